This design comes from an exercise in tuning for small area and a short achievable clock period on the open sky130 flow, not from production work. Where RTL was checked, it was by simulation tests only, not by an equivalence proof against the original. The runs stand in the order in which they began. Some may have run side by side, so a run need not build on the results above it, and the first need not be the original design. The series may have gaps, and a smaller design here may also do less where the tests do not look. The RTL of run 1 was laid out without a check of its function. Power and IR drop assume default switching activity.

[flow/config.mk]
export PLATFORM = sky130hd
export DESIGN_NAME = cpu5
export DESIGN_NICKNAME = cpu5
export VERILOG_FILES = /design/flow/design.v
export SDC_FILE = /design/flow/constraint.sdc
export NUM_CORES = 4
export LEC_CHECK = 0
export CAP_MARGIN = 20
export CORE_MARGIN = 2
export CORE_UTILIZATION = 40
export SLEW_MARGIN = 20
[flow/constraint.sdc]
create_clock -name core_clock -period 6.0 [get_ports {clk}]
set_input_delay 1.2000 -clock core_clock [delete_from_list [all_inputs] [get_ports {clk}]]
set_output_delay 1.2000 -clock core_clock [all_outputs]
set_load 0.01 [all_outputs]
[flow/design.v]
`timescale 1ns / 1ps
module DFF1(DFFIN1, DFFOUT1, clk);
    input DFFIN1, clk;
    output reg DFFOUT1;
    always @(posedge clk) begin
        DFFOUT1 <= DFFIN1;
    end
endmodule
`timescale 1ns / 1ps
module DFF2(
    input [1:0] DFFIN2,
    input clk,
    output reg [1:0] DFFOUT2
    );
    always @(posedge clk) begin
        DFFOUT2 <= DFFIN2;
    end
endmodule
`timescale 1ns / 1ps
module DFF3(DFFIN3, DFFOUT3, clk);
    input [2:0] DFFIN3; 
    input clk;
    output reg [2:0] DFFOUT3;
    always @(posedge clk) begin
        DFFOUT3 <= DFFIN3;
    end
endmodule
`timescale 1ns / 1ps
module DFF32(DFFIN32, DFFOUT32, clk);
    input [31:0] DFFIN32;
    input clk;
    output reg [31:0] DFFOUT32;
    always @(posedge clk) begin
        DFFOUT32 <= DFFIN32;
    end
endmodule
`timescale 1ns / 1ps
module PC_pipe(
    input [31:0] branchIn,
    output reg [31:0] val,
    input clk, rst
    );
    always@(posedge clk) begin
        if(rst)
            val <= 32'b0;
        else
            val <= branchIn;
    end
endmodule
`timescale 1ns / 1ps
module IF_ID(
    input [31:0] ibus, pcPlus4ValIn,
    input clk,
    output [31:0] instruction, pcPlus4ValOut
    );
    DFF32 instrBusVal(
        .DFFIN32(ibus),
        .DFFOUT32(instruction),
        .clk(clk)
    );
    DFF32 pcPlus4Val(
        .DFFIN32(pcPlus4ValIn),
        .DFFOUT32(pcPlus4ValOut),
        .clk(clk)
    );
endmodule
`timescale 1ns / 1ps
module ID_EX(
    input [31:0] dselIn, signExt_in, abus_in, bbus_in,
    input imm_in, clk, Cin_in, storeValIn, loadValIn, setValIn,
    input [1:0] setValTypeIn,
    input [2:0] S_in,
    output [31:0] dSelOut, signExt_out, abus_out, bbus_out,
    output imm_out, Cin_out, storeValOut, loadValOut, setValOut,
    output [1:0] setValTypeOut,
    output [2:0] S_out
    );
    DFF32 muxVal(
        .DFFIN32(dselIn),
        .DFFOUT32(dSelOut),
        .clk(clk)
    );
    DFF32 signExtVal(
        .DFFIN32(signExt_in),
        .DFFOUT32(signExt_out),
        .clk(clk)
    );
    DFF32 Abus_val(
        .DFFIN32(abus_in),
        .DFFOUT32(abus_out),
        .clk(clk)
    );
    DFF32 Bbus_val(
        .DFFIN32(bbus_in),
        .DFFOUT32(bbus_out),
        .clk(clk)
    );
    DFF3 Sval(
        .DFFIN3(S_in),
        .DFFOUT3(S_out),
        .clk(clk)
    );
    DFF1 CinVal(
        .DFFIN1(Cin_in),
        .DFFOUT1(Cin_out),
        .clk(clk)
    );
    DFF1 immVal(
        .DFFIN1(imm_in),
        .DFFOUT1(imm_out),
        .clk(clk)
    );
    DFF1 storeVal(
        .DFFIN1(storeValIn),
        .DFFOUT1(storeValOut),
        .clk(clk)
    );
    DFF1 loadVal(
        .DFFIN1(loadValIn),
        .DFFOUT1(loadValOut),
        .clk(clk)
    );
    DFF2 setTypeVal(
        .DFFIN2(setValTypeIn),
        .DFFOUT2(setValTypeOut),
        .clk(clk)
    );
    DFF1 setVal(
        .DFFIN1(setValIn),
        .DFFOUT1(setValOut),
        .clk(clk)
    );
endmodule
`timescale 1ns / 1ps
module EX_MEM(
    input [31:0] bOperandIn, dbusIn, dSelIn,
    input clk, storeValIn, loadValIn,
    output [31:0] bOperandOut, dbusOut, dSelOut,
    output storeValOut, loadValOut
    );
    DFF32 dselectVal(
        .DFFIN32(dSelIn),
        .DFFOUT32(dSelOut),
        .clk(clk)
    );
    DFF32 dbusVal(
        .DFFIN32(dbusIn),
        .DFFOUT32(dbusOut),
        .clk(clk)
    );
    DFF32 bOperandVal(
        .DFFIN32(bOperandIn),
        .DFFOUT32(bOperandOut),
        .clk(clk)
    );
    DFF1 storeVal(
        .DFFIN1(storeValIn),
        .DFFOUT1(storeValOut),
        .clk(clk)
    );
    DFF1 loadVal(
        .DFFIN1(loadValIn),
        .DFFOUT1(loadValOut),
        .clk(clk)
    );
endmodule
`timescale 1ns / 1ps
module MEM_WB(
    input [31:0] dbusIn, databusIn, DselIn,
    output [31:0] dbusOut, databusOut, 
    output reg [31:0] DselOut,
    input clk, loadIn, storeIn, 
    output loadOut, storeOut
    );
    always@(posedge clk) begin
        DselOut <= storeIn ? 32'h00000001 : DselIn;
    end
    DFF32 daddrbusVal(
        .DFFIN32(dbusIn),
        .DFFOUT32(dbusOut),
        .clk(clk)
    );
    DFF32 databusVal(
        .DFFIN32(databusIn),
        .DFFOUT32(databusOut),
        .clk(clk)
    );
    DFF1 storeVal(
        .DFFIN1(storeIn),
        .DFFOUT1(storeOut),
        .clk(clk)
    );
    DFF1 loadVal(
        .DFFIN1(loadIn),
        .DFFOUT1(loadOut),
        .clk(clk)
    );
endmodule
`timescale 1ns / 1ps
module adder32(
    input [31:0] a, b,
    output reg [31:0] out
    );
    always@(a, b) begin
        out = a + b;
    end
endmodule
`timescale 1ns / 1ps
module alu32(                
   output[31:0] d,           
   output Cout, V,           
   input [31:0] a, b,        
   input Cin,                
   input [2:0] S,             
   output reg Z
   );
   wire [31:0] c, g, p;     
   wire gout, pout;     
   always@(d) begin          
        if(d == 0)
            Z = 1;
        else
            Z = 0; 
   end     
   alu_cell alucell[31:0] (  
      .d(d),
      .g(g),
      .p(p),
      .a(a),
      .b(b),
      .c(c),
      .S(S)
   );
   lac5 laclevel5(
      .c(c),
      .gout(gout),
      .pout(pout),
      .Cin(Cin),
      .g(g),
      .p(p)
   );
   overflow over(        
    .Cout(Cout),
    .V(V),
    .c31(c[31]),
    .gout(gout),
    .pout(pout),
    .Cin(Cin)
   );   
endmodule
module alu_cell (d, g, p, a, b, c, S);   
   output d, g, p;
   input a, b, c;
   input [2:0] S;      
   reg g,p,d,cint,bint;
   always @(a,b,c,S,p,g) begin 
     bint = S[0] ^ b;
     g = a & bint;
     p = a ^ bint;
     cint = S[1] & c;
     if(S[2] == 1)
         case(S[1:0])
            2'b00: d = a|b;
            2'b01: d = ~(a|b);
            2'b10: d = a&b;
            2'b11: d = 0;
         endcase
      else
            d = p ^ cint;
end
endmodule
module overflow (Cin, c31, Cout, V, gout, pout);     
    output Cout;
    output V;
    input Cin;
    input c31;
    input gout;
    input pout;
    assign Cout = gout | (pout & Cin);   
    assign V = c31 ^ Cout;               
endmodule
module lac(c, gout, pout, Cin, g, p);    
   output [1:0] c;
   output gout;
   output pout;
   input Cin;
   input [1:0] g;
   input [1:0] p;
   assign c[0] = Cin;
   assign c[1] = g[0] | ( p[0] & Cin );
   assign gout = g[1] | ( p[1] & g[0] );
   assign pout = p[1] & p[0];
endmodule
module lac2 (c, gout, pout, Cin, g, p);  
   output [3:0] c;
   output gout, pout;
   input Cin;
   input [3:0] g, p;
   wire [1:0] cint, gint, pint;
   lac leaf0(
      .c(c[1:0]),
      .gout(gint[0]),
      .pout(pint[0]),
      .Cin(cint[0]),
      .g(g[1:0]),
      .p(p[1:0])
   );
   lac leaf1(        
      .c(c[3:2]),
      .gout(gint[1]),
      .pout(pint[1]),
      .Cin(cint[1]),
      .g(g[3:2]),
      .p(p[3:2])
   );
   lac root(         
      .c(cint),
      .gout(gout),
      .pout(pout),
      .Cin(Cin),
      .g(gint),
      .p(pint)
   );
endmodule   
module lac3 (c, gout, pout, Cin, g, p);      
   output [7:0] c;
   output gout, pout;
   input Cin;
   input [7:0] g, p;
   wire [1:0] cint, gint, pint;
   lac2 leaf0(      
      .c(c[3:0]),
      .gout(gint[0]),
      .pout(pint[0]),
      .Cin(cint[0]),
      .g(g[3:0]),
      .p(p[3:0])
   );
   lac2 leaf1(
      .c(c[7:4]),
      .gout(gint[1]),
      .pout(pint[1]),
      .Cin(cint[1]),
      .g(g[7:4]),
      .p(p[7:4])
   );
   lac root(
      .c(cint),
      .gout(gout),
      .pout(pout),
      .Cin(Cin),
      .g(gint),
      .p(pint)
   );
endmodule
module lac4 (c, gout, pout, Cin, g, p);      
   output [15:0] c;
   output gout, pout;
   input Cin;
   input [15:0] g, p;
   wire [1:0] cint, gint, pint;
   lac3 leaf0(
      .c(c[7:0]),
      .gout(gint[0]),
      .pout(pint[0]),
      .Cin(cint[0]),
      .g(g[7:0]),
      .p(p[7:0])      
   );
   lac3 leaf1(
      .c(c[15:8]),
      .gout(gint[1]),
      .pout(pint[1]),
      .Cin(cint[1]),
      .g(g[15:8]),
      .p(p[15:8])
   );
   lac root(
      .c(cint),
      .gout(gout),
      .pout(pout),
      .Cin(Cin),
      .g(gint),
      .p(pint)
   );
endmodule
module lac5 (c, gout, pout, Cin, g, p);  
   output [31:0] c;
   output gout, pout;
   input Cin;
   input [31:0] g, p;
   wire [1:0] cint, gint, pint;
   lac4 leaf0(
      .c(c[15:0]),
      .gout(gint[0]),
      .pout(pint[0]),
      .Cin(cint[0]),
      .g(g[15:0]),
      .p(p[15:0])      
   );
    lac4 leaf1(
      .c(c[31:16]),
      .gout(gint[1]),
      .pout(pint[1]),
      .Cin(cint[1]),
      .g(g[31:16]),
      .p(p[31:16])
   );
   lac root(
      .c(cint),
      .gout(gout),
      .pout(pout),
      .Cin(Cin),
      .g(gint),
      .p(pint)
   );
endmodule
`timescale 1ns / 1ps
module comparisonModule(
    input [31:0] compInput,
    output reg [31:0] compOut,
    input C, Z,
    input [1:0] setType
    );
    always@(*) begin
        case(setType)
            2'b00: begin         
                if(!C && !Z)
                    compOut = 32'b1;
                else
                    compOut = 32'b0;
            end         
            2'b10: begin         
                if(!C || Z)
                    compOut = 32'b1;
                else
                    compOut = 32'b0;
            end
            default: compOut = compInput;
        endcase
    end
endmodule
`timescale 1ns / 1ps
module decoder(
    input [4:0] r_in,
    output wire [31:0] r_out
    );
    assign r_out = 32'b1 << r_in;
endmodule
`timescale 1ns / 1ps
module equalityModule(
    input [31:0] AvalIn, BvalIn,
    output reg [31:0] AvalOut, BvalOut,
    input eq, eqType, clk,
    output reg eqResult
    );
    always@(*) begin
        AvalOut = AvalIn;            
        BvalOut = BvalIn;
        if(eq == 1'b1)
            case(eqType)
                1'b0: eqResult = (AvalIn == BvalIn);     
                1'b1: eqResult = (AvalIn != BvalIn);     
            endcase
        else
            eqResult = 1'b0;
    end
endmodule
`timescale 1ns / 1ps
module leftShift2Module(
    input [31:0] in,
    output reg [31:0] out
    );
    always@(in) begin
        out = in << 2;
    end
endmodule
`timescale 1ns / 1ps
module mux(
    input [31:0] a, b,
    input sel,
    output [31:0] out
    );
    assign out = sel ? a : b;
endmodule
`timescale 1ns / 1ps
module opcode_decoder(
    input [5:0] ibus_opcode, funct,
    output reg imm, Cin, store, load, set, eq, eqType,
    output reg [2:0] S,
    output reg [1:0] setType
    );
    always@(*) begin
        store = 1'b0;
        load  = 1'b0;
        set   = 1'b0;
        eq    = 1'b0;
        setType = 2'b11;
        eqType = 1'b0;
        imm   = 1'b0;
        Cin   = 1'b0;
        S     = 3'b000;
        case(ibus_opcode)
            6'b000000:       
            begin
                case(funct)
                6'b000011:       
                    begin
                    S = 3'b010; 
                    Cin = 0; 
                    imm = 1'b0;
                end
                6'b000010:       
                    begin
                        S = 3'b011;
                        Cin = 1;
                        imm = 1'b0;
                    end
                6'b000001:       
                    begin
                        S = 3'b000;
                        Cin = 0;
                        imm = 1'b0;
                    end
                6'b000111:       
                    begin
                        S = 3'b110;
                        Cin = 0;
                        imm = 1'b0;
                    end
                6'b000100:       
                    begin
                        S = 3'b100;
                        Cin = 0;
                        imm = 1'b0;
                    end
                6'b110110:       
                    begin
                        S = 3'b011;
                        Cin = 1;
                        imm = 1'b0;
                        set = 1'b1;
                        setType = 2'b00;
                    end
                6'b110111:       
                    begin
                        S = 3'b011;
                        Cin = 1;
                        imm = 1'b0;
                        set = 1'b1;
                        setType = 2'b10;
                    end
                endcase
            end
            6'b000011:       
                begin
                    S = 3'b010; 
                    Cin = 0; 
                    imm = 1'b1;
                end
            6'b000010:       
                begin
                    S = 3'b011;
                    Cin = 1;
                    imm = 1'b1;
                end
            6'b000001:       
                begin
                    S = 3'b000;
                    Cin = 0;
                    imm = 1'b1;
                end
            6'b001111:       
                begin
                    S = 3'b110;
                    Cin = 0;
                    imm = 1'b1;
                end
            6'b001100:       
                begin
                    S = 3'b100;
                    Cin = 0;
                    imm = 1'b1;
                end
            6'b011110:       
                begin
                    S = 3'b010;
                    Cin = 0;
                    imm = 1'b1;
                    load = 1'b1;
                end
            6'b011111:       
                begin
                    S = 3'b010;
                    Cin = 0;
                    imm = 1'b1;
                    store = 1'b1;
                end
            6'b110000:       
                begin
                    eq = 1'b1;
                    eqType = 1'b0;
                end
            6'b110001:       
                begin
                    eq = 1'b1;
                    eqType = 1'b1;
                end
        endcase
    end
endmodule
`timescale 1ns / 1ps
module regfile(Aselect, Dselect, dbus, clk, Bselect, abus, bbus);
    input [31:0] Aselect, Bselect, Dselect, dbus;
    input clk;
    output reg [31:0] abus, bbus;
    reg [31:0] R [1:31];
    genvar i;
    generate
        for (i = 1; i < 32; i = i + 1) begin : regs
            always @(posedge clk) begin
                if (Dselect[i] == 1'b1) R[i] <= dbus;
            end
        end
    endgenerate
    integer k;
    always @(*) begin
        abus = 32'b0;
        bbus = 32'b0;
        for (k = 1; k < 32; k = k + 1) begin
            if (Aselect[k]) abus = abus | (Dselect[k] ? dbus : R[k]);
            if (Bselect[k]) bbus = bbus | (Dselect[k] ? dbus : R[k]);
        end
    end
endmodule
`timescale 1ns / 1ps
module signExt(
    input [15:0] unex,
    output reg [31:0] ext
    );
    always @(unex) begin
        ext <= $signed(unex);
    end
endmodule
`timescale 1ns / 1ps
module cpu5(
    input reset,
    input clk,
    input [31:0] ibus,
    input [31:0] databus_in,
    output [31:0] databus_out,
    output databus_oe,
    output [31:0] iaddrbus,
    output [31:0] daddrbus
    );
    wire
    IDimm, IDcin, IDstore, IDload, eqOut,
    IDset, IDeq, IDeqType, EXset, ALUZ2comp,
    ALUCOUT2comp;
    wire [1:0]
    IDsetType, EXsetType;
    wire [2:0]
    ID_S, EX_S;
    wire[31:0] 
    IFpcplus4, branchMux2PC,
    instrBus2Decoders, Aselect, Bselect, destReg,
    IDextended, IDdselect, IDabus2eq, IDbbus2eq, 
    pcplus4plusbranch, IDeqabus2idex, IDeqbbus2idex,
    IDpcplus4, lshifttwo2adder, IDdselectMux, Abus2idex, Bbus2idex,
    EXabus, EXbbus, EXboperand, EXextended, EXimm, 
    EXcin, EXstore, EXload, EXdselect, EXdbus2comp,
    compDbus2exmem, compDbus2mux,
    MEMload, MEMstore, MEMdselect, MEMboperand,
    WBdselect, WBdbus, WBload, WBdatabus, regdbus;
    PC_pipe PC(
        .branchIn(branchMux2PC),
        .val(iaddrbus),
        .clk(clk),
        .rst(reset)
    );
    adder32 PCplus4Adder(
        .a(32'd4),
        .b(iaddrbus),
        .out(IFpcplus4)
    );
    IF_ID ifid_pipeline(
        .clk(clk),
        .ibus(ibus),
        .instruction(instrBus2Decoders),
        .pcPlus4ValIn(IFpcplus4),
        .pcPlus4ValOut(IDpcplus4)
    );
    mux branchMux(
        .a(pcplus4plusbranch),
        .b(IFpcplus4),
        .sel(eqOut),
        .out(branchMux2PC)
    );
    leftShift2Module left2(
        .in(IDextended),
        .out(lshifttwo2adder)
    );
    adder32 branchAddrAdder(
        .a(lshifttwo2adder),
        .b(IDpcplus4),
        .out(pcplus4plusbranch)
    );
    equalityModule eqMod(
        .AvalIn(IDabus2eq),
        .BvalIn(IDbbus2eq),
        .AvalOut(IDeqabus2idex),
        .BvalOut(IDeqbbus2idex),
        .eq(IDeq),
        .eqType(IDeqType),
        .eqResult(eqOut),
        .clk(clk)
    );
    decoder rsDecoder(
        .r_in(instrBus2Decoders[25:21]),
        .r_out(Aselect)
    );
    decoder rtDecoder(
        .r_in(instrBus2Decoders[20:16]),
        .r_out(Bselect)
    );
    decoder rdDecoder(
        .r_in(instrBus2Decoders[15:11]),
        .r_out(destReg)
    );
    opcode_decoder opDecoder(
        .ibus_opcode(instrBus2Decoders[31:26]),
        .funct(instrBus2Decoders[5:0]),
        .imm(IDimm),
        .Cin(IDcin),
        .store(IDstore),
        .load(IDload),
        .S(ID_S),
        .set(IDset),
        .eq(IDeq),
        .eqType(IDeqType),
        .setType(IDsetType)
    );
    signExt sign_extender(
        .unex(instrBus2Decoders[15:0]),
        .ext(IDextended)
    );
    mux ID_Mux(
        .a(Bselect),
        .b(destReg),
        .sel(IDimm),
        .out(IDdselectMux)
    );
    assign IDdselect = IDeq ? 32'h00000001 : IDdselectMux;
    regfile register_file(
        .Aselect(Aselect),
        .Bselect(Bselect),
        .Dselect(WBdselect),
        .abus(IDabus2eq),
        .bbus(IDbbus2eq),
        .dbus(regdbus),
        .clk(clk)
    );
    ID_EX idex_pipeline(
        .dselIn(IDdselect),
        .dSelOut(EXdselect),
        .abus_in(IDeqabus2idex),
        .abus_out(EXabus),
        .bbus_in(IDeqbbus2idex),
        .bbus_out(EXboperand),
        .signExt_in(IDextended),
        .signExt_out(EXextended),
        .imm_in(IDimm),
        .imm_out(EXimm),
        .Cin_in(IDcin),
        .Cin_out(EXcin),
        .S_in(ID_S),
        .S_out(EX_S),
        .storeValIn(IDstore),
        .storeValOut(EXstore),
        .loadValIn(IDload),
        .loadValOut(EXload),
        .setValIn(IDset),
        .setValOut(EXset),
        .setValTypeIn(IDsetType),
        .setValTypeOut(EXsetType),
        .clk(clk)
    );
    alu32 ALU(
        .a(EXabus),
        .b(EXbbus),
        .d(EXdbus2comp),
        .S(EX_S),
        .Cin(EXcin),
        .Z(ALUZ2comp),
        .Cout(ALUCOUT2comp)
    );
    mux EX_Mux(
        .a(EXextended),
        .b(EXboperand),
        .sel(EXimm),
        .out(EXbbus)
    );
    comparisonModule compMod(
        .compInput(EXdbus2comp),
        .compOut(compDbus2mux),
        .C(ALUCOUT2comp),
        .Z(ALUZ2comp),
        .setType(EXsetType)
    );
    mux compMux(
        .a(compDbus2mux),
        .b(EXdbus2comp),
        .sel(EXset),
        .out(compDbus2exmem)
    );
    EX_MEM exmem_pipeline(
        .bOperandIn(EXboperand),
        .bOperandOut(MEMboperand),
        .dbusIn(compDbus2exmem),
        .dbusOut(daddrbus),
        .dSelIn(EXdselect),
        .dSelOut(MEMdselect),
        .storeValIn(EXstore),
        .storeValOut(MEMstore),
        .loadValIn(EXload),
        .loadValOut(MEMload),
        .clk(clk)
    );
    assign databus_out = MEMboperand;
    assign databus_oe  = MEMstore;
    MEM_WB memwb_pipeline(
        .dbusIn(daddrbus),
        .dbusOut(WBdbus),
        .databusIn(databus_in),
        .databusOut(WBdatabus),
        .DselIn(MEMdselect),
        .DselOut(WBdselect),
        .loadIn(MEMload),
        .loadOut(WBload),
        .storeIn(MEMstore),
        .clk(clk)
    );
    mux WB_LoadMux(
        .a(WBdatabus),
        .b(WBdbus),
        .sel(WBload),
        .out(regdbus)
    );
endmodule
[flow/run.sh]
#!/bin/bash
# synth_recipe.tcl (not shown) runs the flow's synth.tcl, then flattens the netlist and writes it again
# the make line also repeats each setting of config.mk as NAME=value (left out here)
make -C /OpenROAD-flow-scripts/flow DESIGN_CONFIG=/design/flow/config.mk WORK_HOME=/design/flow/orfs CLKGATE_MAP_FILE= SYNTH_SCRIPT=/design/flow/synth_recipe.tcl finish
==> results of run 1 <==
[cells in the mapped netlist, types with 30 or more instances]
cell	instances	area, sq um
a2111o_1	35	394
dfxtp_1	1402	28100
nand2_1	100	375
nand4_1	90	563
nand3_1	223	1120
xnor2_1	83	727
mux2i_1	36	360
o21ai_0	46	230
nor2_1	1165	4370
clkbuf_1	505	1900
nor2b_1	38	238
buf_2	147	736
a22oi_1	554	4160
inv_1	89	334
nor4_1	54	338
xor2_1	43	377
ha_1	62	776
or4_1	30	225
a21oi_1	1101	5510
buf_1	63	236
nor3_1	76	380
a2111oi_0	665	5820
[layer usage]
layer	up-vias	track usage	share of wire
met2	5344	0.544	0.40
met5	-	0	0.00018
met1	30100	0.512	0.38
met4	4	0.276	0.086
li1	26500	-	-
met3	1450	0.118	0.14
[cell type report]
class | count | share of cell area
antenna | 21 | 0.000734
multi-input combinational | 4809 | 0.422
clock buffer | 225 | 0.0623
tap | 2030 | 0.0355
clock inverter | 52 | 0.00941
inverter | 91 | 0.00477
timing repair buffer | 567 | 0.0722
sequential | 1402 | 0.394
[cells by family (layout without fill, tap and decap cells)]
group,count (synthesis),in the layout,share of synthesized area
xor gates and xnor gates,126,126,0.0181
buffers and inverters,835,935,0.0571
other,0,21,0
muxes,51,51,0.0106
AOI/OAI and AO/OA,2627,2627,0.296
adders and majority gates,89,89,0.0173
DFF,1402,1402,0.460
and+or+nand+nor,1916,1916,0.141
[path summary, 6_finish.rpt]
kind                                                          endpoint  depth (start not counted)  slack [ns]
worst min register to register  exmem_pipeline.dselectVal.DFFOUT32[16]                          0        0.32
worst max register to register                              PC.val[29]                         13        0.15
worst min-delay path            exmem_pipeline.dselectVal.DFFOUT32[16]                          0        0.32
worst max-delay path                                        PC.val[29]                         13        0.15
[cell usage in the layout (no fill, tap or decap), drive strengths merged, types with 11 or more instances in the layout]
| cell type | netlist | layout |
|---|---|---|
| clkbuf | 505 | 225 |
| nand3b | 14 | 14 |
| xor2 | 43 | 43 |
| nor4 | 54 | 54 |
| a221oi | 13 | 13 |
| ha | 62 | 62 |
| a21o | 19 | 19 |
| buf | 239 | 406 |
| a21oi | 1106 | 1106 |
| a31oi | 11 | 11 |
| a211oi | 40 | 40 |
| dfxtp | 1402 | 1402 |
| o211ai | 14 | 14 |
| or3 | 16 | 16 |
| clkinv | 2 | 27 |
| nor2 | 1167 | 1167 |
| o21ai | 49 | 49 |
| nand3 | 223 | 223 |
| maj3 | 26 | 26 |
| mux2i | 51 | 51 |
| clkdlybuf4s50 | 0 | 161 |
| and3 | 20 | 20 |
| a22oi | 554 | 554 |
| nand2b | 18 | 18 |
| or2 | 12 | 12 |
| nor3 | 76 | 76 |
| nand4 | 90 | 90 |
| nor2b | 38 | 38 |
| a2111o | 35 | 35 |
| and2 | 30 | 30 |
| a22o | 19 | 19 |
| bufinv | 0 | 13 |
| xnor2 | 83 | 83 |
| nand2 | 100 | 100 |
| a2111oi | 665 | 665 |
| or4 | 32 | 32 |
| diode | 0 | 21 |
| a222oi | 29 | 29 |
| inv | 89 | 96 |
[power groups by stage]
stage          clock [W]  combinational (W)  sequential, W
2_1_floorplan          0            0.00688         0.0139
3_3_place_gp           0             0.0105         0.0144
3_5_place_dp           0             0.0106         0.0144
4_1_cts          0.00987             0.0107         0.0142
5_1_grt           0.0102             0.0120         0.0145
6_report         0.00987             0.0112         0.0143
[what timing repair did]
action                                  in CTS  in global routing
buffers inserted                             0                  2
hold buffers                                 0                  0
endpoints found under the setup margin       0                 32
gates resized for setup                      0                  2
[worst register-to-register path, delay by kind of cell, from the launching register on]
kind	cells	cell delay (ns)
simple gates	7	2.89
compound gates	3	1.35
buf+inv	2	0.78
flops	1	0.48
xor+xnor	1	0.26
[per-stage QoR]
step,cell area (sq um),setup TNS (ns)
after floorplan,61000,0
after global placement,66300,-3.88
after detailed placement,66300,0
after CTS,71500,0
after global routing,71600,0
final,71600,0
==> impl_metrics.json, run 1 <==
{
  "end_kind": "flop",
  "largest-register": "register_file.R",
  "slowest_delay_ns": 0.98,
  "cts_tree": "done",
  "ys.flop_type": "dfxtp_1",
  "place_ws_ns": 0.284,
  "synth_cells": 7046,
  "io_pins": 163,
  "seqCellArea_sq_um": 28200,
  "r2r-start": "ifid_pipeline.instrBusVal.DFFOUT32[23]",
  "dr.pass1.iters": 10,
  "worstMarginPinSlew_ns": 1.30,
  "via_per_inst": 6.90,
  "clkSinkCount": 1402,
  "crit_start": "ifid_pipeline.instrBusVal.DFFOUT32[23]",
  "swShare": 0.377,
  "clock-root-buffer": "clkbuf_16",
  "routedWlPerCell_microns": 34.8,
  "io_buffers": 162,
  "route.detailed.drc": 0,
  "fin_crit_sh": 0.975,
  "largest_reg_flops": 992,
  "switchingPower_w": 0.0133,
  "critPathMaxFanout": 34,
  "finalPower_w": 0.0354,
  "drv_slew": 0,
  "grt_pass1_vias": 56900,
  "ys_ff_latch": 1402,
  "async_reset_ff_frac": 0,
  "synth-edff-count": 0,
  "rsz0062_at_grt": "false",
  "syn_to_final_growth_pct": 17.4,
  "hpwlAfterDp_microns": 212000,
  "finClkSkew_ns": 0.0284,
  "place_congestion": 1.02,
  "crit_chain": "or3b_2 > buf_4 > a2111oi_0 > a2111oi_1 > nand3_1 > or4_1 > xor2_1 > nor4_1 > and4_1 > and4b_1 > buf_12 > nor3_1 > a211oi_2",
  "ir_drop_mv": 0.337,
  "required_ns": 6.72,
  "synth.distinct_cells": 80,
  "cp_top_family": "simple AND/OR/NAND/NOR gates",
  "min-delay-start": "idex_pipeline.muxVal.DFFOUT32[16]",
  "die_w_microns": 395,
  "power.leakage_nw": 27.5,
  "period_minus_slack_ns": 5.85,
  "cellPowerDensity_nw_per_um2": 494,
  "clkPwrFrac": 0.279,
  "dieHeight_microns": 395,
  "initial_core_util": 0.402,
  "grt_max_degree": 64,
  "multi_input_area_sq_um": 30200,
  "crit_slowest_cell": "a2111oi_1",
  "clk-insertion-delay-late_ns": 0.82,
  "critical_path_class": "flop to flop",
  "grt_pass1_wl_microns": 437000,
  "routed_wl_microns": 320000,
  "cts_buffers": 152,
  "arrival_ns": 6.57,
  "cellInternalPower_w": 0.0220,
  "clk_path_buf_depth": 3,
  "drive_above_1_share": 0.117,
  "max_freq_mhz": 171,
  "die_area_sq_um": 156000,
  "ant_nets": 0,
  "ys_warn_count": 30,
  "hold_viol": 0,
  "final_util": 0.472,
  "avgSynthCellArea_sq_um": 8.66,
  "grt-ovfl-total": 0,
  "fin_cells": 9197,
  "start_kind": "flop",
  "nets": 7152,
  "finalSetupViolCount": 0,
  "setup_ws_ns": 0.149,
  "via_count": 63400,
  "slew_headroom": 0.130,
  "h-tree-depth": 4,
  "drv_cap": 0,
  "rows": 143,
  "fillers": 14600,
  "hp-class": "flop to flop",
  "critPathBufInv": 2,
  "place_inst": 8894,
  "hold-worst-slack_ns": 0.321,
  "pwr-share-comb": 0.317,
  "drtIter0Drc": 10900,
  "coreArea_sq_um": 152000,
  "clk_pin_slew_worst_paths_ns": 0.06,
  "ys_seq_area_frac": 0.460,
  "antenna_found_initial": 23,
  "synth_area_sq_um": 61000,
  "power_frac_seq": 0.404,
  "status": "no timing/DRC/antenna violations",
  "grt_usage": 0.391
}
==> run 2: changes to the inputs <==
==> flow/design.v (replaced) <==
`timescale 1ns / 1ps
module adder32 #(parameter W = 32) (
    input  [W-1:0] a, b,
    input          ci,
    output [W-1:0] s,
    output         co
    );
    localparam L = (W > 32) ? 6 : (W > 16) ? 5 : (W > 8) ? 4 : (W > 4) ? 3 : (W > 2) ? 2 : 1;
    wire [W-1:0] p0 = a ^ b;
    wire [W-1:0] g0 = a & b;
    wire [W-1:0] g [0:L];
    wire [W-1:0] p [0:L];
    assign g[0] = {g0[W-1:1], g0[0] | (p0[0] & ci)};
    assign p[0] = p0;
    genvar k, i;
    generate
        for (k = 0; k < L; k = k + 1) begin : lvl
            for (i = 0; i < W; i = i + 1) begin : bitk
                if (i >= (1 << k)) begin : comb
                    assign g[k+1][i] = g[k][i] | (p[k][i] & g[k][i - (1 << k)]);
                    assign p[k+1][i] = p[k][i] & p[k][i - (1 << k)];
                end else begin : pass
                    assign g[k+1][i] = g[k][i];
                    assign p[k+1][i] = p[k][i];
                end
            end
        end
    endgenerate
    assign s  = p0 ^ {g[L][W-2:0], ci};
    assign co = g[L][W-1];
endmodule
`timescale 1ns / 1ps
module cpu5(
    input reset,
    input clk,
    input [31:0] ibus,
    input [31:0] databus_in,
    output [31:0] databus_out,
    output databus_oe,
    output [31:0] iaddrbus,
    output [31:0] daddrbus
    );
    reg  [31:2] pc;              
    reg  [31:1] id_sa, id_sb;    
    reg         id_hita, id_hitb;  
    reg  [31:2] id_pc4;          
    reg         id_br, id_bne;
    reg  [15:0] id_imm;
    reg  [4:0]  id_d;            
    reg         id_useimm, id_binv, id_cin;
    reg         id_arith, id_xor, id_and, id_or, id_set;
    reg         id_load, id_store;
    reg  [31:0] ex_a;            
    reg  [31:0] ex_op;           
    reg  [31:0] ex_sd;           
    reg         ex_cin;
    reg         ex_arith, ex_xor, ex_and, ex_or, ex_set;
    reg         ex_load, ex_store;
    reg  [4:0]  ex_d;
    reg  [31:0] mem_res, mem_sd;
    reg         mem_load, mem_store;
    reg  [4:0]  mem_d;
    reg  [31:0] wb_val;
    reg  [4:0]  wb_d;
    wire [31:2] pc4;
    wire        unused_c0;
    adder32 #(.W(30)) pcinc (.a(pc), .b(30'd0), .ci(1'b1), .s(pc4), .co(unused_c0));
    wire [5:0] op = ibus[31:26];
    wire [5:0] fn = ibus[5:0];
    wire [4:0] rs = ibus[25:21];
    wire [4:0] rt = ibus[20:16];
    wire [4:0] rd = ibus[15:11];
    wire is_br    = op[5];
    wire is_mem   = ~op[5] & op[4];
    wire is_load  = is_mem & ~op[0];
    wire is_store = is_mem & op[0];
    wire is_r     = ~op[3] & ~op[1] & ~op[0];
    wire [2:0] k   = is_r ? fn[2:0] : (op[4] ? 3'b011 : op[2:0]);
    wire       set = is_r & fn[5];
    wire       sub = ~set & (k == 3'b010);
    wire hita = (mem_d == rs) & (mem_d != 5'd0);
    wire hitb = (mem_d == rt) & (mem_d != 5'd0);
    always @(posedge clk) begin
        id_sa     <= hita ? 31'b0 : 32'b1 << rs >> 1;
        id_sb     <= hitb ? 31'b0 : 32'b1 << rt >> 1;
        id_hita   <= hita;
        id_hitb   <= hitb;
        id_pc4    <= pc4;
        id_br     <= is_br;
        id_bne    <= op[0];
        id_imm    <= ibus[15:0];
        id_d      <= (is_br | is_store) ? 5'd0 : (is_r ? rd : rt);
        id_useimm <= ~is_r;
        id_set    <= set;
        id_binv   <= set | sub;
        id_cin    <= sub | (set & ~fn[0]);
        id_arith  <= ~set & ~k[2] & k[1];
        id_xor    <= ~set & (k == 3'b001);
        id_and    <= ~set & (k == 3'b111);
        id_or     <= ~set & (k == 3'b100);
        id_load   <= is_load;
        id_store  <= is_store;
    end
    reg  [31:0] R [1:31];
    genvar i;
    generate
        for (i = 1; i < 32; i = i + 1) begin : regs
            wire we = (wb_d == i);
            always @(posedge clk) R[i] <= (R[i] & {32{~we}}) | (wb_val & {32{we}});
        end
    endgenerate
    reg  [31:0] ra, rb;
    integer j;
    always @(*) begin
        ra = {32{id_hita}} & wb_val;
        rb = {32{id_hitb}} & wb_val;
        for (j = 1; j < 32; j = j + 1) begin
            ra = ra | ({32{id_sa[j]}} & R[j]);
            rb = rb | ({32{id_sb[j]}} & R[j]);
        end
    end
    wire [31:0] va = ra;
    wire [31:0] vb = rb;
    wire [31:2] id_tgt;
    wire        unused_c1;
    adder32 #(.W(30)) tgtadd (.a(id_pc4), .b({{14{id_imm[15]}}, id_imm}), .ci(1'b0),
                              .s(id_tgt), .co(unused_c1));
    wire [31:2] pc_eq = (id_br & ~id_bne) ? id_tgt : pc4;
    wire [31:2] pc_ne = (id_br &  id_bne) ? id_tgt : pc4;
    wire        eq    = (va == vb);
    always @(posedge clk) begin
        if (reset)   pc <= 30'd0;
        else if (eq) pc <= pc_eq;
        else         pc <= pc_ne;
    end
    always @(posedge clk) begin
        ex_a      <= va;
        ex_op     <= (id_useimm ? {{16{id_imm[15]}}, id_imm} : vb) ^ {32{id_binv}};
        ex_sd     <= vb;
        ex_set    <= id_set;
        ex_cin    <= id_cin;
        ex_arith  <= id_arith;
        ex_xor    <= id_xor;
        ex_and    <= id_and;
        ex_or     <= id_or;
        ex_load   <= id_load;
        ex_store  <= id_store;
        ex_d      <= id_d;
    end
    wire [31:0] sum;
    wire        cout;
    adder32 #(.W(32)) alu_add (.a(ex_a), .b(ex_op), .ci(ex_cin), .s(sum), .co(cout));
    wire [31:0] res = ({32{ex_arith}} & sum)
                    | ({32{ex_xor}}   & (ex_a ^ ex_op))
                    | ({32{ex_and}}   & (ex_a & ex_op))
                    | ({32{ex_or}}    & (ex_a | ex_op))
                    | {31'b0, ex_set & ~cout};
    always @(posedge clk) begin
        mem_res   <= res;
        mem_sd    <= ex_sd;
        mem_load  <= ex_load;
        mem_store <= ex_store;
        mem_d     <= ex_d;
    end
    assign daddrbus    = mem_res;
    assign databus_out = mem_sd;
    assign databus_oe  = mem_store;
    always @(posedge clk) begin
        wb_val <= mem_load ? databus_in : mem_res;
        wb_d   <= mem_d;
    end
    assign iaddrbus = {pc, 2'b00};
endmodule
--- a/flow/config.mk
+++ b/flow/config.mk
@@ -8,4 +8,5 @@
 export CAP_MARGIN = 20
 export CORE_MARGIN = 2
-export CORE_UTILIZATION = 40
+export CORE_UTILIZATION = 30
+export SETUP_SLACK_MARGIN = 1.8
 export SLEW_MARGIN = 20
==> run 2 against run 1 <==
Clock skew rose by 0.013 ns. Sequential cell count fell by 36. Worst setup slack improved by 1.6 ns. Fmax rose by 37%. Sequential share of layout area rose by 16 points. Non-clock buffer count fell by 101. First-iteration DRC count fell by 5.7%. Design area fell by 4.9%. Power fell by 28%. Global-route usage fell by 12 points. Sequential power fell by 13%. Die area rose by 21%. Largest power group unchanged.
==> impl_metrics.json, run 2 <==
{
  "fin_crit_sh": 0.711,
  "fin_cells": 7009,
  "cp_top_family": "simple AND/OR/NAND/NOR gates",
  "period_minus_slack_ns": 4.27,
  "die_w_microns": 433,
  "synth_cells": 4039,
  "clk-insertion-delay-late_ns": 0.82,
  "syn_to_final_growth_pct": 23.3,
  "synth-edff-count": 992,
  "avgSynthCellArea_sq_um": 13.7,
  "route.detailed.drc": 0,
  "dr.pass1.iters": 14,
  "r2r-start": "id_sa[10]",
  "crit_chain": "buf_6 > a22oi_1 > nand4_1 > or4_4 > xor2_1 > nor4_2 > nand4_1 > nor4_4 > mux2i_4 > buf_12 > buf_12 > nor2_1 > a22o_1",
  "crit_slowest_cell": "or4_4",
  "yosysTopAreaCellShare": 0.539,
  "critPathMaxFanout": 32,
  "worstMarginPinSlew_ns": 1.15,
  "grt_usage": 0.276,
  "grt_use_met1": 0.339,
  "ir_drop_mv": 0.321,
  "critical_path_class": "flop to flop",
  "crit_cells": 13,
  "grtUsageMet2": 0.395,
  "fillers": 17300,
  "grt_pass1_vias": 42100,
  "start_kind": "flop",
  "synth.distinct_cells": 64,
  "cellPowerDensity_nw_per_um2": 372,
  "finalSetupViolCount": 0,
  "fin_tns_setup_ns": 0,
  "cts_buffers": 145,
  "drive_above_1_share": 0.166,
  "drv_slew": 0,
  "finClkSkew_ns": 0.0419,
  "yosysMostFrequentCell": "a22oi_1",
  "r2r_slack_ns": 1.73,
  "place_ws_ns": 1.10,
  "drtIter0Drc": 10300,
  "crit_start": "id_sa[10]",
  "max_freq_mhz": 234,
  "drv_cap": 0,
  "grt_pass1_wl_microns": 356000,
  "via_count": 45700,
  "io_buffers": 160,
  "routed_wl_microns": 276000,
  "grt-ovfl-total": 0,
  "async_reset_ff_frac": 0,
  "critPathBufInv": 3,
  "io_pins": 163,
  "arrival_ns": 4.95,
  "ys_warn_count": 4,
  "reg2reg_depth": 13,
  "rsz0062_at_grt": "true",
  "required_ns": 6.68,
  "clock-root-buffer": "clkbuf_16",
  "end_kind": "flop",
  "dieHeight_microns": 433,
  "hpwlAfterDp_microns": 157000,
  "hold-worst-slack_ns": 0.324,
  "clk_path_buf_depth": 3,
  "clkSinkCount": 1366,
  "mostFrequentLayoutCell": "a22oi_1",
  "h-tree-depth": 4,
  "top_usage_layer": "met2",
  "slowest_delay_ns": 0.58,
  "ys_ff_latch": 1366,
  "ys_seq_area_frac": 0.674,
  "r2r_end": "pc[28]",
  "coreArea_sq_um": 183000,
  "via_per_inst": 6.52,
  "place_inst": 6556,
  "cts_tree": "done",
  "die_area_sq_um": 188000,
  "grt_max_degree": 34,
  "ant_nets": 0,
  "endpoint": "pc[28]",
  "hp-class": "flop to flop",
  "routedWlPerCell_microns": 39.3,
  "rows": 157,
  "finalPower_w": 0.0254,
  "synth_area_leaders": "edfxtp_1, a22oi_1, dfxtp_1",
  "place_congestion": 0.998,
  "hold_viol": 0,
  "antenna_found_initial": 17,
  "power.leakage_nw": 22.9,
  "synth_area_sq_um": 55300,
  "met3_usage": 0.128,
  "slew_headroom": 0.229,
  "clk_pin_slew_worst_paths_ns": 0.06,
  "yosysTopAreaCell": "edfxtp_1",
  "nets": 4571,
  "setup_ws_ns": 1.73,
  "synth.cells.most_frequent": "a22oi_1, edfxtp_1, dfxtp_1",
  "ys.flop_type": "edfxtp_1",
  "mostFrequentLayoutCells": "a22oi_1, edfxtp_1, dfxtp_1",
  "initial_core_util": 0.302,
  "status": "no timing/DRC/antenna violations"
}
==> run 2: changes by cell type in the layout (fill, tap and decap cells not counted), moves of 62 or more <==
cell	change
a2111oi_0	-662
a21oi_1	-1028
a22oi_1	+459
buf_4	-165
dfxtp_1	-1074
edfxtp_1	+992
nand3_1	-200
nand4_1	+182
nor2_1	-966
nor3_1	-62
==> run 2: timing repair <==
action,in CTS,in global routing
hold buffers,0,0
setup buffers,6,157
pin swaps,1,10
gates resized for setup,102,148
gates cloned,0,4
setup endpoints to repair,30,37
==> run 2: metrics by stage <==
stage,util,area (sq um)
5_1_grt,0.372,68100
3_5_place_dp,0.330,60400
2_1_floorplan,-,55300
6_report,0.372,68100
3_3_place_gp,0.329,60300
4_1_cts,0.359,65800
==> run 2: metal layers <==
layer  share of wire  up-vias
li1                -    17100
met1            0.34    22000
met2            0.40     5039
met3            0.17     1508
met4           0.087       18
met5         0.00078        -
==> run 2: logic make-up (layout without fill, tap and decap cells) <==
family | after synthesis | count (layout) | share of synthesized area
AOI/OAI and AO/OA | 1294 | 1294 | 0.170
xor gates and xnor gates | 145 | 145 | 0.0230
adders and majority gates | 97 | 97 | 0.0224
buffers and inverters | 342 | 833 | 0.0245
DFF | 1366 | 1366 | 0.674
muxes | 76 | 76 | 0.0145
other | 1 | 16 | 0.0000678
and+or+nand+nor | 718 | 718 | 0.0713
==> run 2: worst min path at each step <==
| stage | startpoint | to | slack, ns | depth (start not counted) |
|---|---|---|---|---|
| floorplan | id_and | ex_and | 0.31 | 0 |
| global placement | ex_load | mem_load | 0.31 | 0 |
| detailed placement | ex_sd[2] | mem_sd[2] | 0.31 | 0 |
| CTS | id_or | ex_or | 0.32 | 0 |
| global route | ex_sd[19] | mem_sd[19] | 0.33 | 0 |
| finish | id_or | ex_or | 0.32 | 0 |
==> run 2: layout make-up <==
cell class              count  area (sq um)  area share
clock inverters            71           888      0.0130
clock buffers             199          4130      0.0606
multi-input cells        2332         17200       0.252
diodes                     14          35.0    0.000514
flip-flops and latches   1366         37500       0.551
inverters                  97           364     0.00534
well taps                2464          3080      0.0452
repair buffers            466          4940      0.0724
==> run 2: power by group <==
part           internal (W)  switching [W]
Sequential           0.0115       0.000967
Clock               0.00556        0.00395
Combinational       0.00123        0.00216
Total                0.0183        0.00708
==> run 3: changes to the inputs <==
==> flow/flow/run.sh (new file) <==
#!/bin/bash
# Layout flow: the standard ORFS flow with two changes:
#  - clock tree synthesis runs without dummy loads (no extra load cells to
#    balance the clock buffers);
#  - the port buffers are sky130_fd_sc_hd__buf_2 cells.
# Each tool's output is kept in the ORFS logs under orfs/logs; make's own
# output goes to flow_make.log here.
set -euo pipefail
bash standard.sh \
  "CTS_ARGS=-sink_clustering_enable -repair_clock_nets -dont_use_dummy_load -sink_clustering_size 22 -sink_clustering_max_diameter 80" \
  "BUFFER_PORTS_ARGS=-inputs -outputs -buffer_cell sky130_fd_sc_hd__buf_2" \
  finish > flow_make.log 2>&1
==> flow/standard.sh (new file) <==
#!/bin/bash
# synth_recipe.tcl (not shown) runs the flow's synth.tcl, then flattens the netlist and writes it again
# the make line also repeats each setting of config.mk as NAME=value (left out here)
make -C /OpenROAD-flow-scripts/flow DESIGN_CONFIG=/design/flow/config.mk WORK_HOME=/design/flow/orfs CLKGATE_MAP_FILE= SYNTH_SCRIPT=/design/flow/synth_recipe.tcl "${@:-finish}"
--- a/flow/config.mk
+++ b/flow/config.mk
@@ -9,4 +9,5 @@
 export CORE_MARGIN = 2
 export CORE_UTILIZATION = 30
-export SETUP_SLACK_MARGIN = 1.8
+export PLACE_DENSITY = 0.4
+export SETUP_SLACK_MARGIN = 2.2
 export SLEW_MARGIN = 20
removed: flow/run.sh
==> run 3 against run 2 <==
First-iteration DRC count is 7.9% lower. Cell count down 1.5%. Largest power group unchanged. Critical path type unchanged. Area after synthesis unchanged. Still clean on timing, DRC and antenna.
==> impl_metrics.json, run 3 <==
{
  "avgSynthCellArea_sq_um": 13.7,
  "antenna_found_initial": 26,
  "clkPwrFrac": 0.274,
  "start_kind": "flop",
  "yosysTopAreaCell": "edfxtp_1",
  "max_freq_mhz": 224,
  "drtIter0Drc": 9467,
  "synth.cells.most_frequent": "a22oi_1, edfxtp_1, dfxtp_1",
  "period_minus_slack_ns": 4.45,
  "synth_area_leaders": "edfxtp_1, a22oi_1, dfxtp_1",
  "clk_pin_slew_worst_paths_ns": 0.09,
  "coreArea_sq_um": 183000,
  "fillers": 17600,
  "finalSetupViolCount": 0,
  "via_count": 45200,
  "routedWlPerCell_microns": 44.5,
  "ys.flop_type": "edfxtp_1",
  "ys_ff_latch": 1366,
  "slew_headroom": 0.171,
  "grt_pass1_vias": 42500,
  "grt_usage": 0.317,
  "fin_crit_sh": 0.742,
  "mostFrequentLayoutCell": "edfxtp_1",
  "grt-ovfl-total": 0,
  "arrival_ns": 5.08,
  "switchingPower_w": 0.00653,
  "end_kind": "flop",
  "required_ns": 6.62,
  "final_util": 0.359,
  "hp-class": "flop to flop",
  "synth-edff-count": 992,
  "io_pins": 163,
  "grt_pass1_wl_microns": 398000,
  "via_per_inst": 6.54,
  "place_congestion": 0.956,
  "drv_slew": 0,
  "synth.distinct_cells": 64,
  "rows": 157,
  "io_buffers": 160,
  "critical_path_class": "flop to flop",
  "finClkSkew_ns": 0.113,
  "rsz0062_at_grt": "true",
  "drive_above_1_share": 0.204,
  "clk_path_buf_depth": 3,
  "route.detailed.drc": 0,
  "yosysTopAreaCellShare": 0.539,
  "status": "no timing/DRC/antenna violations",
  "yosysMostFrequentCell": "a22oi_1",
  "worstMarginPinSlew_ns": 1.24,
  "hold_buffers": 0,
  "dr.pass1.iters": 14,
  "ys_warn_count": 4,
  "drv_cap": 0,
  "initial_core_util": 0.302,
  "cellPowerDensity_nw_per_um2": 333,
  "clock-root-buffer": "clkbuf_16",
  "cts_tree": "done",
  "h-tree-depth": 3,
  "die_area_sq_um": 188000,
  "synth_cells": 4039,
  "nets": 4598,
  "synth_area_sq_um": 55300,
  "power.leakage_nw": 22.2,
  "ir_drop_mv": 0.219,
  "cellInternalPower_w": 0.0154,
  "grt_max_degree": 34,
  "power_frac_seq": 0.564,
  "mostFrequentLayoutCells": "edfxtp_1, a22oi_1, dfxtp_1",
  "ys_seq_area_frac": 0.674,
  "hpwlAfterDp_microns": 184000,
  "clk-insertion-delay-late_ns": 0.78,
  "fin_tns_setup_ns": 0,
  "dieHeight_microns": 433,
  "ant_nets": 0,
  "syn_to_final_growth_pct": 19.0,
  "clkSinkCount": 1366,
  "swShare": 0.298,
  "pwr-share-comb": 0.161,
  "async_reset_ff_frac": 0,
  "cts_buffers": 94,
  "hold_viol": 0,
  "die_w_microns": 433,
  "routed_wl_microns": 307000,
  "critPathMaxFanout": 8
}
## run 3: cell types whose count changed in the layout (fill, tap and decap cells not counted), sizes merged
cell,change
buf,+238
clkinvlp,-8
clkbuf,-107
diode,-4
inv,-12
bufbuf,+2
clkinv,-35
clkdlybuf4s50,-160
bufinv,-16
## run 3: power by group through the flow
stage / Combinational, W / Clock, W / Sequential [W]
after floorplan: 0.00135 / 0 / 0.0124
after global placement: 0.00312 / 0 / 0.0127
after detailed placement: 0.00311 / 0 / 0.0126
after CTS: 0.00337 / 0.00608 / 0.0123
after global routing: 0.00374 / 0.00638 / 0.0124
final: 0.00354 / 0.00601 / 0.0124
## run 3: worst max-delay path, stage by stage (launching register included)
cell     delay, ns
dfxtp_4       0.43
buf_6         0.19
a22oi_1       0.21
nand4_1       0.14
or4_4         0.63
xor2_4        0.22
nor4_4        0.51
nand4_1       0.48
nor4_4        0.47
mux2i_4       0.38
buf_6         0.15
buf_12        0.13
nor2_1        0.07
a22o_1        0.24
## run 3: cell type report
class | instances | area, sq um | share of cell area
antenna | 10 | 25.0 | 0.000381
clock buffer | 94 | 2350 | 0.0358
inverter | 97 | 364 | 0.00554
multi-input combinational | 2332 | 17500 | 0.266
sequential | 1366 | 37500 | 0.571
tap | 2464 | 3080 | 0.0469
timing repair buffer | 544 | 4940 | 0.0751
## run 3: per-stage QoR
step	std cells	power, W	hold WS [ns]	cell area (sq um)	setup WS [ns]
6_report	6907	0.0219	0.308	65800	1.55
5_1_grt	6898	0.0225	0.317	65700	1.55
4_1_cts	6838	0.0218	0.318	64900	1.87
3_5_place_dp	6604	0.0157	0.312	60000	0.588
3_3_place_gp	6600	0.0158	0.310	59900	0.613
2_1_floorplan	4040	0.0138	0.310	55300	2.61
## run 3: metal layers
metal | part of all wire | GRT usage
met5 | 0.0015 | 0
met4 | 0.065 | 0.162
met3 | 0.14 | 0.125
met2 | 0.41 | 0.455
met1 | 0.38 | 0.413
## run 3: final timing paths
path           endpoint  cells after the start      start  slack (ns)
min reg2reg  mem_sd[10]                      0  ex_sd[10]        0.31
min          mem_sd[10]                      0  ex_sd[10]        0.31
max reg2reg      pc[28]                     13  id_sb[16]        1.55
max              pc[28]                     13  id_sb[16]        1.55
## run 3: logic make-up (layout without fill, tap and decap cells)
kind of cell / after synthesis / in the layout / share of synthesized area
AO/OA/AOI/OAI: 1294 / 1294 / 0.170
other: 1 / 12 / 0.0000678
buffers and inverters: 342 / 735 / 0.0245
AND/OR/NAND/NOR: 718 / 718 / 0.0713
multiplexers: 76 / 76 / 0.0145
XOR/XNOR: 145 / 145 / 0.0230
flip-flops: 1366 / 1366 / 0.674
adder cells (fa/ha/maj): 97 / 97 / 0.0224
## run 3: repair_timing
item,4_1_cts,5_1_grt
resized for setup,273,78
buffers inserted,135,56
cloned,5,3
pin swaps,27,19
endpoints found under the setup margin,35,34
==> run 4: changes to the inputs <==
--- a/flow/flow/run.sh
+++ b/flow/flow/run.sh
@@ -8,5 +8,5 @@
 set -euo pipefail
 bash standard.sh \
-  "CTS_ARGS=-sink_clustering_enable -repair_clock_nets -dont_use_dummy_load -sink_clustering_size 22 -sink_clustering_max_diameter 80" \
+  "CTS_ARGS=-sink_clustering_enable -repair_clock_nets -dont_use_dummy_load -sink_clustering_size 30 -sink_clustering_max_diameter 60" \
   "BUFFER_PORTS_ARGS=-inputs -outputs -buffer_cell sky130_fd_sc_hd__buf_2" \
   finish > flow_make.log 2>&1
--- a/flow/config.mk
+++ b/flow/config.mk
@@ -10,4 +10,4 @@
 export CORE_UTILIZATION = 30
 export PLACE_DENSITY = 0.4
-export SETUP_SLACK_MARGIN = 2.2
+export SETUP_SLACK_MARGIN = 1.9
 export SLEW_MARGIN = 20
==> run 4 against run 3 <==
Fmax grew 3.8%. Sequential share of layout area is 0.086 points lower. Clock power is 23% higher. Die area unchanged. Still clean. Area after synthesis is the same. First-iteration DRC count down 1.3%. Utilization is 0.051 points higher. Combinational power shrank 4%. Power rose by 5.7%. Highest routed layer unchanged. Non-clock buffer count down 46. Largest power group unchanged. Via count down 0.73%.
==> impl_metrics.json, run 4 <==
{
  "status": "no timing/DRC/antenna violations",
  "dr.pass1.iters": 9,
  "routed_wl_microns": 302000,
  "avgSynthCellArea_sq_um": 13.7,
  "synth-edff-count": 992,
  "nets": 4592,
  "period_minus_slack_ns": 4.29,
  "dieHeight_microns": 433,
  "rsz0062_at_grt": "true",
  "mostFrequentLayoutCell": "a22oi_1",
  "required_ns": 6.64,
  "ys_seq_area_frac": 0.674,
  "end_kind": "flop",
  "grt-ovfl-total": 0,
  "via_per_inst": 6.50,
  "synth.distinct_cells": 64,
  "grt_pass1_wl_microns": 391000,
  "clk_pin_slew_worst_paths_ns": 0.08,
  "critPathMaxFanout": 9,
  "die_area_sq_um": 188000,
  "io_pins": 163,
  "syn_to_final_growth_pct": 19.1,
  "hold-worst-slack_ns": 0.301,
  "grt_max_degree": 34,
  "hpwlAfterDp_microns": 184000,
  "grt_usage": 0.311,
  "yosysTopAreaCell": "edfxtp_1",
  "drv_cap": 0,
  "coreArea_sq_um": 183000,
  "die_w_microns": 433,
  "antenna_found_initial": 19,
  "synth_area_sq_um": 55300,
  "routedWlPerCell_microns": 43.8,
  "fin_crit_sh": 0.715,
  "initial_core_util": 0.302,
  "mostFrequentLayoutCells": "a22oi_1, edfxtp_1, dfxtp_1",
  "worstMarginPinSlew_ns": 1.23,
  "arrival_ns": 4.93,
  "ir_drop_mv": 0.323,
  "route.detailed.drc": 0,
  "cellPowerDensity_nw_per_um2": 352,
  "clk_path_buf_depth": 3,
  "seqCellArea_sq_um": 37500,
  "clock-root-buffer": "clkbuf_16",
  "grt_pass1_vias": 41900,
  "place_congestion": 0.956,
  "drv_slew": 0,
  "cts_buffers": 134,
  "finalSetupViolCount": 0,
  "finalPower_w": 0.0232,
  "ys.flop_type": "edfxtp_1",
  "hold_viol": 0,
  "critical_path_class": "flop to flop",
  "clkSinkCount": 1366,
  "drive_above_1_share": 0.193,
  "fillers": 17600,
  "rows": 157,
  "synth.cells.most_frequent": "a22oi_1, edfxtp_1, dfxtp_1",
  "synth_cells": 4039,
  "h-tree-depth": 4,
  "max_freq_mhz": 233,
  "yosysMostFrequentCell": "a22oi_1",
  "cts_tree": "done",
  "via_count": 44900,
  "power.leakage_nw": 22.3,
  "hp-class": "flop to flop",
  "yosysTopAreaCellShare": 0.539,
  "ys_warn_count": 4,
  "ant_nets": 0,
  "async_reset_ff_frac": 0,
  "synth_area_leaders": "edfxtp_1, a22oi_1, dfxtp_1",
  "finClkSkew_ns": 0.0891,
  "r2r_slack_ns": 1.71,
  "clk-insertion-delay-late_ns": 0.84,
  "ys_ff_latch": 1366,
  "drtIter0Drc": 9348,
  "hold_buffers": 0,
  "slew_headroom": 0.182,
  "multi_input_area_sq_um": 17200,
  "fin_tns_setup_ns": 0,
  "start_kind": "flop",
  "io_buffers": 160
}
run 4: kinds of logic after synthesis:
kind of cell | after synthesis | share of synthesized area
compound gates | 1294 | 0.170
xor+xnor | 145 | 0.0230
fa+ha+maj | 97 | 0.0224
buf+inv | 342 | 0.0245
flops | 1366 | 0.674
mux | 76 | 0.0145
other cells | 1 | 0.0000678
simple gates | 718 | 0.0713
run 4: cell type report:
cell class,instances,share of cell area
Sequential cell,1366,0.570
Tap cell,2464,0.0468
Multi-Input combinational cell,2332,0.261
Clock buffer,134,0.0509
Inverter,97,0.00553
Timing Repair Buffer,498,0.0651
Antenna cell,8,0.000304
run 4: path summary, 6_finish.rpt:
path,from,endpoint,depth (start not counted)
worst max-delay path,id_sb[11],pc[22],12
worst min-delay path,id_and,ex_and,0
worst min register to register,id_and,ex_and,0
worst max register to register,id_sb[11],pc[22],12
run 4: timing repair:
item,in CTS,in global routing
endpoints found under the setup margin,33,33
pin swaps,4,24
cloned,0,3
gates resized for setup,72,197
setup buffers,4,146
run 4: worst max-delay path, cell delays in order, from the launching register on:
cell       delay [ns]
dfxtp_4          0.46
buf_4            0.30
a22oi_1          0.21
nand4_1          0.14
or4_1            0.83
xnor2_1          0.33
nand4_1          0.42
nor4_4           0.45
mux2i_4          0.35
buf_12           0.16
clkbuf_16        0.16
mux2i_1          0.21
nor2_1           0.05
run 4: where the power goes:
part           switching (W)  leakage, nW  internal [W]
combinational        0.00230         8.45       0.00109
clock                0.00348         1.65       0.00391
sequential          0.000905         12.2        0.0115
total                0.00669         22.3        0.0165
run 4: layer usage:
layer	GRT usage	vias to the layer above	wire (microns)
met2	0.452	4242	125000
met4	0.144	20	19000
met1	0.411	22400	115000
li1	-	17000	-
met3	0.113	1180	42800
met5	0.000260	-	219
run 4: through the flow:
stage	util	area [sq um]	instances	setup slack (ns)
2_1_floorplan	-	55300	4040	2.61
3_3_place_gp	0.327	59900	6600	0.613
3_5_place_dp	0.328	60000	6604	0.588
4_1_cts	0.348	63600	6742	1.46
5_1_grt	0.360	65800	6891	1.75
6_report	0.360	65900	6899	1.71
==> run 5: changes to the inputs <==
--- a/flow/flow/run.sh
+++ b/flow/flow/run.sh
@@ -8,5 +8,5 @@
 set -euo pipefail
 bash standard.sh \
-  "CTS_ARGS=-sink_clustering_enable -repair_clock_nets -dont_use_dummy_load -sink_clustering_size 30 -sink_clustering_max_diameter 60" \
+  "CTS_ARGS=-sink_clustering_enable -repair_clock_nets -dont_use_dummy_load -sink_clustering_size 26 -sink_clustering_max_diameter 80" \
   "BUFFER_PORTS_ARGS=-inputs -outputs -buffer_cell sky130_fd_sc_hd__buf_2" \
   finish > flow_make.log 2>&1
==> run 5 against run 4 <==
Routed wire length rose by 1.2%. Synthesized cell count did not move. Design area fell by 1.0%. Still clean on timing, DRC and antenna. Hold slack improved by 0.0022 ns. Critical endpoint unchanged. Largest cell class unchanged.
==> impl_metrics.json, run 5 <==
{
  "status": "no timing/DRC/antenna violations",
  "place_inst": 6604,
  "drive_above_1_share": 0.193,
  "start_kind": "flop",
  "grt_max_degree": 34,
  "ys_seq_area_frac": 0.674,
  "yosysTopAreaCellShare": 0.539,
  "r2r_slack_ns": 1.73,
  "hpwlAfterDp_microns": 184000,
  "crit_start": "id_sb[10]",
  "slew_headroom": 0.165,
  "place_congestion": 0.956,
  "r2r-start": "id_sb[10]",
  "finalSetupViolCount": 0,
  "finClkSkew_ns": 0.111,
  "end_kind": "flop",
  "rsz0062_at_grt": "true",
  "rows": 157,
  "required_ns": 6.59,
  "cts_buffers": 92,
  "max_freq_mhz": 234,
  "crit_slowest_cell": "or4_4",
  "r2r_end": "pc[22]",
  "hold_depth": 0,
  "ys.flop_type": "edfxtp_1",
  "arrival_ns": 4.87,
  "clk_pin_slew_worst_paths_ns": 0.09,
  "h-tree-depth": 3,
  "clk_path_buf_depth": 3,
  "synth_cells": 4039,
  "period_minus_slack_ns": 4.27,
  "critical_path_class": "flop to flop",
  "grt_usage": 0.317,
  "synth.cells.most_frequent": "a22oi_1, edfxtp_1, dfxtp_1",
  "ir_drop_mv": 0.210,
  "dieHeight_microns": 433,
  "synth.distinct_cells": 64,
  "hold_buffers": 0,
  "grt_pass1_vias": 42300,
  "ys_warn_count": 4,
  "yosysMostFrequentCell": "a22oi_1",
  "mostFrequentLayoutCells": "a22oi_1, edfxtp_1, dfxtp_1",
  "fin_crit_sh": 0.712,
  "fin_cells": 6876,
  "route.detailed.drc": 0,
  "nets": 4568,
  "drtIter0Drc": 9413,
  "yosys.area_share.simple": 0.0713,
  "async_reset_ff_frac": 0,
  "antenna_found_initial": 18,
  "hp-class": "flop to flop",
  "cts_tree": "done",
  "slowest_delay_ns": 0.57,
  "ys_ff_latch": 1366,
  "routedWlPerCell_microns": 44.5,
  "synth-edff-count": 992,
  "io_buffers": 160,
  "synthAdderAreaFrac": 0.0224,
  "routed_wl_microns": 306000,
  "synth_top_family_by_area": "compound AO/OA/AOI/OAI gates",
  "io_pins": 163,
  "die_area_sq_um": 188000,
  "reg2reg_depth": 13,
  "coreArea_sq_um": 183000,
  "endpoint": "pc[22]",
  "ant_nets": 0,
  "dr.pass1.iters": 11,
  "synth_mux_area_frac": 0.0145,
  "crit_chain": "buf_12 > a22oi_1 > nand4_1 > or4_4 > xor2_2 > nor4_4 > nand4_1 > nor4_4 > mux2i_4 > buf_6 > buf_12 > mux2i_1 > nor2_1",
  "initial_core_util": 0.302,
  "die_w_microns": 433,
  "fin_tns_setup_ns": 0,
  "grt-ovfl-total": 0,
  "clk-insertion-delay-late_ns": 0.79,
  "mostFrequentLayoutCell": "a22oi_1",
  "finalPower_w": 0.0218,
  "cellPowerDensity_nw_per_um2": 335,
  "critPathMaxFanout": 14,
  "grt_pass1_wl_microns": 397000,
  "hold_viol": 0,
  "avgSynthCellArea_sq_um": 13.7,
  "clock-root-buffer": "clkbuf_16",
  "drv_slew": 0,
  "synth_area_leaders": "edfxtp_1, a22oi_1, dfxtp_1",
  "worstMarginPinSlew_ns": 1.25,
  "power.leakage_nw": 21.9,
  "drv_cap": 0,
  "synthXorXnorAreaFrac": 0.0230,
  "clkSinkCount": 1366,
  "via_count": 44900,
  "yosysTopAreaCell": "edfxtp_1",
  "via_per_inst": 6.53,
  "syn_to_final_growth_pct": 17.9,
  "synth_compound_area_frac": 0.170,
  "synth_area_sq_um": 55300
}
[run 5: stage by stage]
| stage | hold WS [ns] | worst slack [ns] | cell area (sq um) | util |
|---|---|---|---|---|
| finish | 0.303 | 1.73 | 65200 | 0.356 |
| floorplan | 0.310 | 2.61 | 55300 | - |
| global placement | 0.310 | 0.613 | 59900 | 0.327 |
| global route | 0.312 | 1.74 | 65100 | 0.356 |
| CTS | 0.313 | 1.79 | 64600 | 0.353 |
| detailed placement | 0.312 | 0.588 | 60000 | 0.328 |
[run 5: routing by layer]
metal	track usage	vias to the layer above	wire, microns
met1	0.414	22700	118000
met5	0.00208	-	130
met3	0.119	1104	41800
met4	0.167	16	19700
li1	-	17000	-
met2	0.453	4143	126000
[run 5: cells by family (layout without fill, tap and decap cells)]
| group | Yosys count | after routing |
|---|---|---|
| fa+ha+maj | 97 | 97 |
| buf+inv | 342 | 705 |
| flops | 1366 | 1366 |
| other cells | 1 | 11 |
| mux | 76 | 76 |
| xor+xnor | 145 | 145 |
| compound gates | 1294 | 1294 |
| simple gates | 718 | 718 |
[run 5: how the worst min path moves through the flow]
| stage | from | endpoint | slack, ns |
|---|---|---|---|
| 2_1_floorplan | id_and | ex_and | 0.31 |
| 3_3_place_gp | ex_d[0] | mem_d[0] | 0.31 |
| 3_5_place_dp | id_store | ex_store | 0.31 |
| 4_1_cts | ex_sd[10] | mem_sd[10] | 0.31 |
| 5_1_grt | ex_sd[10] | mem_sd[10] | 0.31 |
| 6_report | ex_sd[10] | mem_sd[10] | 0.30 |
[run 5: cell type report]
cell class	instances	area, sq um
Multi-Input combinational cell	2332	17400
Fill cell	17700	118000
Antenna cell	9	22.5
Clock buffer	92	2300
Inverter	97	364
Timing Repair Buffer	516	4510
Tap cell	2464	3080
Sequential cell	1366	37500
[run 5: repair_timing]
item                       in CTS  in global routing
setup buffers                 136                 30
pin swaps                      10                 18
cloned                          3                  2
setup endpoints to repair      33                 33
gates resized for setup       239                 58
[run 5: where the power goes]
group | internal [W] | total [W] | switching [W]
Sequential | 0.0115 | 0.0124 | 0.000888
Clock | 0.00271 | 0.00595 | 0.00325
Combinational | 0.00113 | 0.00350 | 0.00237
[run 5: worst max-delay path, delay by kind of cell, from the launching register on]
kind	cells	cell delay, ns
mux	2	0.60
xor+xnor	1	0.21
flops	1	0.42
compound gates	1	0.21
buf+inv	3	0.49
simple gates	6	2.13
==> run 6: changes to the inputs <==
--- a/flow/flow/run.sh
+++ b/flow/flow/run.sh
@@ -8,5 +8,5 @@
 set -euo pipefail
 bash standard.sh \
-  "CTS_ARGS=-sink_clustering_enable -repair_clock_nets -dont_use_dummy_load -sink_clustering_size 26 -sink_clustering_max_diameter 80" \
+  "CTS_ARGS=-sink_clustering_enable -repair_clock_nets -dont_use_dummy_load -sink_clustering_size 30 -sink_clustering_max_diameter 90" \
   "BUFFER_PORTS_ARGS=-inputs -outputs -buffer_cell sky130_fd_sc_hd__buf_2" \
   finish > flow_make.log 2>&1
==> run 6 against run 5 <==
Clock power decreased by 8.4%. Power is 2.3% lower. Routed wire length increased by 0.37%. Worst setup slack worse by 0.018 ns. Utilization decreased by 0.085 points. Fmax decreased by 0.41%. Critical path depth grew 1. Largest cell class unchanged.
==> impl_metrics.json, run 6 <==
{
  "switchingPower_w": 0.00641,
  "max_freq_mhz": 233,
  "drtIter0Drc": 9397,
  "clock-root-buffer": "clkbuf_16",
  "clkSinkCount": 1366,
  "synth.cells.most_frequent": "a22oi_1, edfxtp_1, dfxtp_1",
  "rsz0062_at_grt": "true",
  "initial_core_util": 0.302,
  "syn_to_final_growth_pct": 17.6,
  "grt-ovfl-total": 0,
  "via_count": 45200,
  "yosysTopAreaCell": "edfxtp_1",
  "die_area_sq_um": 188000,
  "swShare": 0.300,
  "cts_tree": "done",
  "required_ns": 6.59,
  "routedWlPerCell_microns": 44.6,
  "dieHeight_microns": 433,
  "fillers": 17700,
  "mostFrequentLayoutCells": "a22oi_1, edfxtp_1, dfxtp_1",
  "reg2reg_depth": 14,
  "hold_depth": 0,
  "drive_above_1_share": 0.193,
  "clkPwrFrac": 0.255,
  "grt_usage": 0.319,
  "yosysMostFrequentCell": "a22oi_1",
  "ant_nets": 0,
  "route.detailed.drc": 0,
  "rows": 157,
  "yosys.area_share.simple": 0.0713,
  "dr.pass1.iters": 15,
  "die_w_microns": 433,
  "period_minus_slack_ns": 4.29,
  "slew_headroom": 0.211,
  "worstMarginPinSlew_ns": 1.18,
  "start_kind": "flop",
  "synth_top_family_by_area": "compound AO/OA/AOI/OAI gates",
  "final_util": 0.355,
  "finalSetupViolCount": 0,
  "synth_area_leaders": "edfxtp_1, a22oi_1, dfxtp_1",
  "ir_drop_mv": 0.222,
  "place_congestion": 0.956,
  "cts_buffers": 77,
  "mostFrequentLayoutCell": "a22oi_1",
  "crit_start": "id_sa[28]",
  "power.leakage_nw": 21.8,
  "yosysTopAreaCellShare": 0.539,
  "grt_pass1_vias": 42700,
  "finClkSkew_ns": 0.0705,
  "hold_viol": 0,
  "placed_cell_area_sq_um": 60000,
  "seqCellArea_sq_um": 37500,
  "cellInternalPower_w": 0.0149,
  "ys.flop_type": "edfxtp_1",
  "grt_pass1_wl_microns": 399000,
  "synth_area_sq_um": 55300,
  "clk_pin_slew_worst_paths_ns": 0.09,
  "via_per_inst": 6.57,
  "ys_seq_area_frac": 0.674,
  "crit_slowest_cell": "or4_4",
  "crit_chain": "buf_6 > a22oi_1 > nand4_1 > or4_4 > xor2_4 > nor4_4 > nand4_1 > nor4_4 > mux2i_4 > buf_12 > buf_4 > buf_12 > mux2i_1 > nor2_1",
  "r2r-start": "id_sa[28]",
  "status": "no timing/DRC/antenna violations",
  "power_frac_seq": 0.579,
  "drv_cap": 0,
  "h-tree-depth": 3,
  "ys_ff_latch": 1366,
  "fin_crit_sh": 0.715,
  "arrival_ns": 4.88,
  "critPathMaxFanout": 15,
  "slowest_delay_ns": 0.65,
  "hp-class": "flop to flop",
  "antenna_found_initial": 26,
  "synth.distinct_cells": 64,
  "synth-edff-count": 992,
  "io_pins": 163,
  "drv_slew": 0,
  "end_kind": "flop",
  "hpwlAfterDp_microns": 184000,
  "routed_wl_microns": 307000,
  "final_area_sq_um": 65000,
  "synth_mux_area_frac": 0.0145,
  "ys_warn_count": 4,
  "clk-insertion-delay-late_ns": 0.76,
  "nets": 4565,
  "coreArea_sq_um": 183000,
  "cellPowerDensity_nw_per_um2": 328,
  "critical_path_class": "flop to flop",
  "avgSynthCellArea_sq_um": 13.7,
  "synth_compound_area_frac": 0.170,
  "pwr-share-comb": 0.166,
  "multi_input_area_sq_um": 17400,
  "min-delay-start": "ex_sd[10]",
  "fin_tns_setup_ns": 0,
  "synthXorXnorAreaFrac": 0.0230,
  "synth_cells": 4039,
  "async_reset_ff_frac": 0,
  "synthAdderAreaFrac": 0.0224,
  "io_buffers": 160,
  "clk_path_buf_depth": 3,
  "grt_max_degree": 34
}
## run 6: cell counts after synthesis
No cell type changed its count.
## run 6: stage by stage
step	setup slack (ns)	hold slack (ns)	std cells	total power (W)
6_report	1.71	0.316	6875	0.0213
5_1_grt	1.72	0.324	6867	0.0219
4_1_cts	1.82	0.322	6860	0.0213
3_5_place_dp	0.588	0.312	6604	0.0157
3_3_place_gp	0.613	0.310	6600	0.0158
2_1_floorplan	2.61	0.310	4040	0.0138
## run 6: cell type report
type	instances	area share
flip-flops and latches	1366	0.577
well taps	2464	0.0474
inverters	97	0.00560
clock buffers	77	0.0296
diodes	11	0.000423
repair buffers	528	0.0718
multi-input cells	2332	0.268
## run 6: worst max-delay path: cells and delay by family (launching register included)
family	cells	cell delay [ns]
compound gates	1	0.25
xor+xnor	1	0.25
buf+inv	4	0.61
mux	2	0.52
flops	1	0.38
simple gates	6	2.06
## run 6: what timing repair did
item | in CTS | in global routing
pin swaps | 37 | 13
gates resized for setup | 308 | 15
hold buffers | 0 | 0
endpoints found under the setup margin | 33 | 33
cloned | 5 | 0
buffers inserted | 174 | 3
## run 6: final timing paths
path	endpoint	slack [ns]
worst max-delay path	pc[22]	1.71
worst min-delay path	mem_sd[10]	0.32
worst max register to register	pc[22]	1.71
worst min register to register	mem_sd[10]	0.32
## run 6: routing by layer
layer  wire (microns)  global-route usage  share of wire  vias to the layer above
met2           125000               0.455           0.41                     4239
met1           118000               0.412           0.38                    22700
met5              327              0.0122         0.0011                        -
met4            20900               0.171          0.068                       20
met3            42900               0.125           0.14                     1238
li1                 -                   -              -                    16900
## run 6: power by group through the flow
stage	Sequential (W)	Combinational [W]	Clock, W
floorplan	0.0124	0.00135	0
global placement	0.0127	0.00312	0
global route	0.0124	0.00375	0.00580
finish	0.0123	0.00353	0.00545
detailed placement	0.0126	0.00311	0
CTS	0.0123	0.00341	0.00551
## run 6: kinds of logic (layout without fill, tap and decap cells)
kind of cell	after synthesis	after routing
xor+xnor	145	145
simple gates	718	718
mux	76	76
other cells	1	13
flops	1366	1366
buf+inv	342	702
fa+ha+maj	97	97
compound gates	1294	1294
==> run 7: changes to the inputs <==
--- a/flow/config.mk
+++ b/flow/config.mk
@@ -10,4 +10,4 @@
 export CORE_UTILIZATION = 30
 export PLACE_DENSITY = 0.4
-export SETUP_SLACK_MARGIN = 1.9
+export SETUP_SLACK_MARGIN = 1.5
 export SLEW_MARGIN = 20
==> run 7 against run 6 <==
Still clean. Die area is the same. Count of clock-buffer cells in the layout stayed put. Sequential power is essentially flat. Routed wire length is 2.2% lower. Global-route usage fell by 0.77 points. Combinational power is 6.5% lower. Via count fell by 1.7%. Sequential share of layout area increased by 1.9 points. Sequential cell count is the same. Worst setup slack got worse by 0.26 ns. Critical path type unchanged. Largest power group unchanged.
==> impl_metrics.json, run 7 <==
{
  "status": "no timing/DRC/antenna violations",
  "wl_met3_microns": 40200,
  "r2r-start": "id_sb[27]",
  "fin_crit_sh": 0.759,
  "clkPwrFrac": 0.257,
  "grt_pass1_wl_microns": 391000,
  "avgSynthCellArea_sq_um": 13.7,
  "dieHeight_microns": 433,
  "via_per_inst": 6.59,
  "end_kind": "flop",
  "required_ns": 6.59,
  "async_reset_ff_frac": 0,
  "route.met2.wl_microns": 124000,
  "final_area_sq_um": 62900,
  "critical_path_class": "flop to flop",
  "highest_layer": "met5",
  "synth_area_sq_um": 55300,
  "synth-edff-count": 992,
  "finalSetupViolCount": 0,
  "crit_start": "id_sb[27]",
  "mostFrequentLayoutCell": "a22oi_1",
  "grt_pass1_vias": 41600,
  "critPathMaxFanout": 15,
  "start_kind": "flop",
  "via_count": 44400,
  "antenna_found_initial": 22,
  "synth.distinct_cells": 64,
  "placed_cell_area_sq_um": 60000,
  "slew_headroom": 0.186,
  "synth_area_leaders": "edfxtp_1, a22oi_1, dfxtp_1",
  "initial_core_util": 0.302,
  "rsz0062_at_grt": "false",
  "cts_tree": "done",
  "ant_nets": 0,
  "io_pins": 163,
  "power_frac_seq": 0.586,
  "fillers": 17800,
  "fin_cells": 6742,
  "die_w_microns": 433,
  "clk_path_buf_depth": 3,
  "clock-root-buffer": "clkbuf_16",
  "io_buffers": 160,
  "synth_cells": 4039,
  "routedWlPerCell_microns": 44.5,
  "r2r_slack_ns": 1.45,
  "grt_max_degree": 34,
  "clk_pin_slew_worst_paths_ns": 0.11,
  "drtIter0Drc": 9264,
  "arrival_ns": 5.14,
  "place_congestion": 0.956,
  "drv_cap": 0,
  "finClkSkew_ns": 0.0759,
  "cellPowerDensity_nw_per_um2": 336,
  "pwr-share-comb": 0.156,
  "max_freq_mhz": 220,
  "nets": 4431,
  "clkSinkCount": 1366,
  "swShare": 0.300,
  "grt-ovfl-total": 0,
  "route.detailed.drc": 0,
  "min-delay-start": "ex_sd[10]",
  "m1WireLength_microns": 117000,
  "ys_warn_count": 4,
  "routed_wl_microns": 300000,
  "cellInternalPower_w": 0.0148,
  "h-tree-depth": 3,
  "die_area_sq_um": 188000,
  "power.leakage_nw": 20.9,
  "yosysTopAreaCell": "edfxtp_1",
  "place_inst": 6604,
  "drive_above_1_share": 0.153,
  "drv_slew": 0,
  "dr.pass1.iters": 12,
  "cts_buffers": 77,
  "period_minus_slack_ns": 4.55,
  "ys.flop_type": "edfxtp_1",
  "yosysTopAreaCellShare": 0.539,
  "ys_seq_area_frac": 0.674,
  "fin_tns_setup_ns": 0,
  "rows": 157,
  "syn_to_final_growth_pct": 13.7,
  "synth.cells.most_frequent": "a22oi_1, edfxtp_1, dfxtp_1",
  "worstMarginPinSlew_ns": 1.22,
  "coreArea_sq_um": 183000,
  "hold_viol": 0,
  "grt_usage": 0.311,
  "ys_ff_latch": 1366,
  "hpwlAfterDp_microns": 184000,
  "clk-insertion-delay-late_ns": 0.76,
  "switchingPower_w": 0.00633,
  "mostFrequentLayoutCells": "a22oi_1, edfxtp_1, dfxtp_1",
  "ir_drop_mv": 0.220,
  "yosysMostFrequentCell": "a22oi_1",
  "hp-class": "flop to flop",
  "hold_buffers": 0
}
run 7: changes by cell type in the layout (fill, tap and decap cells not counted), sizes merged:
cell and delta:
bufbuf -2, diode +1, buf -132
run 7: cell families (layout without fill, tap and decap cells):
logic type                 count (synthesis)  count (layout)  share of synthesized area
AOI/OAI and AO/OA                       1294            1294                      0.170
muxes                                     76              76                     0.0145
buffers and inverters                    342             568                     0.0245
adders and majority gates                 97              97                     0.0224
and+or+nand+nor                          718             718                     0.0713
other                                      1              14                  0.0000678
DFF                                     1366            1366                      0.674
xor gates and xnor gates                 145             145                     0.0230
run 7: worst max-delay path, stage by stage (launching register included):
cell     delay (ns)
dfxtp_2        0.52
buf_4          0.32
a22oi_1        0.19
nand4_1        0.12
or4_4          0.66
xor2_1         0.30
nor4_4         0.47
nand4_1        0.48
nor4_4         0.36
mux2i_4        0.36
buf_12         0.15
buf_16         0.17
mux2i_1        0.20
nor2_1         0.06
run 7: worst paths after layout:
kind | to | cells after the start
setup reg to reg | pc[6] | 13
hold / removal | mem_sd[10] | 0
setup / recovery | pc[6] | 13
hold reg to reg | mem_sd[10] | 0
run 7: final cells by class:
| type | count | area, sq um | share of cell area |
|---|---|---|---|
| Antenna cell | 12 | 30.0 | 0.000478 |
| Clock buffer | 77 | 1930 | 0.0306 |
| Inverter | 97 | 364 | 0.00579 |
| Multi-Input combinational cell | 2332 | 17000 | 0.271 |
| Sequential cell | 1366 | 37500 | 0.596 |
| Tap cell | 2464 | 3080 | 0.0490 |
| Timing Repair Buffer | 394 | 2970 | 0.0472 |
run 7: power by group through the flow:
stage / Sequential (W) / Clock [W] / Combinational, W
finish: 0.0124 / 0.00544 / 0.00330
floorplan: 0.0124 / 0 / 0.00135
global route: 0.0124 / 0.00580 / 0.00351
detailed placement: 0.0126 / 0 / 0.00311
CTS: 0.0124 / 0.00551 / 0.00319
global placement: 0.0127 / 0 / 0.00312
run 7: per-stage QoR:
step / hold WS [ns] / utilization / power [W] / setup slack [ns]
after floorplan: 0.310 / - / 0.0138 / 2.61
after global placement: 0.310 / 0.327 / 0.0158 / 0.613
after detailed placement: 0.312 / 0.328 / 0.0157 / 0.588
after CTS: 0.322 / 0.342 / 0.0211 / 1.50
after global routing: 0.324 / 0.343 / 0.0218 / 1.52
final: 0.312 / 0.343 / 0.0211 / 1.45
run 7: what timing repair did:
| action | 4_1_cts | 5_1_grt |
|---|---|---|
| cloned | 1 | 0 |
| endpoints found under the setup margin | 30 | 32 |
| buffers inserted | 30 | 17 |
| pin swaps | 4 | 5 |
| resized for setup | 113 | 10 |
run 7: routing by layer:
layer / global-route usage / up-vias
met4: 0.151 / 16
met5: 0.00104 / -
met3: 0.111 / 1095
met2: 0.451 / 4177
li1: - / 16700
met1: 0.410 / 22400
==> run 8: changes to the inputs <==
--- a/flow/config.mk
+++ b/flow/config.mk
@@ -10,4 +10,4 @@
 export CORE_UTILIZATION = 30
 export PLACE_DENSITY = 0.4
-export SETUP_SLACK_MARGIN = 1.5
+export SETUP_SLACK_MARGIN = 2.4
 export SLEW_MARGIN = 20
==> run 8 against run 7 <==
Hold slack gained 0.0033 ns. Power increased by 0.73%. Count of clock-buffer cells in the layout unchanged. Clock skew is 0.0012 ns lower. Largest cell class unchanged. Area after synthesis unchanged. First-iteration DRC count rose by 2.7%. Cell count grew 1.6%. Fmax rose by 5.3%. Design area increased by 2.8%. Sequential share of layout area down 1.6 points.
==> impl_metrics.json, run 8 <==
{
  "synthXorXnorAreaFrac": 0.0230,
  "hold-worst-slack_ns": 0.315,
  "rsz0062_at_grt": "true",
  "synth_mux_area_frac": 0.0145,
  "required_ns": 6.61,
  "yosysMostFrequentCell": "a22oi_1",
  "status": "no timing/DRC/antenna violations",
  "via_count": 44900,
  "end_kind": "flop",
  "finClkSkew_ns": 0.0746,
  "clk_path_buf_depth": 3,
  "r2r-start": "id_sa[26]",
  "nets": 4541,
  "yosysTopAreaCellShare": 0.539,
  "h-tree-depth": 3,
  "grt-ovfl-total": 0,
  "worstMarginPinSlew_ns": 1.23,
  "synth.cells.most_frequent": "a22oi_1, edfxtp_1, dfxtp_1",
  "grt_pass1_vias": 42300,
  "start_kind": "flop",
  "avgSynthCellArea_sq_um": 13.7,
  "hold_viol": 0,
  "fin_crit_sh": 0.721,
  "arrival_ns": 4.94,
  "yosys.area_share.simple": 0.0713,
  "dieHeight_microns": 433,
  "route.detailed.drc": 0,
  "io_pins": 163,
  "async_reset_ff_frac": 0,
  "syn_to_final_growth_pct": 17.0,
  "die_area_sq_um": 188000,
  "initial_core_util": 0.302,
  "ys_seq_area_frac": 0.674,
  "cts_tree": "done",
  "dr.pass1.iters": 12,
  "fin_tns_setup_ns": 0,
  "cts_buffers": 77,
  "grt_pass1_wl_microns": 397000,
  "synth_area_sq_um": 55300,
  "io_buffers": 160,
  "synth_compound_area_frac": 0.170,
  "clk-insertion-delay-late_ns": 0.77,
  "mostFrequentLayoutCell": "a22oi_1",
  "ys.flop_type": "edfxtp_1",
  "r2r_slack_ns": 1.68,
  "ant_nets": 0,
  "synth_cells": 4039,
  "clk_pin_slew_worst_paths_ns": 0.11,
  "ys_warn_count": 4,
  "routedWlPerCell_microns": 44.6,
  "r2r_end": "pc[28]",
  "antenna_found_initial": 20,
  "final_util": 0.353,
  "drtIter0Drc": 9511,
  "crit_start": "id_sa[26]",
  "ir_drop_mv": 0.229,
  "setup_ws_ns": 1.68,
  "endpoint": "pc[28]",
  "routed_wl_microns": 305000,
  "grt_usage": 0.316,
  "via_per_inst": 6.56,
  "die_w_microns": 433,
  "place_ws_ns": 0.588,
  "cellPowerDensity_nw_per_um2": 329,
  "clock-root-buffer": "clkbuf_16",
  "period_minus_slack_ns": 4.32,
  "finalSetupViolCount": 0,
  "synth-edff-count": 992,
  "reg2reg_depth": 12,
  "drv_cap": 0,
  "coreArea_sq_um": 183000,
  "yosysTopAreaCell": "edfxtp_1",
  "synth.distinct_cells": 64,
  "hpwlAfterDp_microns": 184000,
  "hold_buffers": 0,
  "synthAdderAreaFrac": 0.0224,
  "clkSinkCount": 1366,
  "final_area_sq_um": 64700,
  "ys_ff_latch": 1366,
  "critPathMaxFanout": 15,
  "synth_area_leaders": "edfxtp_1, a22oi_1, dfxtp_1",
  "placed_cell_area_sq_um": 60000,
  "critical_path_class": "flop to flop",
  "rows": 157,
  "max_freq_mhz": 231,
  "hp-class": "flop to flop",
  "power.leakage_nw": 21.6,
  "grt_max_degree": 34,
  "drive_above_1_share": 0.189,
  "mostFrequentLayoutCells": "a22oi_1, edfxtp_1, dfxtp_1",
  "drv_slew": 0,
  "synth_top_family_by_area": "compound AO/OA/AOI/OAI gates",
  "slew_headroom": 0.182,
  "place_congestion": 0.956
}
[run 8: cell types whose count changed in the layout (fill, tap and decap cells not counted), moves of 7 or more]
cell / previous run / this run
a22oi_1: 1025 / 996
a22oi_2: 2 / 31
buf_12: 13 / 37
buf_4: 177 / 224
buf_6: 35 / 60
buf_8: 5 / 15
dfxtp_1: 298 / 291
dfxtp_2: 30 / 19
dfxtp_4: 46 / 64
or4_1: 42 / 35
or4_4: 23 / 30
[run 8: timing repair]
| action | in CTS | in global routing |
|---|---|---|
| endpoints found under the setup margin | 39 | 35 |
| pin swaps | 19 | 21 |
| resized for setup | 226 | 77 |
| cloned | 1 | 3 |
| buffers inserted | 133 | 21 |
[run 8: worst min path at each step]
stage          cells past startpoint      start    endpoint  slack, ns
3_5_place_dp                       0   id_store    ex_store       0.31
2_1_floorplan                      0     id_and      ex_and       0.31
3_3_place_gp                       0    ex_d[0]    mem_d[0]       0.31
5_1_grt                            0  ex_sd[10]  mem_sd[10]       0.32
4_1_cts                            0  ex_sd[10]  mem_sd[10]       0.32
6_report                           0  ex_sd[10]  mem_sd[10]       0.32
[run 8: cells by family after synthesis]
family                     Yosys count
muxes                               76
AOI/OAI and AO/OA                 1294
DFF                               1366
adders and majority gates           97
and+or+nand+nor                    718
xor gates and xnor gates           145
other                                1
buffers and inverters              342
[run 8: final cells by class]
cell class / instances / area (sq um)
fill: 17700 / 118000
clock buffer: 77 / 1930
sequential: 1366 / 37500
timing repair buffer: 504 / 4340
inverter: 97 / 368
antenna: 11 / 27.5
tap: 2464 / 3080
multi-input combinational: 2332 / 17400
[run 8: metal layers]
metal	GRT usage	share of wire	up-vias
met4	0.160	0.063	22
met5	0.00104	0.00077	-
li1	-	-	16900
met1	0.412	0.38	22600
met2	0.456	0.41	4155
met3	0.120	0.14	1192
[run 8: critical path, stage by stage (launching register included)]
cell,delay (ns)
dfxtp_4,0.45
buf_12,0.19
a22oi_2,0.21
nand4_1,0.16
or4_4,0.66
xor2_4,0.25
nor4_4,0.40
nand4_1,0.51
nor4_4,0.37
mux2i_4,0.36
buf_12,0.21
nor2_1,0.09
a22o_1,0.27
[run 8: stage by stage]
step / std cells / total power, W
after floorplan: 4040 / 0.0138
after global placement: 6600 / 0.0158
after detailed placement: 6604 / 0.0157
after CTS: 6815 / 0.0212
after global routing: 6842 / 0.0219
final: 6851 / 0.0213
[run 8: power breakdown]
part           total (W)  leakage [nW]  internal (W)  switching, W
Combinational    0.00349          8.51       0.00112       0.00237
Clock            0.00543         0.949       0.00229       0.00314
Sequential        0.0124          12.2        0.0115      0.000885
Total             0.0213          21.6        0.0149       0.00639

-- separate check: timing with driven ports --
How much do the figures lean on ideal ports? The routed layouts below were timed once more, with nothing changed but the port constraints.
Step 1, drivers: a clkbuf_16 drives clk and a buf_2 each remaining input, both assumed.
Step 2 moves the port delays by t, midway between the first and last clock arrival at a register: inputs arrive t later, outputs are due t later. That takes back most of the time a late clock gives input paths.
Slacks: ideal ports / drivers / drivers and shift; pairs: ideal ports / drivers.
run | shift t [ns] | slack for setup (ns) | slew at the worst register clock pin (ns) | pins driven straight from the clock port
run 1 | 0.884 | 0.149 / 0.149 / 0.149 | 0.07 / 0.07 | 1
run 2 | 0.887 | 1.732 / 1.732 / 1.732 | 0.07 / 0.07 | 1
run 3 | 0.811 | 1.545 / 1.545 / 1.545 | 0.09 / 0.09 | 1
run 4 | 0.889 | 1.709 / 1.709 / 1.643 | 0.09 / 0.09 | 1
run 5 | 0.829 | 1.725 / 1.725 / 1.636 | 0.10 / 0.10 | 1
run 6 | 0.815 | 1.707 / 1.707 / 1.707 | 0.12 / 0.12 | 1
run 7 | 0.808 | 1.446 / 1.446 / 1.446 | 0.12 / 0.12 | 1
run 8 | 0.828 | 1.675 / 1.675 / 1.675 | 0.12 / 0.12 | 1
After both steps every run listed still meets setup and hold. The setup slack of run 5, which loses most, moves by 0.000 ns with the drivers and by -0.089 ns with both steps.
